From an optimization exercise on the open Yosys and OpenROAD flow, aimed at small area and a short achievable clock period; shortcuts taken in it are not production practice.
Where RTL was checked, it was by simulation tests only, not by an equivalence proof against the original.
Order is by start time. A run may have started before the one above it ended, and the first run may already hold edits.
Some runs may be left out. An edit can pass the tests and still lose a function that they never use.
The RTL of runs 6 and 7 was laid out without a check of its function.

`flow/config.mk`:
```
export PLATFORM = sky130hd
export DESIGN_NAME = iir_cascaded_serial
export DESIGN_NICKNAME = iir_cascaded_serial
export VERILOG_FILES = /design/flow/design.v
export SDC_FILE = /design/flow/constraint.sdc
export NUM_CORES = 4
export LEC_CHECK = 0
export CAP_MARGIN = 20
export CORE_MARGIN = 2
export CORE_UTILIZATION = 40
export SLEW_MARGIN = 20
```
`flow/constraint.sdc`:
```
create_clock -name core_clock -period 17.0 [get_ports {clk}]
set_input_delay 3.4000 -clock core_clock [delete_from_list [all_inputs] [get_ports {clk}]]
set_output_delay 3.4000 -clock core_clock [all_outputs]
set_load 0.01 [all_outputs]
```
`flow/design.v`:
```
module biquad_iir_df2t #(
    parameter DATA_WIDTH = 16,
    parameter COEFF_WIDTH = 16
) (
    input  wire                         clk,
    input  wire                         rst,
    input  wire signed [DATA_WIDTH-1:0] x_in,
    input  wire signed [COEFF_WIDTH-1:0] b0,
    input  wire signed [COEFF_WIDTH-1:0] b1,
    input  wire signed [COEFF_WIDTH-1:0] b2,
    input  wire signed [COEFF_WIDTH-1:0] a1,
    input  wire signed [COEFF_WIDTH-1:0] a2,
    output reg  signed [DATA_WIDTH-1:0] y_out
);
    reg signed [DATA_WIDTH+COEFF_WIDTH-1:0] s1, s2;
    reg signed [DATA_WIDTH+COEFF_WIDTH-1:0] y_temp;
    always @(posedge clk or posedge rst) begin
        if (rst) begin
            s1 <= 0;
            s2 <= 0;
            y_out <= 0;
        end else begin
            y_temp = (b0 * x_in) + s1;
            y_out <= y_temp >>> COEFF_WIDTH;  
            s1 <= (b1 * x_in) - (a1 * y_temp) + s2;
            s2 <= (b2 * x_in) - (a2 * y_temp);
        end
    end
endmodule
module iir_cascaded_serial #(
    parameter DATA_WIDTH = 16,
    parameter COEFF_WIDTH = 16
) (
    input  wire                         clk,
    input  wire                         rst,
    input  wire signed [DATA_WIDTH-1:0] x_in,
    input  wire signed [COEFF_WIDTH-1:0] b0_1,
    input  wire signed [COEFF_WIDTH-1:0] b1_1,
    input  wire signed [COEFF_WIDTH-1:0] b2_1,
    input  wire signed [COEFF_WIDTH-1:0] a1_1,
    input  wire signed [COEFF_WIDTH-1:0] a2_1,
    input  wire signed [COEFF_WIDTH-1:0] b0_2,
    input  wire signed [COEFF_WIDTH-1:0] b1_2,
    input  wire signed [COEFF_WIDTH-1:0] b2_2,
    input  wire signed [COEFF_WIDTH-1:0] a1_2,
    input  wire signed [COEFF_WIDTH-1:0] a2_2,
    output wire signed [DATA_WIDTH-1:0] y_out
);
    wire signed [DATA_WIDTH-1:0] stage1_out;
    biquad_iir_df2t #(
        .DATA_WIDTH(DATA_WIDTH),
        .COEFF_WIDTH(COEFF_WIDTH)
    ) biquad1 (
        .clk(clk),
        .rst(rst),
        .x_in(x_in),
        .b0(b0_1),
        .b1(b1_1),
        .b2(b2_1),
        .a1(a1_1),
        .a2(a2_1),
        .y_out(stage1_out)
    );
    biquad_iir_df2t #(
        .DATA_WIDTH(DATA_WIDTH),
        .COEFF_WIDTH(COEFF_WIDTH)
    ) biquad2 (
        .clk(clk),
        .rst(rst),
        .x_in(stage1_out),
        .b0(b0_2),
        .b1(b1_2),
        .b2(b2_2),
        .a1(a1_2),
        .a2(a2_2),
        .y_out(y_out)
    );
endmodule
```
`flow/run.sh`:
```
#!/bin/bash
# synth_recipe.tcl (not shown) runs the flow's synth.tcl, then flattens the netlist and writes it again
# the make line also repeats each setting of config.mk as NAME=value (left out here)
make -C /OpenROAD-flow-scripts/flow DESIGN_CONFIG=/design/flow/config.mk WORK_HOME=/design/flow/orfs CLKGATE_MAP_FILE= SYNTH_SCRIPT=/design/flow/synth_recipe.tcl finish
```
==> results of run 1 <==
## cells in the mapped netlist, types with 4 or more instances
| master | number |
|---|---|
| xnor3_1 | 16 |
| a221oi_1 | 4 |
| nor3_1 | 26 |
| o311ai_0 | 4 |
| clkinv_1 | 6 |
| o21ai_1 | 4 |
| o21a_1 | 25 |
| o211ai_1 | 4 |
| a21o_1 | 62 |
| clkbuf_1 | 532 |
| nor2b_1 | 17 |
| and3_1 | 12 |
| nor3b_1 | 4 |
| and2_1 | 1343 |
| nand3_1 | 23 |
| dfrtp_1 | 160 |
| o21bai_1 | 31 |
| a211oi_1 | 11 |
| xor2_1 | 58 |
| a2111oi_0 | 4 |
| a31oi_1 | 8 |
| nand2_1 | 1640 |
| nor4_1 | 4 |
| a31o_2 | 7 |
| ha_1 | 834 |
| xnor2_1 | 277 |
| o21ba_2 | 4 |
| nor2_1 | 214 |
| nand4_1 | 5 |
| nand2b_1 | 40 |
| o31ai_1 | 5 |
| fa_1 | 3112 |
| or3_1 | 7 |
| a41oi_1 | 7 |
| inv_1 | 3423 |
| o21ai_0 | 46 |
| a21oi_1 | 107 |
| or2_2 | 7 |
## cell type report
type                            instances  area (um2)
Timing Repair Buffer                  615        5330
Tap cell                             3743        4680
Sequential cell                       160        4020
Inverter                             3429       12900
Multi-Input combinational cell       8013       95200
Antenna cell                           11        27.5
Clock buffer                           28         647
Fill cell                           27700      160000
Clock inverter                          5        52.6
## per-stage QoR
step	hold slack [ps]	cell area [um2]	cells	setup slack, ps
2_1_floorplan	579	114000	12100	416
3_3_place_gp	648	122000	16000	-123
3_5_place_dp	626	122000	16000	-265
4_1_cts	659	123000	16000	344
5_1_grt	688	123000	16000	-12.5
6_report	638	123000	16000	544
## registers in the layout, indices dropped and copies added, names as in the netlist
name           cells
biquad1.s1        32
biquad1.s2        32
biquad1.y_out     16
biquad2.s1        32
biquad2.s2        32
biquad2.y_out     16
## worst max-delay path, delay by kind of cell
family | cells | cell delay (ps)
AOI/OAI and AO/OA | 8 | 1620
xor gates and xnor gates | 15 | 2890
adders and majority gates | 15 | 7150
buffers and inverters | 13 | 1440
and+or+nand+nor | 3 | 400
## final timing paths
| check | startpoint | endpoint | slack, ps | cells after the start |
|---|---|---|---|---|
| hold / removal | biquad1.s2[0] | biquad1.s1[0] | 640 | 2 |
| setup / recovery | b0_1[7] | biquad1.s1[31] | 540 | 54 |
| min in group asynchronous | rst | biquad1.y_out[4] | 3400 | 2 |
| hold reg to reg | biquad1.s2[0] | biquad1.s1[0] | 640 | 2 |
| setup reg to reg | biquad1.y_out[1] | biquad2.s2[31] | 2920 | 49 |
| max in group asynchronous | rst | biquad1.y_out[5] | 12040 | 3 |
## cell families (layout without fill, tap and decap cells)
| group | after synthesis | after routing | share of synthesized area, % |
|---|---|---|---|
| buf+inv | 3963 | 4077 | 13.1 |
| fa+ha+maj | 3946 | 3946 | 64.0 |
| simple gates | 3349 | 3349 | 14.3 |
| compound gates | 367 | 367 | 2.18 |
| xor+xnor | 351 | 351 | 2.90 |
| flops | 160 | 160 | 3.52 |
| other cells | 0 | 11 | 0 |
## repair_timing
| item | CTS | global route |
|---|---|---|
| gates resized for setup | 0 | 9 |
| hold buffers | 0 | 0 |
| buffers inserted | 0 | 3 |
| endpoints found under the setup margin | 0 | 4 |
## routing by layer
metal / part of all wire (%) / GRT usage [%] / vias up / wire, um
met2: 50 / 40.8 / 2246 / 160000
met1: 40 / 30.2 / 41600 / 130000
met4: 3.3 / 6.88 / 36 / 10600
li1: - / - / 34200 / -
met3: 6.1 / 3.51 / 520 / 19600
met5: 0.076 / 0 / - / 243
==> flow_summary_export.csv, run 1 <==
group,metric,value,unit
run_status,outcome,"finished clean",
min_path,hold_path_class,"flop to flop",
drt,drc,0,
drt,ant_nets,0,
yosys,syn-instance-count,12100,
worst_setup_path,arrival,16920,ps
yosys,ys_ff_latch,160,
finish,final_nets,16400,
finish,drive_gt1_share,4.62,%
clocking,cts_sinks,160,
floorplan,design.portCount,194,
yosys,synth_edf_count,0,
drt,vias,78600,
worst_setup_path,path_class,"primary input to flop",
worst_setup_path,max_stage_delay,540,ps
clocking,cts_buffers,25,
timing,min_period,16460,ps
timing,finalCritPeriodShare,96.8,%
worst_setup_path,cpMostUsedCell,"fa_1",
placement,gp_congestion,0.899,
drt,routed_via_density,4.91,
timing,hold_violations,0,
worst_setup_path,crit_path_start_kind,"primary input",
clocking,htree_levels,4,
global_routing,grt_max_degree,102,
yosys,synth_cell_types,63,
finish,syn_to_final_growth,8.12,%
yosys,synth-async-reset-ratio,100,%
clocking,path_clk_slew,70,ps
finish,final_util,43.5,%
finish,most-common-layout-cells,"inv_1 (3422), fa_1 (3110), nand2_1 (1640), and2_1 (1343), ha_1 (834)",
timing,skew,24.7,ps
global_routing,grt_overflow_total,0,
drt,totalWireLength,320000,um
global_routing,antenna_found_initial,35,
floorplan,die_w,537,um
yosys,yosysWarnings,1,
timing,maxSlewHeadroom,20.0,%
finish,final_common_cell,"inv_1",
clocking,clk_latency,600,ps
yosys,synth_top_area_cell,"fa_1",
floorplan,initial_utilization,40.2,%
worst_setup_path,path_max_fanout,9,
flow_run,cap_violations,0,
drt,post_drt_wl_per_cell,20.0,um
clocking,cts_tree,"built",
yosys,synth_top_flop_cell,"dfrtp_1",
global_routing,grt_pass1_vias,88300,
floorplan,fp-row-count,195,
yosys,synthTopCellsByArea,"fa_1 (55%), inv_1 (11%), ha_1 (9.2%), and2_1 (7.4%), nand2_1 (5.4%)",
yosys,syn_avg_cell_area,9.36,um2
floorplan,core-area,0.283,mm2
clocking,cts_buffer_depth,3,
timing,setup_tns,0,ps
yosys,synth.top_cell.area_share,54.8,%
floorplan,die_area,0.288,mm2
worst_setup_path,crit_path_end_kind,"flop",
timing,maxSlewViolCount,0,
yosys,synth_nets,16300,
yosys,yosysSeqAreaShare,3.52,%
timing,worst_pin_slew,1200,ps
placement,port_buffers,193,
timing,fmax,60.8,MHz
worst_setup_path,crit_slowest_cell,"fa_1",
yosys,netlist_area,0.114,mm2
placement,place_hpwl,269000,um
drt,first_iter_violations,4204,
drt,first_pass_iters,6,
worst_setup_path,crit_required,17470,ps
global_routing,grt_pass1_wl,517000,um
floorplan,dieHeight,537,um
timing,setup-violations-final,0,
global_routing,grt.total_usage,23.4,%
clocking,cts_root_buf,"clkbuf_16",
Power of run 1 is not shown: default switching activity piles up to over one toggle a cycle in this logic, so the estimate is an artifact.
--- run 2: outline of the changes from run 1 ---
flow/design.v: 78 -> 2559 lines; modules unchanged: 0
  iir_sec: new, 2528 lines, shown in part
  iir_cascaded_serial: edited, 49 -> 31 lines
  removed: biquad_iir_df2t
==> module iir_sec as of run 2, first 43 of 2528 lines <==
module iir_sec (
    input  wire        clk,
    input  wire        rst,
    input  wire [15:0] u,
    input  wire [15:0] b0,
    input  wire [15:0] b1,
    input  wire [15:0] b2,
    input  wire [15:0] a1,
    input  wire [15:0] a2,
    output wire [15:0] y
);
  reg  [15:0] X, B1, B2, A1, A2;
  reg  [31:0] Tc, Ts, Sc, Ss;
  wire [31:0] t = Tc + Ts;
  assign y = t[31:16];
  wire duone0_1 = u[0] ^ 1'b0;
  wire dutwo0_2 = (u[1] & ~u[0] & ~1'b0) | (~u[1] & u[0] & 1'b0);
  wire duone1_3 = u[2] ^ u[1];
  wire dutwo1_4 = (u[3] & ~u[2] & ~u[1]) | (~u[3] & u[2] & u[1]);
  wire duone2_5 = u[4] ^ u[3];
  wire dutwo2_6 = (u[5] & ~u[4] & ~u[3]) | (~u[5] & u[4] & u[3]);
  wire duone3_7 = u[6] ^ u[5];
  wire dutwo3_8 = (u[7] & ~u[6] & ~u[5]) | (~u[7] & u[6] & u[5]);
  wire duone4_9 = u[8] ^ u[7];
  wire dutwo4_10 = (u[9] & ~u[8] & ~u[7]) | (~u[9] & u[8] & u[7]);
  wire duone5_11 = u[10] ^ u[9];
  wire dutwo5_12 = (u[11] & ~u[10] & ~u[9]) | (~u[11] & u[10] & u[9]);
  wire duone6_13 = u[12] ^ u[11];
  wire dutwo6_14 = (u[13] & ~u[12] & ~u[11]) | (~u[13] & u[12] & u[11]);
  wire duone7_15 = u[14] ^ u[13];
  wire dutwo7_16 = (u[15] & ~u[14] & ~u[13]) | (~u[15] & u[14] & u[13]);
  wire dxone0_17 = X[0] ^ 1'b0;
  wire dxtwo0_18 = (X[1] & ~X[0] & ~1'b0) | (~X[1] & X[0] & 1'b0);
  wire dxone1_19 = X[2] ^ X[1];
  wire dxtwo1_20 = (X[3] & ~X[2] & ~X[1]) | (~X[3] & X[2] & X[1]);
  wire dxone2_21 = X[4] ^ X[3];
  wire dxtwo2_22 = (X[5] & ~X[4] & ~X[3]) | (~X[5] & X[4] & X[3]);
  wire dxone3_23 = X[6] ^ X[5];
  wire dxtwo3_24 = (X[7] & ~X[6] & ~X[5]) | (~X[7] & X[6] & X[5]);
  wire dxone4_25 = X[8] ^ X[7];
  wire dxtwo4_26 = (X[9] & ~X[8] & ~X[7]) | (~X[9] & X[8] & X[7]);
  wire dxone5_27 = X[10] ^ X[9];
  wire dxtwo5_28 = (X[11] & ~X[10] & ~X[9]) | (~X[11] & X[10] & X[9]);
==> module iir_cascaded_serial as of run 2 <==
module iir_cascaded_serial #(
    parameter DATA_WIDTH = 16,
    parameter COEFF_WIDTH = 16
) (
    input  wire                         clk,
    input  wire                         rst,
    input  wire signed [DATA_WIDTH-1:0] x_in,
    input  wire signed [COEFF_WIDTH-1:0] b0_1,
    input  wire signed [COEFF_WIDTH-1:0] b1_1,
    input  wire signed [COEFF_WIDTH-1:0] b2_1,
    input  wire signed [COEFF_WIDTH-1:0] a1_1,
    input  wire signed [COEFF_WIDTH-1:0] a2_1,
    input  wire signed [COEFF_WIDTH-1:0] b0_2,
    input  wire signed [COEFF_WIDTH-1:0] b1_2,
    input  wire signed [COEFF_WIDTH-1:0] b2_2,
    input  wire signed [COEFF_WIDTH-1:0] a1_2,
    input  wire signed [COEFF_WIDTH-1:0] a2_2,
    output wire signed [DATA_WIDTH-1:0] y_out
);
    wire [15:0] y1;
    iir_sec biquad1 (
        .clk(clk), .rst(rst), .u(x_in),
        .b0(b0_1), .b1(b1_1), .b2(b2_1), .a1(a1_1), .a2(a2_1),
        .y(y1)
    );
    iir_sec biquad2 (
        .clk(clk), .rst(rst), .u(y1),
        .b0(b0_2), .b1(b1_2), .b2(b2_2), .a1(a1_2), .a2(a2_2),
        .y(y_out)
    );
endmodule
==> flow_summary_export.csv, run 2 <==
group,metric,value,unit
run_status,outcome,"finished clean",
clocking,clk_latency,830,ps
finish,final_common_cell,"a21oi_1",
clocking,cts_buffer_depth,4,
timing,hold_violations,0,
worst_setup_path,cpMostUsedCell,"xnor2_1",
clocking,htree_levels,3,
clocking,cts_buffers,70,
yosys,synthMostInstantiatedCell,"a21oi_1",
min_path,hold_path_class,"flop to flop",
worst_setup_path,path_max_fanout,48,
global_routing,grt_pass1_wl,659000,um
drt,routed_via_density,6.21,
timing,setup_tns,0,ps
placement,place_hpwl,307000,um
timing,min_period,9440,ps
worst_setup_path,crit_path_start,"biquad1.Ts[10]",
clocking,post-cts-setup-buffers,0,
yosys,syn-instance-count,15200,
finish,syn_to_final_growth,5.26,%
floorplan,initial_utilization,40.1,%
placement,gp_congestion,0.936,
floorplan,fp-row-count,193,
clocking,cts_root_buf,"clkbuf_16",
timing,setup-violations-final,0,
clocking,path_clk_slew,60,ps
worst_setup_path,path_class,"flop to flop",
timing,rsz0062_at_grt,"false",
worst_setup_path,max_stage_delay,530,ps
global_routing,grt_pass1_vias,99700,
timing,finalCritPeriodShare,55.5,%
yosys,ys_ff_latch,414,
yosys,synth_nets,17100,
yosys,synth_top_area_cell,"fa_1",
floorplan,core-area,0.276,mm2
yosys,synthTopCellsByArea,"fa_1 (27%), a21oi_1 (7.8%), dfrtp_1 (6.5%), clkbuf_1 (5.3%), inv_1 (5.1%)",
yosys,netlist_area,0.111,mm2
finish,fillCellCount,28400,
floorplan,dieHeight,530,um
worst_setup_path,crit_required,17690,ps
yosys,synth-async-reset-ratio,69.1,%
finish,most-common-layout-cells,"a21oi_1 (1720), inv_1 (1511), fa_1 (1499), nand2_1 (1462), nor2_1 (1283)",
global_routing,grt_overflow_total,0,
drt,totalWireLength,438000,um
yosys,synth_cell_types,88,
yosys,synth_edf_count,0,
floorplan,design.portCount,194,
yosys,synth.top_cell.area_share,27.1,%
timing,fmax,106,MHz
timing,maxSlewHeadroom,16.3,%
clocking,cts_tree,"built",
floorplan,die_w,530,um
yosys,syn_avg_cell_area,7.26,um2
worst_setup_path,path_buf_inv,5,
floorplan,die_area,0.281,mm2
drt,ant_nets,0,
worst_setup_path,crit_slowest_cell,"ha_1",
clocking,cts_resized,0,
drt,drc,0,
finish,multiInputGateArea,0.0887,mm2
worst_setup_path,crit_path_start_kind,"flop",
finish,final_nets,15800,
yosys,yosysSeqAreaShare,8.78,%
timing,skew,44.6,ps
finish,drive_gt1_share,5.62,%
drt,vias,110000,
global_routing,antenna_found_initial,3,
yosys,yosysWarnings,1,
drt,first_iter_violations,14600,
drt,first_pass_iters,8,
drt,post_drt_wl_per_cell,24.7,um
worst_setup_path,crit_path_end_kind,"flop",
global_routing,grt.total_usage,30.5,%
worst_setup_path,rr_startpoint,"biquad1.Ts[10]",
worst_setup_path,r2r_slack,7560,ps
yosys,synth_top_flop_cell,"dfrtp_1",
timing,maxSlewViolCount,0,
worst_setup_path,arrival,10130,ps
flow_run,cap_violations,0,
timing,worst_pin_slew,1260,ps
worst_setup_path,crit_family,"adder cells",
clocking,cts_sinks,414,
global_routing,grt_max_degree,135,
min_path,min_from,"biquad2.A2[1]",
finish,seq_area,0.00992,mm2
yosys,yosys-top-cells-count,"a21oi_1 (1721), clkbuf_1 (1556), inv_1 (1517), fa_1 (1500), nand2_1 (1462)",
clocking,cts-hold-fix-buffers,0,
placement,port_buffers,193,
-- run 2: cell types whose count changed in the layout (fill, tap and decap cells not counted), moves of 154 or more --
| cell | before | now |
|---|---|---|
| a22oi_1 | 0 | 311 |
| and2_1 | 1343 | 53 |
| maj3_1 | 0 | 429 |
| nor2_1 | 211 | 1283 |
| a21oi_1 | 106 | 1720 |
| ha_1 | 834 | 153 |
| o22ai_1 | 3 | 764 |
| a221oi_1 | 4 | 282 |
| fa_1 | 3110 | 1499 |
| o21ai_0 | 45 | 1098 |
| nand2_1 | 1640 | 1462 |
| nand3_1 | 23 | 264 |
| inv_1 | 3422 | 1511 |
| a31oi_1 | 8 | 162 |
-- run 2: kinds of logic after synthesis --
group                    Yosys count  synth area share, %
AO/OA/AOI/OAI                   5271                 29.4
flip-flops                       414                 8.78
buffers and inverters           3466                 11.8
XOR/XNOR                         409                 3.33
AND/OR/NAND/NOR                 3528                 13.3
adder cells (fa/ha/maj)         2083                 32.7
multiplexers                      76                0.711
-- run 2: worst reg2reg max path, delay by kind of cell, from the launching register on --
family	cells	cell delay, ps
AND/OR/NAND/NOR	4	1010
XOR/XNOR	11	1970
buffers and inverters	5	1230
AO/OA/AOI/OAI	5	1350
adder cells (fa/ha/maj)	8	3420
flip-flops	1	360
-- run 2: metal layers --
| layer | GRT usage [%] | vias to the layer above | share of wire [%] |
|---|---|---|---|
| li1 | - | 49800 | - |
| met1 | 40.4 | 53100 | 39 |
| met2 | 46.8 | 6510 | 44 |
| met3 | 4.77 | 1098 | 10 |
| met4 | 18.3 | 2 | 7.3 |
| met5 | 0 | - | 0.0030 |
-- run 2: final cells by class --
type / count / area share, %
Multi-Input combinational cell: 11400 / 76.1
Clock buffer: 93 / 1.73
Tap cell: 3705 / 3.98
Antenna cell: 4 / 0.00859
Timing Repair Buffer: 617 / 4.42
Clock inverter: 30 / 0.238
Inverter: 1544 / 4.98
Sequential cell: 414 / 8.51
-- run 2: per-stage QoR --
step / std cells / setup slack [ps] / cell area, um2 / util (%) / hold slack (ps)
6_report: 17800 / 7560 / 117000 / 42.2 / 789
5_1_grt: 17800 / 6930 / 117000 / 42.2 / 836
4_1_cts: 17800 / 7590 / 116000 / 42.2 / 803
3_5_place_dp: 17600 / 7590 / 114000 / 41.4 / 773
3_3_place_gp: 17600 / 7630 / 114000 / 41.4 / 781
2_1_floorplan: 15200 / 5710 / 111000 / - / 623
-- run 2: worst paths after layout --
kind | cells past startpoint | end
worst min register to register | 1 | biquad2.Sc[1]
min in group asynchronous | 2 | biquad1.Ss[26]
worst min-delay path | 1 | biquad2.Sc[1]
worst max register to register | 33 | biquad1.Ts[31]
worst max-delay path | 33 | biquad1.Ts[31]
max in group asynchronous | 3 | biquad2.Ss[29]
Power of run 2 is left out for the same reason.
==> run 3, diff against run 2 <==
==> flow/flow/run.sh (new file) <==
#!/bin/bash
# Own flow: the standard layout (standard.sh) with the synthesis script
# replaced by flow/synth.tcl (same registers; different combinational mapping).
# make's full output goes to orfs_make.log; ORFS keeps each step's log under orfs/logs.
set -euo pipefail
W=$(pwd)
export FLOW_ABC_SCRIPT=$W/flow/abc.script
bash standard.sh SYNTH_SCRIPT=$W/flow/synth.tcl finish > $W/orfs_make.log 2>&1
==> flow/flow/abc.script (new file) <==
&get -n
&st
&dch
&nf
&put
==> flow/flow/synth.tcl (new file) <==
# Standard synthesis (synth_recipe.tcl) with two changes that touch only
# combinational logic: Yosys's early "abc -fast" is skipped so extract_fa sees
# the RTL's full adders as written, and the final ABC mapping uses
# flow/abc.script (one delay-oriented mapping with structural choices) instead
# of ORFS's speed script, which rewrites the XOR-heavy Booth logic into
# larger AND/OR logic.
proc synth {args} { yosys synth -nofsm -noshare -noabc {*}$args }
proc abc {args} {
  set i [lsearch $args -script]
  if {$i >= 0} { lset args [expr {$i+1}] $::env(FLOW_ABC_SCRIPT) }
  yosys abc {*}$args
}
source $::env(SCRIPTS_DIR)/synth.tcl
# left out here: clear keep_hierarchy, flatten, clean up, hide names made inside functions, write 1_2_yosys.v
==> flow/standard.sh (new file) <==
#!/bin/bash
# synth_recipe.tcl (not shown) runs the flow's synth.tcl, then flattens the netlist and writes it again
# the make line also repeats each setting of config.mk as NAME=value (left out here)
make -C /OpenROAD-flow-scripts/flow DESIGN_CONFIG=/design/flow/config.mk WORK_HOME=/design/flow/orfs CLKGATE_MAP_FILE= SYNTH_SCRIPT=/design/flow/synth_recipe.tcl "${@:-finish}"
removed: flow/run.sh
==> flow_summary_export.csv, run 3 <==
group,metric,value,unit
run_status,outcome,"finished clean",
yosys,synth-async-reset-ratio,69.1,%
yosys,synth-simple-area-share,2.15,%
min_path,hold_path_class,"flop to flop",
clocking,cts_sinks,414,
yosys,synth_fa_ha_area_share,44.0,%
timing,finalCritPeriodShare,51.6,%
timing,hold_violations,0,
global_routing,antenna_found_initial,3,
yosys,muxShareOfSynthArea,0.146,%
worst_setup_path,path_max_fanout,29,
placement,dp_slack,8290,ps
yosys,synth_top_area_cell,"fa_1",
yosys,synth_xor_area_share,21.7,%
global_routing,busiest_layer,"met2",
placement,port_buffers,193,
timing,worst_pin_slew,1100,ps
worst_setup_path,arrival,9360,ps
clocking,clk_latency,750,ps
finish,final_common_cell,"xnor2_1",
timing,rsz0062_at_grt,"false",
yosys,synth_top_flop_cell,"dfrtp_1",
global_routing,use_met1,40.8,%
yosys,synth_top_family_by_area,"adder cells",
floorplan,dieHeight,431,um
timing,maxSlewHeadroom,26.6,%
drt,totalWireLength,284000,um
drt,ant_nets,0,
finish,drive_gt1_share,7.26,%
timing,skew,41.0,ps
finish,syn_to_final_growth,13.0,%
yosys,synth_compound_area_share,16.8,%
timing,setup_tns,0,ps
clocking,post-cts-setup-buffers,0,
timing,fmax,114,MHz
worst_setup_path,crit_path_start_kind,"flop",
yosys,synth_edf_count,0,
clocking,cts_buffers,60,
finish,fillCellCount,16700,
clocking,htree_levels,2,
worst_setup_path,crit_required,17580,ps
floorplan,die_area,0.185,mm2
finish,most-common-layout-cells,"xnor2_1 (1594), fa_1 (1502), a22oi_1 (749), o22ai_1 (726), clkinv_1 (342)",
drt,first_pass_iters,8,
finish,final_nets,8741,
clocking,cts_buffer_depth,3,
floorplan,design.portCount,194,
yosys,syn-instance-count,6411,
placement,gp_congestion,0.953,
yosys,synthMostInstantiatedCell,"xnor2_1",
timing,worst_slack,8220,ps
drt,routed_via_density,6.33,
yosys,yosysSeqAreaShare,13.3,%
global_routing,grt_overflow_total,0,
yosys,netlist_area,0.0728,mm2
drt,drc,0,
clocking,path_clk_slew,60,ps
yosys,yosysWarnings,1,
drt,vias,59100,
drt,first_iter_violations,7264,
drt,post_drt_wl_per_cell,30.5,um
global_routing,grt.total_usage,30.7,%
yosys,yosys-top-cells-count,"xnor2_1 (1645), fa_1 (1502), a22oi_1 (749), o22ai_1 (726), clkinv_1 (342)",
global_routing,met2_usage,48.2,%
yosys,ys_ff_latch,414,
clocking,cts_resized,0,
yosys,synth.top_cell.area_share,41.3,%
clocking,cts_tree,"built",
yosys,synthTopCellsByArea,"fa_1 (41%), xnor2_1 (20%), dfrtp_1 (9.8%), a22oi_1 (7.7%), o22ai_1 (6.2%)",
global_routing,grtUsageMet3,6.78,%
floorplan,initial_utilization,40.3,%
timing,min_period,8780,ps
worst_setup_path,crit_path_end_kind,"flop",
placement,place_hpwl,203000,um
yosys,synth_cell_types,52,
global_routing,grt_pass1_wl,427000,um
floorplan,die_w,431,um
yosys,syn_avg_cell_area,11.4,um2
worst_setup_path,path_class,"flop to flop",
floorplan,fp-row-count,156,
floorplan,core-area,0.181,mm2
worst_setup_path,r2r_slack,8220,ps
timing,setup-violations-final,0,
clocking,cts-hold-fix-buffers,0,
global_routing,grt_max_degree,68,
yosys,synth_nets,8247,
flow_run,cap_violations,0,
clocking,cts_root_buf,"clkbuf_16",
timing,maxSlewViolCount,0,
global_routing,grt_pass1_vias,62600,
==> run 3: cell types whose count changed in the layout (fill, tap and decap cells not counted), moves of 438 or more <==
| cell | change |
|---|---|
| inv_1 | -1511 |
| nor2_1 | -1173 |
| o21ai_0 | -973 |
| nand2_1 | -1292 |
| a22oi_1 | +438 |
| xnor2_1 | +1380 |
| a21oi_1 | -1595 |
==> run 3: final cells by class <==
cell class	instances	area (um2)	area share, %
multi-input combinational	5639	62400	75.8
sequential	414	9770	11.9
timing repair buffer	448	3850	4.67
tap	2370	2970	3.60
clock buffer	72	1610	1.95
inverter	342	1290	1.57
clock inverter	41	407	0.494
antenna	2	5.00	0.00608
==> run 3: stage by stage <==
| step | hold slack (ps) | instances | area (um2) | util [%] |
|---|---|---|---|---|
| floorplan | 527 | 6411 | 72800 | - |
| global placement | 606 | 9213 | 80300 | 44.4 |
| detailed placement | 587 | 9213 | 80300 | 44.4 |
| CTS | 614 | 9326 | 82300 | 45.5 |
| global route | 655 | 9326 | 82300 | 45.5 |
| finish | 629 | 9328 | 82300 | 45.5 |
==> run 3: layer usage <==
layer / part of all wire (%) / up-vias
li1: - / 23700
met1: 38 / 30400
met2: 46 / 4229
met3: 11 / 784
met4: 5.3 / 2
met5: 0.0049 / -
==> run 3: kinds of logic after synthesis <==
| family | Yosys count |
|---|---|
| flops | 414 |
| mux | 10 |
| compound gates | 1831 |
| xor+xnor | 1771 |
| simple gates | 369 |
| buf+inv | 358 |
| fa+ha+maj | 1658 |
==> run 3: critical path: stages (launching register included) <==
cell	delay (ps)
dfrtp_2	510
buf_4	530
a21oi_1	150
nor2_2	690
buf_4	390
a22oi_1	120
xnor2_1	230
fa_1	470
fa_1	460
fa_1	490
fa_1	590
fa_1	550
fa_1	460
fa_1	500
fa_1	480
fa_1	480
fa_1	500
fa_1	520
fa_1	480
==> run 3: worst paths after layout <==
| check | start | endpoint | depth (start not counted) |
|---|---|---|---|
| min reg2reg | biquad2.A2[0] | biquad2.Sc[0] | 2 |
| max in group asynchronous | rst | biquad1.X[5] | 4 |
| min | biquad2.A2[0] | biquad2.Sc[0] | 2 |
| min in group asynchronous | rst | biquad1.Ts[8] | 2 |
| max reg2reg | biquad1.X[7] | biquad1.Ts[23] | 18 |
| max | biquad1.X[7] | biquad1.Ts[23] | 18 |
Power of run 3 is left out for the same reason.
==> run 4, diff against run 3 <==
--- a/flow/flow/run.sh
+++ b/flow/flow/run.sh
@@ -7,2 +7,2 @@
 export FLOW_ABC_SCRIPT=$W/flow/abc.script
-bash standard.sh SYNTH_SCRIPT=$W/flow/synth.tcl finish > $W/orfs_make.log 2>&1
+bash standard.sh SYNTH_SCRIPT=$W/flow/synth.tcl SETUP_SLACK_MARGIN=10 finish > $W/orfs_make.log 2>&1
==> flow_summary_export.csv, run 4 <==
group,metric,value,unit
finish,most-common-layout-cells,"xnor2_1 (1555), fa_1 (1136), o22ai_1 (725), a22oi_1 (678), buf_4 (375)",
global_routing,grt_max_degree,117,
clocking,path_clk_slew,70,ps
min_path,hold_path_class,"flop to flop",
placement,place_hpwl,200000,um
yosys,yosysWarnings,1,
clocking,cts_sinks,414,
global_routing,grt_pass1_wl,442000,um
finish,final_nets,9026,
worst_setup_path,critPathCapture,"biquad1.Ts[19]",
worst_setup_path,crit_path_start,"biquad1.X[15]",
finish,syn_to_final_growth,23.4,%
floorplan,die_w,431,um
yosys,synth_xor_area_share,21.7,%
floorplan,core-area,0.181,mm2
flow_run,cap_violations,0,
worst_setup_path,crit_path_start_kind,"flop",
yosys,synth_top_area_cell,"fa_1",
global_routing,grt_pass1_vias,65200,
timing,finalCritPeriodShare,43.4,%
worst_setup_path,timing.rr.end,"biquad1.Ts[19]",
floorplan,initial_utilization,40.3,%
clocking,cts_root_buf,"clkbuf_16",
worst_setup_path,reg2regPathDepth,15,
yosys,synth_compound_area_share,16.8,%
timing,min_period,7370,ps
yosys,syn-instance-count,6411,
yosys,yosys-top-cells-count,"xnor2_1 (1645), fa_1 (1502), a22oi_1 (749), o22ai_1 (726), clkinv_1 (342)",
floorplan,die_area,0.185,mm2
clocking,htree_levels,2,
yosys,synthTopCellsByArea,"fa_1 (41%), xnor2_1 (20%), dfrtp_1 (9.8%), a22oi_1 (7.7%), o22ai_1 (6.2%)",
drt,totalWireLength,301000,um
clocking,cts-hold-fix-buffers,0,
timing,hold_violations,0,
yosys,muxShareOfSynthArea,0.146,%
yosys,netlist_area,0.0728,mm2
drt,first_pass_iters,8,
drt,ant_nets,0,
yosys,yosysSeqAreaShare,13.3,%
timing,worst_slack,9630,ps
yosys,ys_ff_latch,414,
clocking,cts_buffers,61,
floorplan,fp-row-count,156,
drt,first_iter_violations,7810,
drt,drc,0,
timing,fmax,136,MHz
global_routing,grt.total_usage,32.1,%
worst_setup_path,path_max_fanout,4,
placement,dp_slack,8460,ps
placement,port_buffers,193,
yosys,synth_nets,8247,
timing,maxSlewViolCount,0,
yosys,synth_cell_types,52,
clocking,clk_latency,760,ps
worst_setup_path,rr_startpoint,"biquad1.X[15]",
timing,worst_pin_slew,1050,ps
worst_setup_path,crit_required,17610,ps
drt,vias,61700,
timing,skew,51.5,ps
yosys,synth-simple-area-share,2.15,%
floorplan,design.portCount,194,
run_status,outcome,"finished clean",
finish,drive_gt1_share,20.3,%
yosys,synth-async-reset-ratio,69.1,%
timing,setup-violations-final,0,
floorplan,dieHeight,431,um
worst_setup_path,r2r_slack,9630,ps
yosys,synth_top_flop_cell,"dfrtp_1",
placement,gp_congestion,0.968,
worst_setup_path,arrival,7980,ps
drt,routed_via_density,6.42,
yosys,synthMostInstantiatedCell,"xnor2_1",
yosys,synth_top_family_by_area,"adder cells",
worst_setup_path,crit_path_end_kind,"flop",
yosys,synth_edf_count,0,
clocking,cts_tree,"built",
yosys,syn_avg_cell_area,11.4,um2
timing,setup_tns,0,ps
global_routing,grt_overflow_total,0,
global_routing,antenna_found_initial,1,
worst_setup_path,path_class,"flop to flop",
finish,final_common_cell,"xnor2_1",
timing,maxSlewHeadroom,30.1,%
drt,post_drt_wl_per_cell,31.3,um
yosys,synth_fa_ha_area_share,44.0,%
yosys,synth.top_cell.area_share,41.3,%
timing,rsz0062_at_grt,"true",
clocking,cts_buffer_depth,3,
run 4: cell count changes in the layout (fill, tap and decap cells not counted), moves of 29 or more:
cell	change
buf_6	+44
o21ai_0	-29
nor2_4	+36
a22oi_2	+71
a22oi_1	-71
nor2_1	-31
bufbuf_16	+30
buf_12	+56
ha_1	-44
a21oi_1	-38
xnor2_1	-39
fa_1	-366
fa_2	+366
buf_4	+120
run 4: per-layer routing:
layer | up-vias | wire, um | GRT usage [%] | part of all wire (%)
met1 | 31700 | 107000 | 40.6 | 36
li1 | 24300 | - | - | -
met5 | - | 0 | 0.104 | 0
met4 | 0 | 23600 | 20.1 | 7.8
met2 | 4560 | 137000 | 49.7 | 45
met3 | 1106 | 33900 | 7.67 | 11
run 4: area by class of cell:
class | instances | area, um2
antenna | 2 | 5.00
clock buffer | 79 | 1750
clock inverter | 37 | 360
fill | 16000 | 90900
inverter | 342 | 1390
multi-input combinational | 5647 | 65700
sequential | 414 | 9800
tap | 2370 | 2970
timing repair buffer | 724 | 7880
run 4: how the worst min path moves through the flow:
stage | from | endpoint | cells after the start
floorplan | biquad2.A2[0] | biquad2.Sc[0] | 2
global placement | biquad1.A2[0] | biquad1.Sc[0] | 2
detailed placement | biquad1.A2[0] | biquad1.Sc[0] | 2
CTS | biquad1.A2[0] | biquad1.Sc[0] | 2
global route | biquad1.A2[0] | biquad1.Sc[0] | 2
finish | biquad1.A2[0] | biquad1.Sc[0] | 2
run 4: cell families after synthesis:
family	count (synthesis)
AOI/OAI and AO/OA	1831
xor gates and xnor gates	1771
adders and majority gates	1658
DFF	414
and+or+nand+nor	369
buffers and inverters	358
muxes	10
run 4: repair_timing:
action                                  4_1_cts  5_1_grt
gates cloned                                 39        9
endpoints found under the setup margin      143       92
pin swaps                                   206      207
hold endpoints to repair                      0        0
resized for setup                           435      233
buffers inserted                            202       48
run 4: per-stage QoR:
| stage | std cells | cell area (um2) | hold slack, ps | utilization, % |
|---|---|---|---|---|
| 6_report | 9615 | 89800 | 714 | 49.7 |
| 5_1_grt | 9613 | 89800 | 730 | 49.7 |
| 4_1_cts | 9556 | 88200 | 708 | 48.8 |
| 3_5_place_dp | 9199 | 81600 | 716 | 45.1 |
| 3_3_place_gp | 9199 | 81600 | 710 | 45.1 |
| 2_1_floorplan | 6411 | 74400 | 527 | - |
run 4: critical path, stage by stage (launching register included):
cell	delay (ps)
dfrtp_2	430
buf_12	150
fa_2	380
fa_2	640
fa_1	470
fa_2	410
fa_2	610
fa_2	460
fa_2	370
fa_2	380
fa_2	560
fa_2	460
fa_2	410
fa_2	580
fa_2	440
fa_1	460
Power of run 4 is left out for the same reason.
## Run 5: large edit since run 4, in outline
flow/design.v: 2559 -> 2565 lines; modules unchanged: 1
  iir_sec: edited, 2528 -> 2534 lines, shown in part
==> module iir_sec, changes in run 5, first 33 of 4634 lines <==
@@ -11,5 +11,7 @@
 );
-  reg  [15:0] X, B1, B2, A1, A2;
-  reg  [31:0] Tc, Ts, Sc, Ss;
-  wire [31:0] t = Tc + Ts;
+  reg  [15:0] X, B2, A1, A2;
+  reg  [31:0] Tc, Ts, Wc, Ws;
+  reg         Tx, Wx;   
+  wire [31:0] t0 = Tc + Ts;
+  wire [31:0] t = {t0[31] ^ Tx, t0[30:0]};
   assign y = t[31:16];
@@ -215,2309 +217,2313 @@
   wire pap200 = ~(((duone7_15 & b0[15]) | (dutwo7_16 & b0[15])) ^ u[15]);
-  wire pbp201 = (dxone0_17 & B1[0]) ^ X[1];
-  wire pbp202 = ((dxone0_17 & B1[1]) | (dxtwo0_18 & B1[0])) ^ X[1];
-  wire pbp203 = ((dxone0_17 & B1[2]) | (dxtwo0_18 & B1[1])) ^ X[1];
-  wire pbp204 = ((dxone0_17 & B1[3]) | (dxtwo0_18 & B1[2])) ^ X[1];
-  wire pbp205 = ((dxone0_17 & B1[4]) | (dxtwo0_18 & B1[3])) ^ X[1];
-  wire pbp206 = ((dxone0_17 & B1[5]) | (dxtwo0_18 & B1[4])) ^ X[1];
-  wire pbp207 = ((dxone0_17 & B1[6]) | (dxtwo0_18 & B1[5])) ^ X[1];
-  wire pbp208 = ((dxone0_17 & B1[7]) | (dxtwo0_18 & B1[6])) ^ X[1];
-  wire pbp209 = ((dxone0_17 & B1[8]) | (dxtwo0_18 & B1[7])) ^ X[1];
-  wire pbp210 = ((dxone0_17 & B1[9]) | (dxtwo0_18 & B1[8])) ^ X[1];
-  wire pbp211 = ((dxone0_17 & B1[10]) | (dxtwo0_18 & B1[9])) ^ X[1];
-  wire pbp212 = ((dxone0_17 & B1[11]) | (dxtwo0_18 & B1[10])) ^ X[1];
-  wire pbp213 = ((dxone0_17 & B1[12]) | (dxtwo0_18 & B1[11])) ^ X[1];
-  wire pbp214 = ((dxone0_17 & B1[13]) | (dxtwo0_18 & B1[12])) ^ X[1];
-  wire pbp215 = ((dxone0_17 & B1[14]) | (dxtwo0_18 & B1[13])) ^ X[1];
-  wire pbp216 = ((dxone0_17 & B1[15]) | (dxtwo0_18 & B1[14])) ^ X[1];
-  wire pbp217 = ~(((dxone0_17 & B1[15]) | (dxtwo0_18 & B1[15])) ^ X[1]);
-  wire pbp218 = (dxone1_19 & B1[0]) ^ X[3];
-  wire pbp219 = ((dxone1_19 & B1[1]) | (dxtwo1_20 & B1[0])) ^ X[3];
-  wire pbp220 = ((dxone1_19 & B1[2]) | (dxtwo1_20 & B1[1])) ^ X[3];
==> flow_summary_export.csv, run 5 <==
group,metric,value,unit
worst_setup_path,path_buf_inv,3,
global_routing,antenna_found_initial,8,
worst_setup_path,r2r_slack,10100,ps
global_routing,grt_max_degree,126,
timing,min_period,6990,ps
yosys,netlist_area,0.0725,mm2
yosys,synth_top_area_cell,"fa_1",
global_routing,grt.total_usage,32.0,%
placement,place_hpwl,199000,um
timing,worst_pin_slew,1120,ps
worst_setup_path,critPathCapture,"y_out[4]",
finish,syn_to_final_growth,18.4,%
finish,fin_cells,9546,
yosys,synth_nets,8320,
clocking,cts-hold-fix-buffers,0,
yosys,syn-instance-count,6482,
global_routing,grt_overflow_total,0,
timing,skew,53.8,ps
floorplan,fp-row-count,156,
drt,vias,62000,
floorplan,design.portCount,194,
timing,finalCritPeriodShare,41.1,%
yosys,synth_top_flop_cell,"dfrtp_1",
drt,routed_via_density,6.50,
global_routing,grt_pass1_vias,65300,
worst_setup_path,reg2regPathDepth,20,
yosys,syn_avg_cell_area,11.2,um2
yosys,synth_cell_types,44,
yosys,synthTopCellsByArea,"fa_1 (41%), xnor2_1 (20%), dfrtp_1 (10%), a22oi_1 (7.3%), o22ai_1 (6.4%)",
min_path,hold_path_class,"flop to flop",
clocking,cts_buffer_depth,3,
timing,rsz0062_at_grt,"true",
timing,hold_violations,0,
floorplan,die_w,430,um
global_routing,grt_pass1_wl,443000,um
yosys,yosysSeqAreaShare,12.7,%
floorplan,dieHeight,430,um
worst_setup_path,cp.depth,10,
clocking,clk_latency,720,ps
finish,multiInputGateArea,0.0639,mm2
yosys,yosys-top-cells-count,"xnor2_1 (1637), fa_1 (1502), o22ai_1 (743), a22oi_1 (707), clkinv_1 (405)",
timing,worst_slack,10010,ps
worst_setup_path,crit_path_end_kind,"output pin",
yosys,synth.top_cell.area_share,41.5,%
clocking,cts_sinks,388,
drt,first_iter_violations,8053,
clocking,cts_buffers,54,
timing,setup-violations-final,0,
timing,fmax,143,MHz
run_status,outcome,"finished clean",
finish,final_common_cell,"xnor2_1",
clocking,cts_tree,"built",
worst_setup_path,crit_path_start,"biquad2.Ts[0]",
worst_setup_path,rr_startpoint,"biquad1.Ts[0]",
floorplan,initial_utilization,40.2,%
drt,post_drt_wl_per_cell,31.5,um
finish,seq_area,0.00926,mm2
worst_setup_path,crit_path_start_kind,"flop",
floorplan,core-area,0.180,mm2
worst_setup_path,max_stage_delay,500,ps
placement,gp_congestion,0.936,
worst_setup_path,path_max_fanout,25,
placement,port_buffers,193,
worst_setup_path,crit_slowest_cell,"fa_2",
finish,most-common-layout-cells,"xnor2_1 (1567), fa_1 (1415), o22ai_1 (743), a22oi_1 (700), clkinv_1 (388)",
drt,totalWireLength,300000,um
clocking,cts_root_buf,"clkbuf_16",
worst_setup_path,path_class,"flop to output pin",
placement,dp_slack,8090,ps
worst_setup_path,crit_family,"buffers and inverters",
clocking,htree_levels,2,
timing,setup_tns,0,ps
finish,drive_gt1_share,12.6,%
drt,first_pass_iters,9,
clocking,path_clk_slew,60,ps
drt,drc,0,
min_path,hold_depth,2,
finish,fillCellCount,16600,
floorplan,die_area,0.185,mm2
timing,maxSlewHeadroom,24.6,%
drt,ant_nets,0,
finish,final_nets,8961,
yosys,yosysWarnings,1,
worst_setup_path,arrival,3590,ps
yosys,synth_edf_count,0,
flow_run,cap_violations,0,
worst_setup_path,crit_required,13600,ps
worst_setup_path,crit_path_cell_trace,"ha_1, fa_2, nand3_4, a2111oi_4, a211oi_2, o21ai_2, xnor2_2, buf_12, clkinv_1, clkdlybuf4s50_1",
yosys,synth-async-reset-ratio,75.3,%
timing,maxSlewViolCount,0,
placement,placedCellCount,9289,
yosys,synthMostInstantiatedCell,"xnor2_1",
worst_setup_path,timing.rr.end,"biquad2.Ws[21]",
yosys,ys_ff_latch,388,
run 5: repair_timing:
action	4_1_cts	5_1_grt
gates cloned	19	12
setup buffers	61	56
setup endpoints to repair	175	92
pin swaps	33	95
gates resized for setup	289	209
run 5: worst register-to-register path, delay by kind of cell (launching register included):
kind                       cells  cell delay [ps]
and+or+nand+nor                1              160
buffers and inverters          2              670
DFF                            1              370
AOI/OAI and AO/OA              6             1460
xor gates and xnor gates       2              340
adders and majority gates      8             3630
muxes                          1              200
run 5: layout make-up:
| type | count | share of cell area [%] |
|---|---|---|
| repair buffers | 594 | 7.05 |
| diodes | 8 | 0.0233 |
| well taps | 2370 | 3.46 |
| repair inverters | 1 | 0.0190 |
| clock inverters | 27 | 0.376 |
| inverters | 405 | 1.99 |
| clock buffers | 74 | 1.77 |
| flip-flops and latches | 388 | 10.8 |
| multi-input cells | 5679 | 74.5 |
run 5: worst min path at each step:
stage / from / slack, ps / to
floorplan: biquad2.Wc[1] / 690 / biquad2.Ts[1]
global placement: biquad2.Wc[1] / 710 / biquad2.Ts[1]
detailed placement: biquad2.Wc[1] / 730 / biquad2.Ts[1]
CTS: biquad2.Wc[1] / 740 / biquad2.Ts[1]
global route: biquad2.Wc[1] / 780 / biquad2.Ts[1]
finish: biquad2.Wc[1] / 730 / biquad2.Ts[1]
run 5: cells by family (layout without fill, tap and decap cells):
family	count (synthesis)	after routing	share of synthesized area, %
buf+inv	421	1101	2.26
other cells	0	8	0
fa+ha+maj	1660	1660	44.2
simple gates	366	372	2.07
mux	7	7	0.104
flops	388	388	12.7
xor+xnor	1755	1755	21.5
compound gates	1885	1885	17.2
run 5: per-layer routing:
metal	track usage [%]	up-vias	wire length (um)
met3	6.64	1296	32100
met2	49.4	4907	137000
met5	0.130	-	0
li1	-	24200	-
met4	22.1	0	26100
met1	40.4	31600	106000
run 5: through the flow:
| stage | hold WS, ps | util, % | cell area (um2) |
|---|---|---|---|
| after floorplan | 693 | - | 73300 |
| after global placement | 712 | 44.7 | 80700 |
| after detailed placement | 729 | 44.7 | 80700 |
| after CTS | 741 | 46.8 | 84500 |
| after global routing | 780 | 47.6 | 85800 |
| final | 733 | 47.6 | 85800 |
Power of run 5 is left out for the same reason.
--- run 6: outline of the changes from run 5 ---
flow/design.v: 2565 -> 2705 lines; modules unchanged: 1
  iir_sec: edited, 2534 -> 2674 lines, shown in part
==> module iir_sec as of run 6, first 44 of 2674 lines <==
module iir_sec (
    input  wire        clk,
    input  wire        rst,
    input  wire [15:0] u,
    input  wire [15:0] b0,
    input  wire [15:0] b1,
    input  wire [15:0] b2,
    input  wire [15:0] a1,
    input  wire [15:0] a2,
    output wire [15:0] y
);
  reg  [15:0] X, B2, A1, A2;
  reg  [31:0] Tc, Ts, Wc, Ws;
  reg         Tx, Wx;   
  wire [31:0] t0 = Tc + Ts;
  wire [31:0] t = {t0[31] ^ Tx, t0[30:0]};
  assign y = t[31:16];
  wire duone0_1 = u[0] ^ 1'b0;
  wire dutwo0_2 = (u[1] & ~u[0] & ~1'b0) | (~u[1] & u[0] & 1'b0);
  wire duone1_3 = u[2] ^ u[1];
  wire dutwo1_4 = (u[3] & ~u[2] & ~u[1]) | (~u[3] & u[2] & u[1]);
  wire duone2_5 = u[4] ^ u[3];
  wire dutwo2_6 = (u[5] & ~u[4] & ~u[3]) | (~u[5] & u[4] & u[3]);
  wire duone3_7 = u[6] ^ u[5];
  wire dutwo3_8 = (u[7] & ~u[6] & ~u[5]) | (~u[7] & u[6] & u[5]);
  wire duone4_9 = u[8] ^ u[7];
  wire dutwo4_10 = (u[9] & ~u[8] & ~u[7]) | (~u[9] & u[8] & u[7]);
  wire duone5_11 = u[10] ^ u[9];
  wire dutwo5_12 = (u[11] & ~u[10] & ~u[9]) | (~u[11] & u[10] & u[9]);
  wire duone6_13 = u[12] ^ u[11];
  wire dutwo6_14 = (u[13] & ~u[12] & ~u[11]) | (~u[13] & u[12] & u[11]);
  wire duone7_15 = u[14] ^ u[13];
  wire dutwo7_16 = (u[15] & ~u[14] & ~u[13]) | (~u[15] & u[14] & u[13]);
  wire dxone0_17 = X[0] ^ 1'b0;
  wire dxtwo0_18 = (X[1] & ~X[0] & ~1'b0) | (~X[1] & X[0] & 1'b0);
  wire dxone1_19 = X[2] ^ X[1];
  wire dxtwo1_20 = (X[3] & ~X[2] & ~X[1]) | (~X[3] & X[2] & X[1]);
  wire dxone2_21 = X[4] ^ X[3];
  wire dxtwo2_22 = (X[5] & ~X[4] & ~X[3]) | (~X[5] & X[4] & X[3]);
  wire dxone3_23 = X[6] ^ X[5];
  wire dxtwo3_24 = (X[7] & ~X[6] & ~X[5]) | (~X[7] & X[6] & X[5]);
  wire dxone4_25 = X[8] ^ X[7];
  wire dxtwo4_26 = (X[9] & ~X[8] & ~X[7]) | (~X[9] & X[8] & X[7]);
  wire dxone5_27 = X[10] ^ X[9];
--- a/flow/flow/run.sh
+++ b/flow/flow/run.sh
@@ -7,2 +7,2 @@
 export FLOW_ABC_SCRIPT=$W/flow/abc.script
-bash standard.sh SYNTH_SCRIPT=$W/flow/synth.tcl SETUP_SLACK_MARGIN=10 finish > $W/orfs_make.log 2>&1
+bash standard.sh SYNTH_SCRIPT=$W/flow/synth.tcl SETUP_SLACK_MARGIN=10 MATCH_CELL_FOOTPRINT=0 "BUFFER_PORTS_ARGS=-buffer_cell sky130_fd_sc_hd__buf_4" finish > $W/orfs_make.log 2>&1
--- a/flow/config.mk
+++ b/flow/config.mk
@@ -9,3 +9,3 @@
 export CORE_MARGIN = 2
-export CORE_UTILIZATION = 40
+export CORE_UTILIZATION = 65
 export SLEW_MARGIN = 20
==> flow_summary_export.csv, run 6 <==
group,metric,value,unit
timing,hold_violations,0,
timing,setup-violations-final,0,
clocking,cts_buffers,51,
drt,vias,66500,
drt,routed_via_density,7.38,
drt,first_iter_violations,8863,
timing,worst_pin_slew,1160,ps
yosys,synth_top_area_cell,"fa_1",
placement,placedCellCount,8856,
worst_setup_path,crit_path_end_kind,"flop",
clocking,cts_tree,"built",
clocking,clk_latency,680,ps
yosys,synth.top_cell.area_share,40.8,%
timing,fmax,141,MHz
yosys,synthTopCellsByArea,"fa_1 (41%), a22oi_1 (13%), xnor2_1 (13%), dfrtp_1 (9.5%), xor2_1 (7.1%)",
placement,gp_congestion,1.01,
floorplan,design.portCount,194,
finish,fin_cells,9017,
finish,multiInputGateArea,0.0674,mm2
timing,skew,26.5,ps
worst_setup_path,path_max_fanout,34,
finish,most-common-layout-cells,"fa_1 (1473), a22oi_1 (1328), xnor2_1 (1124), xor2_1 (599), buf_4 (426)",
yosys,synth_nets,8769,
worst_setup_path,path_class,"flop to flop",
floorplan,core-area,0.117,mm2
clocking,cts_sinks,388,
timing,maxSlewHeadroom,22.7,%
drt,totalWireLength,292000,um
timing,hold_ws,768,ps
worst_setup_path,crit_required,17540,ps
clocking,cts_root_buf,"clkbuf_16",
clocking,htree_levels,2,
min_path,hold_path_class,"flop to flop",
yosys,synth-async-reset-ratio,75.3,%
floorplan,dieHeight,347,um
finish,syn_to_final_growth,13.0,%
yosys,syn-instance-count,6903,
global_routing,grt.total_usage,48.1,%
finish,fillCellCount,8122,
floorplan,initial_utilization,65.7,%
flow_run,cap_violations,0,
timing,min_period,7090,ps
drt,drc,0,
floorplan,die_area,0.120,mm2
yosys,synthMostInstantiatedCell,"fa_1",
worst_setup_path,arrival,7620,ps
yosys,synth_top_flop_cell,"dfrtp_1",
drt,post_drt_wl_per_cell,32.3,um
finish,final_nets,9317,
global_routing,grt_overflow_total,0,
global_routing,grt_max_degree,66,
timing,rsz0062_at_grt,"true",
timing,finalCritPeriodShare,41.7,%
finish,drive_gt1_share,12.5,%
timing,maxSlewViolCount,0,
yosys,yosysSeqAreaShare,12.1,%
yosys,syn_avg_cell_area,11.1,um2
global_routing,antenna_found_initial,7,
global_routing,grt_pass1_vias,72500,
yosys,yosys-top-cells-count,"fa_1 (1560), a22oi_1 (1334), xnor2_1 (1142), xor2_1 (617), clkinv_1 (446)",
drt,ant_nets,0,
run_status,outcome,"finished clean",
placement,port_buffers,193,
yosys,synth_cell_types,66,
clocking,path_clk_slew,60,ps
floorplan,die_w,347,um
yosys,netlist_area,0.0765,mm2
drt,first_pass_iters,7,
placement,place_hpwl,198000,um
timing,setup_tns,0,ps
worst_setup_path,crit_path_start_kind,"flop",
clocking,cts_buffer_depth,3,
yosys,synth_edf_count,0,
finish,seq_area,0.00924,mm2
yosys,ys_ff_latch,388,
yosys,yosysWarnings,1,
global_routing,grt_pass1_wl,435000,um
floorplan,fp-row-count,125,
finish,final_common_cell,"fa_1",
[run 6: path summary, 6_finish.rpt]
check	start	end	slack [ps]	cells after the start
max in group asynchronous	rst	biquad2.X[1]	12050	4
min in group asynchronous	rst	biquad2.Ws[30]	2820	2
worst max-delay path	biquad1.Tc[13]	biquad2.Ws[16]	9910	17
worst min register to register	biquad2.Wc[1]	biquad2.Ts[1]	770	2
worst max register to register	biquad1.Tc[13]	biquad2.Ws[16]	9910	17
worst min-delay path	biquad2.Wc[1]	biquad2.Ts[1]	770	2
[run 6: logic make-up after synthesis]
group,after synthesis,synth area share [%]
buffers and inverters,461,2.33
AO/OA/AOI/OAI,1995,18.6
multiplexers,12,0.168
XOR/XNOR,1766,20.3
adder cells (fa/ha/maj),1688,42.9
flip-flops,388,12.1
AND/OR/NAND/NOR,593,3.60
[run 6: worst max-delay path, stage by stage (launching register included)]
cell and delay [ps]:
dfrtp_1 410, ha_1 590, nand4_1 570, nor2_1 240
o21a_1 310, o21ai_0 170, and3_1 220, or2_1 390
xor2_2 310, buf_4 500, a22oi_1 200, xnor2_1 180
fa_1 460, fa_1 500, fa_1 470, fa_1 490
fa_1 460, fa_1 460
[run 6: what timing repair did]
action                     CTS  global route
setup endpoints to repair  144            97
resized for setup           89           178
setup buffers               33            21
pin swaps                   12            12
gates cloned                 4             8
hold endpoints to repair     0             0
hold buffers                 0             0
[run 6: per-layer routing]
metal | vias up | routed length (um) | global-route usage (%) | share of wire [%]
met5 | - | 46 | 0 | 0.016
met4 | 8 | 31000 | 38.8 | 11
met3 | 2426 | 37800 | 14.4 | 13
met2 | 6011 | 137000 | 79.3 | 47
met1 | 32500 | 85800 | 51.3 | 29
li1 | 25600 | - | - | -
[run 6: through the flow]
step	util (%)	cell area [um2]	setup WS [ps]
6_report	74.2	86500	9910
5_1_grt	74.2	86500	9880
4_1_cts	73.3	85400	9970
3_5_place_dp	71.2	82900	8640
3_3_place_gp	71.2	82900	8690
2_1_floorplan	-	77600	9720
[run 6: final cells by class]
type                    count  area share [%]
clock buffers              70            1.84
clock inverters            24           0.271
diodes                      1         0.00289
repair buffers            505            5.10
flip-flops and latches    388            10.7
well taps                1524            2.21
inverters                 446            2.00
multi-input cells        6059            77.9
Power of run 6 is left out for the same reason.
## Run 7: large edit since run 6, in outline
flow/design.v: 2705 -> 2565 lines; modules unchanged: 1
  iir_sec: edited, 2674 -> 2534 lines, shown in part
==> module iir_sec as of run 7, first 44 of 2534 lines <==
module iir_sec (
    input  wire        clk,
    input  wire        rst,
    input  wire [15:0] u,
    input  wire [15:0] b0,
    input  wire [15:0] b1,
    input  wire [15:0] b2,
    input  wire [15:0] a1,
    input  wire [15:0] a2,
    output wire [15:0] y
);
  reg  [15:0] X, B2, A1, A2;
  reg  [31:0] Tc, Ts, Wc, Ws;
  reg         Tx, Wx;   
  wire [31:0] t0 = Tc + Ts;
  wire [31:0] t = {t0[31] ^ Tx, t0[30:0]};
  assign y = t[31:16];
  wire duone0_1 = u[0] ^ 1'b0;
  wire dutwo0_2 = (u[1] & ~u[0] & ~1'b0) | (~u[1] & u[0] & 1'b0);
  wire duone1_3 = u[2] ^ u[1];
  wire dutwo1_4 = (u[3] & ~u[2] & ~u[1]) | (~u[3] & u[2] & u[1]);
  wire duone2_5 = u[4] ^ u[3];
  wire dutwo2_6 = (u[5] & ~u[4] & ~u[3]) | (~u[5] & u[4] & u[3]);
  wire duone3_7 = u[6] ^ u[5];
  wire dutwo3_8 = (u[7] & ~u[6] & ~u[5]) | (~u[7] & u[6] & u[5]);
  wire duone4_9 = u[8] ^ u[7];
  wire dutwo4_10 = (u[9] & ~u[8] & ~u[7]) | (~u[9] & u[8] & u[7]);
  wire duone5_11 = u[10] ^ u[9];
  wire dutwo5_12 = (u[11] & ~u[10] & ~u[9]) | (~u[11] & u[10] & u[9]);
  wire duone6_13 = u[12] ^ u[11];
  wire dutwo6_14 = (u[13] & ~u[12] & ~u[11]) | (~u[13] & u[12] & u[11]);
  wire duone7_15 = u[14] ^ u[13];
  wire dutwo7_16 = (u[15] & ~u[14] & ~u[13]) | (~u[15] & u[14] & u[13]);
  wire dxone0_17 = X[0] ^ 1'b0;
  wire dxtwo0_18 = (X[1] & ~X[0] & ~1'b0) | (~X[1] & X[0] & 1'b0);
  wire dxone1_19 = X[2] ^ X[1];
  wire dxtwo1_20 = (X[3] & ~X[2] & ~X[1]) | (~X[3] & X[2] & X[1]);
  wire dxone2_21 = X[4] ^ X[3];
  wire dxtwo2_22 = (X[5] & ~X[4] & ~X[3]) | (~X[5] & X[4] & X[3]);
  wire dxone3_23 = X[6] ^ X[5];
  wire dxtwo3_24 = (X[7] & ~X[6] & ~X[5]) | (~X[7] & X[6] & X[5]);
  wire dxone4_25 = X[8] ^ X[7];
  wire dxtwo4_26 = (X[9] & ~X[8] & ~X[7]) | (~X[9] & X[8] & X[7]);
  wire dxone5_27 = X[10] ^ X[9];
--- a/flow/flow/run.sh
+++ b/flow/flow/run.sh
@@ -1,4 +1,11 @@
 #!/bin/bash
-# Own flow: the standard layout (standard.sh) with the synthesis script
-# replaced by flow/synth.tcl (same registers; different combinational mapping).
+# Own flow: the standard layout (standard.sh) with these changes:
+#  - synthesis script flow/synth.tcl: the standard synthesis with Yosys's early
+#    "abc -fast" skipped and the final ABC mapping done by flow/abc.script
+#    (same registers, names and cell types; only combinational mapping differs);
+#  - repair_timing aims for 10 ns of setup slack (SETUP_SLACK_MARGIN=10), so the
+#    resizer works on the design's real critical paths, not only on 17 ns;
+#  - resizing may change a cell's footprint (MATCH_CELL_FOOTPRINT=0);
+#  - ports are buffered with buf_4 (BUFFER_PORTS_ARGS) instead of the default cell.
+# The clock period and constraints are the standard flow's (constraint.sdc, config.mk).
 # make's full output goes to orfs_make.log; ORFS keeps each step's log under orfs/logs.
--- a/flow/config.mk
+++ b/flow/config.mk
@@ -10,2 +10,4 @@
 export CORE_UTILIZATION = 65
+export CTS_BUF_LIST = sky130_fd_sc_hd__clkbuf_4 sky130_fd_sc_hd__clkbuf_8
 export SLEW_MARGIN = 20
+export TNS_END_PERCENT = 10
==> flow_summary_export.csv, run 7 <==
group,metric,value,unit
run_status,outcome,"finished clean",
finish,final_util,74.8,%
worst_setup_path,crit_path_end_kind,"output pin",
global_routing,grt.total_usage,49.6,%
timing,setup_tns,0,ps
drt,ant_nets,0,
yosys,synthTopCellsByArea,"fa_1 (42%), xnor2_1 (20%), dfrtp_1 (10%), a22oi_1 (7.4%), o22ai_1 (6.5%)",
placement,place_hpwl,185000,um
yosys,syn-instance-count,6420,
timing,rsz0062_at_grt,"true",
worst_setup_path,timing.rr.end,"biquad1.Ws[21]",
clocking,path_clk_slew,60,ps
drt,post_drt_wl_per_cell,32.5,um
clocking,cts_buffer_depth,3,
finish,most-common-layout-cells,"xnor2_1 (1576), fa_1 (1430), o22ai_1 (754), a22oi_1 (705), buf_4 (441)",
worst_setup_path,path_max_fanout,17,
min_path,hold_path_class,"flop to flop",
global_routing,grt_pass1_vias,65400,
yosys,muxShareOfSynthArea,0.0625,%
yosys,synth-async-reset-ratio,75.3,%
yosys,synth-simple-area-share,1.83,%
floorplan,core-area,0.110,mm2
clocking,cts_buffers,80,
yosys,yosysWarnings,1,
worst_setup_path,path_class,"flop to output pin",
timing,finalCritPeriodShare,41.4,%
clocking,cts_tree,"built",
worst_setup_path,crit_path_start_kind,"flop",
global_routing,grt_max_degree,151,
worst_setup_path,r2r_slack,10030,ps
global_routing,grt_overflow_total,0,
finish,final_common_cell,"xnor2_1",
global_routing,antenna_found_initial,11,
global_routing,grt_pass1_wl,414000,um
min_path,min_from,"biquad2.Wc[1]",
yosys,synth_top_area_cell,"fa_1",
drt,first_pass_iters,9,
yosys,synth_nets,8258,
yosys,synth_top_family_by_area,"adder cells",
timing,worst_pin_slew,1060,ps
finish,syn_to_final_growth,14.5,%
timing,setup-violations-final,0,
worst_setup_path,reg2regPathDepth,20,
yosys,ys_ff_latch,388,
floorplan,die_w,337,um
floorplan,dieHeight,337,um
clocking,cts_sinks,388,
yosys,synthMostInstantiatedCell,"xnor2_1",
yosys,synth_edf_count,0,
timing,maxSlewViolCount,0,
yosys,synth_compound_area_share,17.0,%
worst_setup_path,arrival,3640,ps
clocking,cts_root_buf,"clkbuf_8",
clocking,clk_latency,830,ps
clocking,htree_levels,3,
yosys,synth_cell_types,40,
drt,drc,0,
worst_setup_path,crit_required,13600,ps
timing,skew,53.4,ps
placement,port_buffers,193,
yosys,synth.top_cell.area_share,41.7,%
placement,dpl_cell_area,0.0783,mm2
floorplan,design.portCount,194,
timing,hold_violations,0,
min_path,hold_end,"biquad2.Tc[2]",
yosys,synth_fa_ha_area_share,44.5,%
floorplan,initial_utilization,65.3,%
yosys,yosysSeqAreaShare,12.8,%
timing,maxSlewHeadroom,29.2,%
finish,drive_gt1_share,14.3,%
yosys,syn_avg_cell_area,11.2,um2
timing,min_period,7040,ps
drt,totalWireLength,279000,um
drt,first_iter_violations,9101,
drt,vias,62500,
flow_run,cap_violations,0,
yosys,synth_xor_area_share,21.6,%
timing,hold_ws,770,ps
finish,design_area,0.0825,mm2
floorplan,fp-row-count,122,
yosys,synth_top_flop_cell,"dfrtp_1",
drt,routed_via_density,7.27,
floorplan,die_area,0.114,mm2
placement,gp_congestion,0.994,
timing,fmax,142,MHz
yosys,netlist_area,0.0721,mm2
yosys,yosys-top-cells-count,"xnor2_1 (1636), fa_1 (1502), o22ai_1 (754), a22oi_1 (706), clkinv_1 (397)",
min_path,hold_depth,2,
worst_setup_path,rr_startpoint,"biquad1.Ts[0]",
finish,final_nets,8860,
## run 7: cells by family after synthesis
group,Yosys count
flops,388
simple gates,329
buf+inv,413
compound gates,1864
fa+ha+maj,1660
xor+xnor,1762
mux,4
## run 7: stage by stage
step | setup WS, ps | cells
finish | 9960 | 8588
global route | 9880 | 8584
CTS | 9830 | 8511
detailed placement | 8220 | 8319
global placement | 8270 | 8319
floorplan | 9130 | 6420
## run 7: final cells by class
cell class / instances / area, um2
repair buffers: 533 / 4840
flip-flops and latches: 388 / 9270
diodes: 12 / 30.0
repair inverters: 1 / 5.00
clock buffers: 116 / 1480
clock inverters: 32 / 443
multi-input cells: 5621 / 63000
inverters: 397 / 1570
well taps: 1488 / 1860
fillers: 7808 / 27800
## run 7: worst max-delay path, stage by stage (launching register included)
cell and delay, ps:
dfrtp_1 380, ha_2 420, nand2_1 120, nor2_1 200, a21oi_4 110, o31ai_4 360
a21oi_2 150, o31ai_1 390, xnor2_2 160, buf_6 250, clkinv_1 110, buf_4 150
## run 7: worst max-delay path by stage
stage	startpoint	to	cells past startpoint
floorplan	biquad1.Ts[0]	biquad1.Ws[21]	18
global placement	x_in[3]	biquad1.Ws[17]	13
detailed placement	x_in[3]	biquad1.Ws[17]	13
CTS	biquad2.Tc[2]	y_out[9]	12
global route	biquad2.Ts[16]	biquad2.Ts[28]	20
finish	biquad2.Tc[5]	y_out[8]	11
## run 7: layer usage
layer / wire (um) / GRT usage (%) / up-vias
met1: 87000 / 59.1 / 30900
met2: 123000 / 74.0 / 5782
met4: 31500 / 41.7 / 10
met5: 79 / 0 / -
met3: 37800 / 15.3 / 1847
li1: - / - / 23900
## run 7: what timing repair did
item,4_1_cts,5_1_grt
setup buffers,37,58
endpoints found under the setup margin,171,102
pin swaps,16,29
hold buffers,0,0
gates resized for setup,163,163
gates cloned,7,7
Power of run 7 is left out for the same reason.
==> run 8, diff against run 7 <==
--- a/flow/design.v
+++ b/flow/design.v
@@ -2525,10 +2525,9 @@
     if (rst) begin
-      X <= 16'd0; Tc <= 32'd0; Ts <= 32'd0; Wc <= 32'd0; Ws <= 32'd0; Tx <= 1'b0; Wx <= 1'b0;
+      X <= 16'd0; B2 <= 16'd0; A1 <= 16'd0; A2 <= 16'd0;
+      Tc <= 32'd0; Ts <= 32'd0; Wc <= 32'd0; Ws <= 32'd0; Tx <= 1'b0; Wx <= 1'b0;
     end else begin
-      X <= u; Tc <= tn_a; Ts <= tn_b; Wc <= sn_a; Ws <= sn_b; Tx <= tn_x; Wx <= sn_x;
+      X <= u; B2 <= b2; A1 <= a1; A2 <= a2;
+      Tc <= tn_a; Ts <= tn_b; Wc <= sn_a; Ws <= sn_b; Tx <= tn_x; Wx <= sn_x;
     end
   end
-  always @(posedge clk) begin
-    B2 <= b2; A1 <= a1; A2 <= a2;
-  end
 endmodule
--- a/flow/config.mk
+++ b/flow/config.mk
@@ -10,4 +10,2 @@
 export CORE_UTILIZATION = 65
-export CTS_BUF_LIST = sky130_fd_sc_hd__clkbuf_4 sky130_fd_sc_hd__clkbuf_8
 export SLEW_MARGIN = 20
-export TNS_END_PERCENT = 10
==> flow_summary_export.csv, run 8 <==
group,metric,value,unit
yosys,yosysSeqAreaShare,13.4,%
yosys,syn_avg_cell_area,11.3,um2
timing,worst_slack,9980,ps
worst_setup_path,max_stage_delay,760,ps
finish,final_nets,8822,
global_routing,grt_pass1_wl,420000,um
yosys,synth-async-reset-ratio,100,%
worst_setup_path,path_buf_inv,1,
timing,hold_ws,750,ps
worst_setup_path,crit_required,17580,ps
flow_run,cap_violations,0,
timing,maxSlewHeadroom,29.6,%
min_path,hold_path_class,"flop to flop",
timing,maxSlewViolCount,0,
finish,syn_to_final_growth,14.6,%
worst_setup_path,crit_path_end_kind,"flop",
yosys,netlist_area,0.0726,mm2
finish,drive_gt1_share,15.2,%
drt,drc,0,
placement,dp_slack,8360,ps
floorplan,die_w,338,um
floorplan,dieHeight,338,um
timing,setup-violations-final,0,
yosys,synth_compound_area_share,16.9,%
yosys,synth.top_cell.area_share,41.4,%
yosys,muxShareOfSynthArea,0.0621,%
clocking,cts_tree,"built",
worst_setup_path,cpMostUsedCell,"xnor2_1",
drt,totalWireLength,280000,um
timing,rsz0062_at_grt,"true",
global_routing,grt_max_degree,64,
placement,placedCellCount,8315,
yosys,synth_top_family_by_area,"adder cells",
clocking,htree_levels,2,
run_status,outcome,"finished clean",
worst_setup_path,crit_path_cell_trace,"buf_6, a21oi_1, nor2_2, a22oi_1, xnor2_1, fa_1, fa_1, xnor2_1, xnor2_1, xnor3_1, xnor2_1",
drt,first_pass_iters,7,
worst_setup_path,crit_slowest_cell,"nor2_2",
yosys,yosys-top-cells-count,"xnor2_1 (1636), fa_1 (1502), o22ai_1 (754), a22oi_1 (706), clkinv_1 (397)",
global_routing,antenna_found_initial,4,
floorplan,initial_utilization,65.6,%
drt,ant_nets,0,
worst_setup_path,path_class,"primary input to flop",
worst_setup_path,path_max_fanout,39,
yosys,synth_nets,8258,
floorplan,design.portCount,194,
timing,skew,37.5,ps
yosys,yosysWarnings,1,
yosys,synthTopCellsByArea,"fa_1 (41%), xnor2_1 (20%), dfrtp_1 (13%), a22oi_1 (7.3%), o22ai_1 (6.5%)",
timing,worst_pin_slew,1050,ps
global_routing,grt_pass1_vias,66500,
worst_setup_path,arrival,7600,ps
drt,vias,62400,
clocking,cts_sinks,388,
clocking,cts_root_buf,"clkbuf_16",
yosys,synth-simple-area-share,1.82,%
clocking,cts_buffer_depth,3,
floorplan,die_area,0.114,mm2
clocking,cts-hold-fix-buffers,0,
finish,final_common_cell,"xnor2_1",
global_routing,grt_overflow_total,0,
yosys,ys_ff_latch,388,
yosys,synth_edf_count,0,
drt,first_iter_violations,9078,
yosys,synth_top_flop_cell,"dfrtp_1",
drt,routed_via_density,7.33,
yosys,synth_top_area_cell,"fa_1",
yosys,synthMostInstantiatedCell,"xnor2_1",
floorplan,core-area,0.111,mm2
clocking,path_clk_slew,60,ps
yosys,synth_cell_types,39,
timing,hold_violations,0,
yosys,synth_xor_area_share,21.4,%
timing,fmax,142,MHz
clocking,clk_latency,730,ps
global_routing,grt.total_usage,49.1,%
finish,fin_cells,8516,
yosys,synth_fa_ha_area_share,44.2,%
placement,place_hpwl,186000,um
placement,port_buffers,193,
clocking,cts_buffers,51,
yosys,syn-instance-count,6420,
placement,gp_congestion,0.990,
worst_setup_path,crit_path_start_kind,"primary input",
floorplan,fp-row-count,122,
timing,min_period,7020,ps
finish,most-common-layout-cells,"xnor2_1 (1575), fa_1 (1345), o22ai_1 (754), a22oi_1 (684), buf_4 (438)",
timing,setup_tns,0,ps
worst_setup_path,crit_family,"XOR/XNOR gates",
timing,finalCritPeriodShare,41.3,%
drt,post_drt_wl_per_cell,32.9,um
## run 8: path summary, 6_finish.rpt
path | startpoint | end | slack (ps) | cells after the start
min in group asynchronous | rst | biquad2.Ts[26] | 2720 | 2
setup reg to reg | biquad2.Tc[13] | biquad2.Ws[17] | 10040 | 17
max in group asynchronous | rst | biquad1.X[1] | 11550 | 5
hold / removal | biquad2.Ws[1] | biquad2.Ts[1] | 750 | 2
hold reg to reg | biquad2.Ws[1] | biquad2.Ts[1] | 750 | 2
setup / recovery | x_in[15] | biquad1.Wx | 9980 | 11
## run 8: timing repair
action	in CTS	in global routing
cloned	6	4
setup endpoints to repair	177	95
pin swaps	20	20
buffers inserted	52	42
gates resized for setup	133	137
## run 8: kinds of logic after synthesis
group,Yosys count
adder cells (fa/ha/maj),1660
flip-flops,388
multiplexers,4
buffers and inverters,413
AND/OR/NAND/NOR,329
XOR/XNOR,1762
AO/OA/AOI/OAI,1864
## run 8: final cells by class
type / instances / area (um2)
tap: 1488 / 1860
inverter: 397 / 1570
fill: 7672 / 27500
timing repair buffer: 522 / 4600
multi-input combinational: 5624 / 63500
clock buffer: 67 / 1440
clock inverter: 28 / 408
sequential: 388 / 9740
antenna: 2 / 5.00
## run 8: routing by layer
layer	wire length (um)	track usage [%]
met5	27	0.0417
met4	29000	39.0
met3	38000	15.1
met2	125000	73.7
met1	88500	59.1
## run 8: worst register-to-register path, stage by stage (launching register included)
cell and delay (ps):
dfrtp_1 380, ha_1 470, nand2_1 160, o21ai_0 560, a21oi_1 120, o21ai_2 210
xnor2_2 160, buf_6 340, o22ai_1 210, xnor2_1 170, fa_1 430, fa_1 530
fa_1 490, fa_1 530, fa_1 530, fa_1 590, fa_1 450, fa_2 570
## run 8: stage by stage
| step | util (%) | area (um2) |
|---|---|---|
| after floorplan | - | 73800 |
| after global placement | 71.7 | 79300 |
| after detailed placement | 71.7 | 79300 |
| after CTS | 74.3 | 82200 |
| after global routing | 75.1 | 83200 |
| final | 75.1 | 83200 |
Power of run 8 is left out for the same reason.
==> run 9, diff against run 8 <==
--- a/flow/config.mk
+++ b/flow/config.mk
@@ -10,2 +10,3 @@
 export CORE_UTILIZATION = 65
+export PLACE_DENSITY = 0.75
 export SLEW_MARGIN = 20
==> flow_summary_export.csv, run 9 <==
group,metric,value,unit
global_routing,grt_max_degree,72,
timing,skew,29.8,ps
floorplan,design.portCount,194,
yosys,synthMostInstantiatedCell,"xnor2_1",
min_path,hold_end,"biquad2.Ts[1]",
global_routing,antenna_found_initial,4,
global_routing,grt_pass1_vias,66200,
worst_setup_path,crit_family,"compound AO/OA/AOI/OAI gates",
clocking,cts_root_buf,"clkbuf_16",
timing,worst_pin_slew,1080,ps
clocking,cts_buffer_depth,3,
worst_setup_path,cpMostUsedCell,"buf_12",
placement,placedCellCount,8314,
drt,first_pass_iters,8,
yosys,synth.top_cell.area_share,41.4,%
global_routing,grt_overflow_total,0,
placement,place_hpwl,185000,um
yosys,synth_top_flop_cell,"dfrtp_1",
worst_setup_path,cp.depth,12,
yosys,synth-async-reset-ratio,100,%
yosys,yosysSeqAreaShare,13.4,%
worst_setup_path,crit_required,13600,ps
flow_run,cap_violations,0,
drt,routed_via_density,7.34,
clocking,htree_levels,2,
yosys,ys_ff_latch,388,
timing,maxSlewViolCount,0,
yosys,yosys-top-cells-count,"xnor2_1 (1636), fa_1 (1502), o22ai_1 (754), a22oi_1 (706), clkinv_1 (397)",
clocking,clk_latency,720,ps
floorplan,die_w,338,um
timing,rsz0062_at_grt,"true",
yosys,synth_cell_types,39,
finish,design_area,0.0830,mm2
drt,drc,0,
drt,vias,62500,
worst_setup_path,crit_slowest_cell,"fa_2",
placement,dpl_cell_area,0.0794,mm2
worst_setup_path,path_class,"flop to output pin",
worst_setup_path,crit_path_start_kind,"flop",
timing,setup-violations-final,0,
yosys,syn-instance-count,6420,
min_path,hold_depth,2,
finish,fillCellCount,7788,
drt,first_iter_violations,9227,
placement,port_buffers,193,
yosys,syn_avg_cell_area,11.3,um2
timing,maxSlewHeadroom,27.8,%
clocking,cts_sinks,388,
drt,totalWireLength,279000,um
yosys,synthTopCellsByArea,"fa_1 (41%), xnor2_1 (20%), dfrtp_1 (13%), a22oi_1 (7.3%), o22ai_1 (6.5%)",
timing,hold_violations,0,
yosys,synth_nets,8258,
placement,gp_congestion,0.970,
floorplan,core-area,0.111,mm2
worst_setup_path,timing.rr.end,"biquad2.Ws[17]",
floorplan,dieHeight,338,um
finish,most-common-layout-cells,"xnor2_1 (1575), fa_1 (1348), o22ai_1 (754), a22oi_1 (684), buf_4 (433)",
global_routing,grt.total_usage,48.8,%
finish,final_nets,8816,
finish,final_common_cell,"xnor2_1",
drt,ant_nets,0,
worst_setup_path,r2r_slack,10070,ps
worst_setup_path,path_buf_inv,4,
min_path,hold_path_class,"flop to flop",
yosys,yosysWarnings,1,
run_status,outcome,"finished clean",
floorplan,initial_utilization,65.6,%
clocking,cts_tree,"built",
min_path,min_from,"biquad2.Wc[1]",
worst_setup_path,rr_startpoint,"biquad2.Ts[0]",
timing,fmax,144,MHz
clocking,cts_buffers,52,
finish,syn_to_final_growth,14.4,%
yosys,synth_top_area_cell,"fa_1",
global_routing,grt_pass1_wl,418000,um
worst_setup_path,max_stage_delay,450,ps
worst_setup_path,arrival,3560,ps
worst_setup_path,crit_path_end_kind,"output pin",
timing,finalCritPeriodShare,40.9,%
finish,drive_gt1_share,15.0,%
timing,min_period,6960,ps
floorplan,die_area,0.114,mm2
drt,post_drt_wl_per_cell,32.8,um
worst_setup_path,reg2regPathDepth,18,
worst_setup_path,crit_path_cell_trace,"ha_1, fa_2, nand3_1, nand2_2, a21oi_4, o31ai_4, a221o_2, xnor2_4, buf_12, buf_12, clkinv_1, buf_4",
yosys,netlist_area,0.0726,mm2
floorplan,fp-row-count,122,
worst_setup_path,path_max_fanout,7,
yosys,synth_edf_count,0,
finish,fin_cells,8513,
timing,setup_tns,0,ps
clocking,path_clk_slew,60,ps
==> run 9: cell families after synthesis <==
family          count (synthesis)  share of synthesized area, %
compound gates               1864                          16.9
mux                             4                        0.0621
flops                         388                          13.4
simple gates                  329                          1.82
buf+inv                       413                          2.22
xor+xnor                     1762                          21.4
fa+ha+maj                    1660                          44.2
==> run 9: area by class of cell <==
| cell class | count | area, um2 | share of cell area [%] |
|---|---|---|---|
| inverters | 397 | 1570 | 1.88 |
| flip-flops and latches | 388 | 9740 | 11.7 |
| clock buffers | 66 | 1430 | 1.72 |
| multi-input cells | 5623 | 63500 | 76.5 |
| repair buffers | 515 | 4550 | 5.48 |
| diodes | 4 | 10.0 | 0.0121 |
| well taps | 1488 | 1860 | 2.24 |
| repair inverters | 1 | 5.00 | 0.00603 |
| clock inverters | 31 | 358 | 0.431 |
==> run 9: worst min-delay path, delay by kind of cell, from the launching register on <==
family                   cells  cell delay (ps)
flip-flops                   1              340
adder cells (fa/ha/maj)      2              370
==> run 9: timing repair <==
| action | 4_1_cts | 5_1_grt |
|---|---|---|
| resized for setup | 121 | 141 |
| endpoints found under the setup margin | 172 | 101 |
| buffers inserted | 44 | 44 |
| hold buffers | 0 | 0 |
| pin swaps | 13 | 16 |
| cloned | 5 | 5 |
==> run 9: through the flow <==
stage	setup WS, ps	util [%]	hold slack, ps
2_1_floorplan	8380	-	693
3_3_place_gp	8280	71.7	723
3_5_place_dp	8400	71.7	729
4_1_cts	9910	74.2	739
5_1_grt	9930	75.0	775
6_report	10040	75.0	736
==> run 9: worst max path at each step <==
stage / from / to / slack (ps)
2_1_floorplan: rst / biquad1.A1[0] / 8380
3_3_place_gp: x_in[5] / biquad1.Ws[21] / 8280
3_5_place_dp: x_in[5] / biquad1.Ws[21] / 8400
4_1_cts: biquad2.Tc[2] / y_out[11] / 9910
5_1_grt: biquad2.Tc[0] / biquad2.Ws[21] / 9930
6_report: biquad2.Ts[0] / y_out[4] / 10040
==> run 9: layer usage <==
layer / part of all wire, % / track usage (%)
met5: 0.016 / 0.125
met4: 11 / 39.6
met3: 13 / 13.8
met2: 44 / 73.0
met1: 32 / 59.5
Power of run 9 is left out for the same reason.

-- separate check: timing with driven ports --
How much do the figures lean on ideal ports? The routed layouts below were timed once more, with nothing changed but the port constraints.
Step 1, drivers: a clkbuf_16 drives clk and a buf_2 each remaining input, both assumed.
Step 2 also shifts input and output timing later by t, the mid clock arrival at the registers, as if the neighbouring blocks saw the same clock.
Three values: no drivers, after step 1, after step 2; two values: the first two.
run	shift t [ns]	setup slack, ns	pins driven straight from the clock port
run 1	0.676	0.544 / 0.606 / -0.071	1
run 2	0.903	7.563 / 7.563 / 7.563	1
run 3	0.809	8.225 / 8.225 / 8.225	1
run 4	0.824	9.626 / 9.626 / 8.945	1
run 5	0.782	10.008 / 9.924 / 9.246	1
run 6	0.754	9.913 / 9.913 / 9.350	1
run 7	0.891	9.959 / 9.876 / 9.184	1
run 8	0.793	9.975 / 9.964 / 9.220	1
run 9	0.781	10.042 / 9.959 / 9.324	1
With both steps, setup timing fails in run 1, where it was met with ideal ports. The setup slack of run 7, which loses most, moves by -0.083 ns with the drivers and by -0.775 ns with both steps.
